What follows belongs to an exercise in optimizing a design on an open flow for small area and a short achievable clock period; a production flow would make more cautious choices. Where RTL was checked, it was by simulation tests only, not by an equivalence proof against the original. Order is by start time. A run may have started before the one above it ended, and the first run may already hold edits. Not every run is shown, and edits may drop behaviour that the tests do not exercise. No functional check of the RTL was part of run 7. The clock input has no modelled driver; a real chip could not lean on it and would need a root buffer or a full tree. No activity file was given, so power comes from the tool's default toggle rates.

### flow/design.v
module nibble_mem (
    input  wire        clk,
    input  wire        rst_n,    
    input  wire [3:0]  din,
    input  wire        store,
    input  wire        next,
    input  wire        prev,
    output reg  [3:0]  dout,
    output reg  [5:0]  addr     
);
    reg [3:0] mem [0:63];
    reg store_ff1, store_ff2;
    reg next_ff1,  next_ff2;
    reg prev_ff1,  prev_ff2;
    always @(posedge clk or negedge rst_n) begin
        if (!rst_n) begin
            store_ff1 <= 1'b0; store_ff2 <= 1'b0;
            next_ff1  <= 1'b0; next_ff2  <= 1'b0;
            prev_ff1  <= 1'b0; prev_ff2  <= 1'b0;
        end else begin
            store_ff1 <= store; store_ff2 <= store_ff1;
            next_ff1  <= next;  next_ff2  <= next_ff1;
            prev_ff1  <= prev;  prev_ff2  <= prev_ff1;
        end
    end
    reg store_d, next_d, prev_d;
    wire store_pulse = store_ff2 & ~store_d;
    wire next_pulse  = next_ff2  & ~next_d;
    wire prev_pulse  = prev_ff2  & ~prev_d;
    always @(posedge clk or negedge rst_n) begin
        if (!rst_n) begin
            store_d <= 1'b0;
            next_d  <= 1'b0;
            prev_d  <= 1'b0;
        end else begin
            store_d <= store_ff2;
            next_d  <= next_ff2;
            prev_d  <= prev_ff2;
        end
    end
    integer i;
    wire [5:0] addr_inc = addr + 6'd1;
    wire [5:0] addr_dec = addr - 6'd1;
    wire [5:0] addr_after =
        store_pulse ? addr_inc :
        next_pulse  ? addr_inc :
        prev_pulse  ? addr_dec :
                      addr;
    always @(posedge clk or negedge rst_n) begin
        if (!rst_n) begin
            addr <= 6'd0;
            dout <= 4'd0;
            for (i = 0; i < 64; i = i + 1)
                mem[i] <= 4'd0;
        end else begin
            if (store_pulse) begin
                mem[addr] <= din;
            end
            addr <= addr_after;
            dout <= mem[addr_after];
        end
    end
endmodule
### flow/run.sh
#!/bin/bash
# synth_recipe.tcl (not shown) runs the flow's synth.tcl, then flattens the netlist and writes it again
# the make line also repeats each setting of config.mk as NAME=value (left out here)
make -C /OpenROAD-flow-scripts/flow DESIGN_CONFIG=/design/flow/config.mk WORK_HOME=/design/flow/orfs CLKGATE_MAP_FILE= SYNTH_SCRIPT=/design/flow/synth_recipe.tcl finish
### flow/config.mk
export PLATFORM = sky130hd
export DESIGN_NAME = nibble_mem
export DESIGN_NICKNAME = nibble_mem
export VERILOG_FILES = /design/flow/design.v
export SDC_FILE = /design/flow/constraint.sdc
export NUM_CORES = 4
export LEC_CHECK = 0
export CAP_MARGIN = 20
export CORE_MARGIN = 2
export CORE_UTILIZATION = 40
export SLEW_MARGIN = 20
### flow/constraint.sdc
create_clock -name core_clock -period 4.0 [get_ports {clk}]
set_input_delay 0.8000 -clock core_clock [delete_from_list [all_inputs] [get_ports {clk}]]
set_output_delay 0.8000 -clock core_clock [all_outputs]
set_load 0.01 [all_outputs]
==> flow_summary.yaml, run 1 <==
timing:
  rsz0062_at_grt: "false"
  tightest_slew_ns: 1.08
  relSlewSlack_pct: 28.2
  max_freq_mhz: 268
  slew_violations: 0
  fin_crit_sh_pct: 93.4
  skew_ns: 0.0177
  tns_ns: 0
  final_period_minus_worst_setup_slack_ns: 3.73
  setup_viol: 0
  timing_hold_violations_final: 0
cts:
  cts_root_buf: "clkbuf_16"
  clock-sinks: 275
  path_clk_slew_ns: 0.06
  cts_buffer_depth: 3
  insertion_delay_ns: 0.57
  cts_hold_buf: 0
  cts_max_level: 1
  cts_tree: "built"
  cts_buffers: 30
  cts_resized: 0
  cts_setup_buffers: 0
layout:
  regMostFlops: "mem"
  nets: 1167
  area_growth_pct: 14.8
  largest_registers: "mem x256, addr x6, dout x4"
  antenna_cells: 0
  drive_gt1_share_pct: 34.6
  largest_reg_flops: 256
  fin_util_pct: 46.8
placed_design:
  numPortBuffers: 18
  hpwl_um: 32100
  gp_congestion: 0.998
logic_synthesis:
  netlist_top_cells_area: "dfrtp_1 (52%), mux2_2 (22%), nand3_1 (2.0%)"
  synth_edf_count: 0
  yosys.area.top_type_share_pct: 51.8
  synth_top_flop_cell: "dfrtp_1"
  yosys-top-cells-count: "dfrtp_1 (275), mux2_2 (260), nor2_1 (72)"
  synthCells: 1119
  synth-simple-area-share_pct: 10.6
  avgSynthCellArea_um2: 11.9
  ys_seq_area_share_pct: 51.8
  yosys_warnings: 2
  synth_compound_area_share_pct: 11.4
  synth_top_family_by_area: "multiplexers"
  synth_area_um2: 13300
  synth_top_area_cell: "dfrtp_1"
  synth.most_common_cell: "dfrtp_1"
  synth_nets: 1133
  synth_xor_area_share_pct: 0.311
  yosys-mux-area-fraction_pct: 22.8
  synth_cell_types: 79
  synthAdderAreaFrac_pct: 0.471
  async_reset_ff_share_pct: 100
  yosys_register_bits: 275
critical_path:
  critPathLaunchType: "flop"
  worstPathArrival_ns: 4.17
  path_buf_inv: 1
  critPathRequiredTime_ns: 4.44
  max_stage_delay_ns: 0.56
  crit_family: "simple AND/OR/NAND/NOR gates"
  crit_type: "reg2reg"
  cp_slowest_cell: "or4_1"
  end_kind: "flop"
  crit_path_max_fanout: 15
  path_cells: "nand2b_1, a21boi_2, mux2_4, nor2_4, buf_4, nor2_1, and3_1, a211o_1, or4_1, nor4_1, nand4_1"
global_routing:
  grt-ovfl-total: 0
  grtUsageTotal_pct: 27.1
  grt_max_degree: 105
  grt_pass1_vias: 10100
  grt_first_pass_wirelength_um: 68800
  antenna_found_initial: 0
floorplanning:
  initial_core_util_pct: 40.7
  coreArea_um2: 32600
  dieArea_um2: 34700
  die_w_um: 186
  num_io_pins: 19
  die_y_um: 186
  rows: 66
route:
  vias_per_cell: 6.25
  vias: 10100
  drt_iter0_drc: 1074
  ant_nets: 0
  dr.pass1.iters: 5
  routedWlPerCell_um: 28.3
  wl_um: 45800
  drc: 0
pwr:
  p_sw_w: 0.00455
  total_power_w: 0.0117
  seqPwrFrac_pct: 37.2
  swShare_pct: 38.8
  ir_drop_uv: 363
  comb_power_share_pct: 38.7
  intPower_w: 0.00717
  clkPwrFrac_pct: 24.1
  p_leak_nw: 6.74
  powerDensity_nw_per_um2: 768
status:
  status: "no timing/DRC/antenna violations"
worst_hold_path:
  hold_path.class: "in2async"
flow_run:
  drv_cap: 0
==> worst paths after layout <==
kind	startpoint	to	slack, ns	cells after the start
max reg2reg	next_d$_DFF_PN0_	dout[2]$_DFF_PN0_	0.27	11
min reg2reg	prev_ff1$_DFF_PN0_	prev_ff2$_DFF_PN0_	0.35	0
min in group core_clock	prev_ff1$_DFF_PN0_	prev_ff2$_DFF_PN0_	0.35	0
max	next_d$_DFF_PN0_	dout[2]$_DFF_PN0_	0.27	11
min	rst_n	mem[36][2]$_DFFE_PN0P_	0.26	1
max in group asynchronous	rst_n	mem[62][0]$_DFFE_PN0P_	2.80	2
==> layout by cell type (no fill, tap or decap), types with 4 or more instances in the layout <==
master	netlist	final
o21ai_0	18	18
clkinv_2	0	4
nor3_1	29	25
buf_4	2	58
nor3_2	2	6
a22o_1	20	20
buf_12	0	5
a32oi_1	6	6
o221ai_1	5	5
a22oi_1	32	32
nor4_1	5	5
nand4_1	9	9
and3_1	18	18
mux2i_1	7	7
clkbuf_8	0	8
nand2_1	60	60
a211oi_1	9	9
a221oi_1	19	19
clkbuf_1	50	8
a21oi_1	27	27
or4_1	4	4
a311oi_1	4	4
clkdlybuf4s50_1	0	13
dfrtp_1	275	275
mux2_2	260	260
nor2_1	72	72
inv_1	5	5
ha_1	5	5
nand3_1	54	54
o22ai_1	5	5
o211ai_1	4	4
a221o_1	5	5
clkbuf_16	0	30
a31oi_1	11	11
==> power by group through the flow <==
stage / logic [W] / clock network, W / registers [W]
2_1_floorplan: 0.00276 / 0 / 0.00408
3_3_place_gp: 0.00440 / 0 / 0.00438
3_5_place_dp: 0.00443 / 0 / 0.00439
4_1_cts: 0.00444 / 0.00287 / 0.00435
5_1_grt: 0.00478 / 0.00300 / 0.00445
6_report: 0.00454 / 0.00282 / 0.00436
==> through the flow <==
stage	cell area (um2)	cells	hold WS, ns	worst slack, ns
6_report	15300	1619	0.261	0.266
5_1_grt	15300	1619	0.355	0.126
4_1_cts	15300	1619	0.348	0.316
3_5_place_dp	14200	1563	0.336	0.315
3_3_place_gp	14200	1563	0.334	0.353
2_1_floorplan	13300	1119	0.331	0.593
==> layout make-up <==
class,instances,area [um2]
clock buffers,46,891
clock inverters,10,120
fillers,3019,17400
inverters,7,26.3
multi-input cells,759,6090
flip-flops and latches,275,6880
well taps,442,553
repair buffers,80,696
==> worst reg2reg max path, cell delays in order, from the launching register on <==
cell      delay [ns]
dfrtp_1         0.37
nand2b_1        0.32
a21boi_2        0.29
mux2_4          0.36
nor2_4          0.19
buf_4           0.28
nor2_1          0.24
and3_1          0.25
a211o_1         0.27
or4_1           0.56
nor4_1          0.35
nand4_1         0.14
==> logic make-up after synthesis <==
group | after synthesis
AND/OR/NAND/NOR | 282
multiplexers | 269
buffers and inverters | 85
XOR/XNOR | 3
flip-flops | 275
AO/OA/AOI/OAI | 200
adder cells (fa/ha/maj) | 5
==> metal layers <==
layer,vias to the layer above,GRT usage (%),routed length (um)
met5,-,0,0
met4,0,10.7,2000
met3,117,4.21,3400
met2,485,40.8,19900
met1,5263,39.4,20500
li1,4254,-,-
==> inputs of run 2 (changes only) <==
==> flow/design.v (replaced) <==
module nibble_mem (
    input  wire        clk,
    input  wire        rst_n,    
    input  wire [3:0]  din,
    input  wire        store,
    input  wire        next,
    input  wire        prev,
    output wire [3:0]  dout,
    output reg  [5:0]  addr
);
    reg store_ff1, store_ff2;
    reg next_ff1,  next_ff2;
    reg prev_ff1,  prev_ff2;
    wire store_p = store_ff1 & ~store_ff2;
    wire next_p  = next_ff1  & ~next_ff2;
    wire prev_p  = prev_ff1  & ~prev_ff2;
    reg up;      
    reg dn;      
    reg wr;      
    reg hold;    
    reg step;    
    reg dir;     
    always @(posedge clk or negedge rst_n) begin
        if (!rst_n) begin
            store_ff1 <= 1'b0; store_ff2 <= 1'b0;
            next_ff1  <= 1'b0; next_ff2  <= 1'b0;
            prev_ff1  <= 1'b0; prev_ff2  <= 1'b0;
            up <= 1'b0;
            dn <= 1'b0;
            wr <= 1'b0;
            hold <= 1'b1;
            step <= 1'b0;
            dir  <= 1'b0;
        end else begin
            store_ff1 <= store; store_ff2 <= store_ff1;
            next_ff1  <= next;  next_ff2  <= next_ff1;
            prev_ff1  <= prev;  prev_ff2  <= prev_ff1;
            up <= store_p | next_p;
            dn <= prev_p & ~(store_p | next_p);
            wr <= store_p;
            hold <= ~(store_p | next_p | prev_p);
            step <= store_p | next_p | prev_p;
            if (store_p | next_p)
                dir <= 1'b1;
            else if (prev_p)
                dir <= 1'b0;
        end
    end
    always @(posedge clk or negedge rst_n) begin
        if (!rst_n)
            addr <= 6'd0;
        else if (step)
            addr <= dir ? addr + 6'd1 : addr - 6'd1;
    end
    reg       par;
    reg [3:0] pos [0:63];
    wire [3:0] pv  = {4{par}};
    wire [3:0] x0  = pos[0] ^ pv;             
    wire [3:0] d1  = pos[1] ^ pv;             
    wire [3:0] d63 = pos[63] ^ pv;            
    wire [3:0] w63 = (wr ? din : pos[0]) ^ pv;
    wire [3:0] src_up [0:63];    
    wire [3:0] src_dn [0:63];    
    genvar j;
    generate
        for (j = 1; j < 63; j = j + 1) begin : g_src
            assign src_up[j] = pos[j+1];
        end
        for (j = 2; j < 64; j = j + 1) begin : g_srd
            assign src_dn[j] = pos[j-1];
        end
    endgenerate
    assign src_up[63] = w63;
    assign src_dn[1]  = x0;
    assign src_up[0]  = 4'd0;    
    assign src_dn[0]  = 4'd0;    
    integer i;
    always @(posedge clk or negedge rst_n) begin
        if (!rst_n) begin
            par <= 1'b0;
            for (i = 0; i < 64; i = i + 1)
                pos[i] <= 4'd0;
        end else begin
            par <= ~par;
            pos[0] <= up ? d1 : dn ? d63 : pos[0];
            for (i = 1; i < 64; i = i + 1)
                pos[i] <= ~((pos[i] & {4{hold}}) | (src_up[i] & {4{up}}) | (src_dn[i] & {4{dn}}));
        end
    end
    assign dout = pos[0];
endmodule
==> flow/flow/run.sh (new file) <==
#!/bin/bash
# Layout flow: the standard ORFS flow (standard synthesis unchanged), with
#  - plain buffers (buf_2) on the ports instead of the default port buffer choice,
#  - resizing not restricted to the same cell footprint,
#  - CTS without dummy loads and with larger sink clusters,
#  - repair aimed at a tighter period than the design's (setup margin).
# Each make run writes its full output to a log file in this folder.
set -euo pipefail
export BUFFER_PORTS_ARGS="-buffer_cell sky130_fd_sc_hd__buf_2"
export CTS_ARGS="-sink_clustering_enable -repair_clock_nets -dont_use_dummy_load -sink_clustering_size 30 -sink_clustering_max_diameter 100"
bash standard.sh MATCH_CELL_FOOTPRINT=0 finish > make_finish.log 2>&1
==> flow/standard.sh (new file) <==
#!/bin/bash
# synth_recipe.tcl (not shown) runs the flow's synth.tcl, then flattens the netlist and writes it again
# the make line also repeats each setting of config.mk as NAME=value (left out here)
make -C /OpenROAD-flow-scripts/flow DESIGN_CONFIG=/design/flow/config.mk WORK_HOME=/design/flow/orfs CLKGATE_MAP_FILE= SYNTH_SCRIPT=/design/flow/synth_recipe.tcl "${@:-finish}"
--- a/flow/config.mk
+++ b/flow/config.mk
@@ -7,5 +7,8 @@
 export LEC_CHECK = 0
 export CAP_MARGIN = 20
 export CORE_MARGIN = 2
-export CORE_UTILIZATION = 40
-export SLEW_MARGIN = 20
+export CORE_UTILIZATION = 35
+export CTS_CLUSTER_DIAMETER = 100
+export CTS_CLUSTER_SIZE = 30
+export SETUP_SLACK_MARGIN = 2.4
+export SLEW_MARGIN = 60
removed: flow/run.sh
==> flow_summary.yaml, run 2 <==
status:
  status: "no timing/DRC/antenna violations"
layout:
  multiInputGateArea_um2: 3130
  area_growth_pct: 11.5
  regMostFlops: "pos"
  drive_gt1_share_pct: 14.6
  largest_registers: "pos x256, addr x6"
  largest_reg_flops: 256
  antenna_cells: 0
  regArea_um2: 6900
  nets: 695
  nFillCells: 2721
  final_cell_mix: "dfrtp_1 (269), a222oi_1 (252), buf_4 (21)"
  layout_commonest_cell: "dfrtp_1"
logic_synthesis:
  synth-simple-area-share_pct: 0.944
  synth_top_flop_cell: "dfrtp_1"
  yosys-top-cells-count: "dfrtp_1 (274), a222oi_1 (252), buf_2 (43)"
  synth_top_family_by_area: "compound AO/OA/AOI/OAI gates"
  synth_cell_types: 34
  yosys_warnings: 2
  netlist_top_cells_area: "dfrtp_1 (66%), a222oi_1 (24%), buf_2 (2.1%)"
  yosys.area.top_type_share_pct: 65.5
  yosys_register_bits: 275
  synthCells: 688
  synth_top_area_cell: "dfrtp_1"
  yosys-mux-area-fraction_pct: 0.705
  synth_compound_area_share_pct: 25.9
  synth.most_common_cell: "dfrtp_1"
  synth_edf_count: 0
  async_reset_ff_share_pct: 100
  synth_xor_area_share_pct: 1.00
  ys_seq_area_share_pct: 65.8
  avgSynthCellArea_um2: 15.2
  synth_nets: 702
  synth_area_um2: 10500
  synthAdderAreaFrac_pct: 0.669
cts:
  cts_buffer_depth: 3
  clock-sinks: 275
  path_clk_slew_ns: 0.11
  cts_hold_buf: 0
  cts_max_level: 1
  insertion_delay_ns: 0.49
  cts_root_buf: "clkbuf_16"
  cts_tree: "built"
  cts_buffers: 13
critical_path:
  path_buf_inv: 1
  critPathLaunchType: "flop"
  regToRegEndpoint: "addr[4]$_DFFE_PN0P_"
  crit_family: "flip-flops"
  endpoint: "dout[2]"
  crit_start: "pos[0][2]$_DFFE_PN0P_"
  crit_path_max_fanout: 2
  worstPathArrival_ns: 1.07
  rr_startpoint: "addr[0]$_DFFE_PN0P_"
  path_cells: "buf_6"
  max_stage_delay_ns: 0.45
  crit_type: "reg2out"
  cp.depth: 1
  regToRegSetupSlack_ns: 2.21
  end_kind: "primary output"
  cp_slowest_cell: "dfrtp_2"
  critPathRequiredTime_ns: 3.20
  r2r_cells: 7
floorplanning:
  die_w_um: 177
  coreArea_um2: 29600
  rows: 63
  initial_core_util_pct: 35.4
  num_io_pins: 19
  dieArea_um2: 31300
  die_y_um: 177
route:
  dr.pass1.iters: 14
  wl_um: 21200
  vias: 7084
  routedWlPerCell_um: 19.9
  drc: 0
  ant_nets: 0
  vias_per_cell: 6.63
  drt_iter0_drc: 1708
timing:
  fin_crit_sh_pct: 46.7
  final_period_minus_worst_setup_slack_ns: 1.87
  timing_hold_violations_final: 0
  setup_viol: 0
  skew_ns: 0.0600
  hold_ws_ns: 0.155
  rsz0062_at_grt: "true"
  relSlewSlack_pct: 70.3
  tightest_slew_ns: 0.445
  slew_violations: 0
  tns_ns: 0
  max_freq_mhz: 535
pwr:
  seqPwrFrac_pct: 59.3
  p_sw_w: 0.00199
  clkPwrFrac_pct: 20.3
  total_power_w: 0.00685
  p_leak_nw: 4.56
  ir_drop_uv: 344
  intPower_w: 0.00486
  swShare_pct: 29.0
  comb_power_share_pct: 20.4
  powerDensity_nw_per_um2: 587
global_routing:
  grt_first_pass_wirelength_um: 35100
  grt-ovfl-total: 0
  grt_max_degree: 128
  antenna_found_initial: 0
  grtUsageTotal_pct: 13.1
  grt_pass1_vias: 6717
placed_design:
  numPortBuffers: 18
  gp_congestion: 0.707
  hpwl_um: 10800
flow_run:
  drv_cap: 0
worst_hold_path:
  hold_path.class: "in2async"
run 2: cell count changes after synthesis, sizes merged, moves of 22 or more:
cell,before,now
clkbuf,51,29
nand2,61,0
a22oi,33,0
nor2,75,6
nor3,31,1
a21oi,27,5
buf,27,59
mux2,262,3
nand3,54,0
a222oi,2,252
run 2: metrics by stage:
stage / std cells / setup slack (ns) / area (um2) / utilization, %
global placement: 1017 / 1.98 / 10700 / 36.2
floorplan: 688 / 2.37 / 10500 / -
detailed placement: 1025 / 2.13 / 10900 / 36.8
global route: 1069 / 2.08 / 11700 / 39.5
CTS: 1062 / 2.09 / 11600 / 39.1
finish: 1069 / 2.13 / 11700 / 39.5
run 2: how the worst min path moves through the flow:
| stage | from | end | slack (ns) | cells past startpoint |
|---|---|---|---|---|
| 3_3_place_gp | store_ff1$_DFF_PN0_ | store_ff2$_DFF_PN0_ | 0.35 | 0 |
| 5_1_grt | rst_n | pos[56][3]$_DFF_PN0_ | 0.15 | 1 |
| 4_1_cts | rst_n | pos[56][3]$_DFF_PN0_ | 0.15 | 1 |
| 2_1_floorplan | store_ff1$_DFF_PN0_ | store_ff2$_DFF_PN0_ | 0.35 | 0 |
| 3_5_place_dp | store_ff1$_DFF_PN0_ | store_ff2$_DFF_PN0_ | 0.36 | 0 |
| 6_report | rst_n | pos[58][3]$_DFF_PN0_ | 0.15 | 1 |
run 2: power groups by stage:
stage	registers (W)	clock network, W	logic, W
CTS	0.00404	0.00145	0.00135
global placement	0.00415	0	0.00102
detailed placement	0.00413	0	0.00112
global route	0.00415	0.00154	0.00155
floorplan	0.00395	0	0.000882
finish	0.00406	0.00139	0.00140
run 2: final cells by class:
type | instances | area share [%]
Multi-Input combinational cell | 320 | 26.8
Clock buffer | 13 | 2.79
Sequential cell | 275 | 59.1
Timing Repair Buffer | 66 | 6.87
Tap cell | 390 | 4.18
Inverter | 5 | 0.182
run 2: cell families (layout without fill, tap and decap cells):
group | after synthesis | after routing
compound gates | 278 | 278
flops | 275 | 275
buf+inv | 93 | 84
simple gates | 18 | 18
xor+xnor | 12 | 12
mux | 7 | 7
fa+ha+maj | 5 | 5
run 2: repair_timing:
item                       4_1_cts  5_1_grt
setup buffers                   21        6
pin swaps                        7       16
gates cloned                     3        1
setup endpoints to repair      186       29
resized for setup               21        7
run 2: metal layers:
metal	global-route usage [%]	vias to the layer above	wire length, um
met1	20.1	3774	9870
met4	2.07	0	212
met5	0	-	0
li1	-	3067	-
met3	1.80	16	1080
met2	20.2	227	10100
==> inputs of run 3 (changes only) <==
==> flow/flow/run.sh (replaced) <==
#!/bin/bash
# Layout flow: the standard ORFS flow (standard synthesis unchanged), with
#  - plain buffers (buf_2) on the ports instead of the default port buffer choice,
#  - resizing not restricted to the same cell footprint,
#  - CTS without dummy loads and with larger sink clusters,
set -euo pipefail
export BUFFER_PORTS_ARGS="-buffer_cell sky130_fd_sc_hd__buf_2"
export CTS_ARGS="-sink_clustering_enable -repair_clock_nets -dont_use_dummy_load -sink_clustering_size 30 -sink_clustering_max_diameter 100"
R=orfs/results/sky130hd/nibble_mem/base
bash standard.sh MATCH_CELL_FOOTPRINT=0 cts > make_cts.log 2>&1
ODB_IN=$R/4_cts.odb ODB_OUT=$R/4_cts.odb openroad -no_init -exit flow/rmroot.tcl > rmroot.log 2>&1
bash standard.sh MATCH_CELL_FOOTPRINT=0 finish > make_finish.log 2>&1
==> flow/flow/rmroot.tcl (new file) <==
read_db $::env(ODB_IN)
set block [ord::get_db_block]
set clk_net [[$block findBTerm clk] getNet]
set its [$clk_net getITerms]
if {[llength $its] == 1} {
  set root [[lindex $its 0] getInst]
  set out_net [[$root findITerm X] getNet]
  set loads {}
  foreach it [$out_net getITerms] { if {[$it getInst] ne $root} { lappend loads $it } }
  if {[llength $loads] <= 4 && [llength [$out_net getBTerms]] == 0} {
    foreach it $loads { $it disconnect; $it connect $clk_net }
    [$root findITerm A] disconnect
    [$root findITerm X] disconnect
    puts "rmroot: removed [$root getName], clk now feeds [llength $loads] pins"
    odb::dbInst_destroy $root
    odb::dbNet_destroy $out_net
  }
}
write_db $::env(ODB_OUT)
==> flow_summary.yaml, run 3 <==
placed_design:
  hpwl_um: 10800
  dp_slack_ns: 2.13
  numPortBuffers: 18
  dpl_cell_area_um2: 10900
  gp_congestion: 0.707
pwr:
  powerDensity_nw_per_um2: 582
  ir_drop_uv: 344
  total_power_w: 0.00676
  p_leak_nw: 4.54
route:
  drc: 0
  drt_iter0_drc: 1682
  wl_um: 21000
  highest_layer: "met4"
  met1_length_um: 9860
  vias: 7076
  ant_nets: 0
  wl_met3_um: 1040
  routedWlPerCell_um: 19.7
  dr.pass1.iters: 12
  met2_length_um: 9850
  vias_per_cell: 6.64
critical_path:
  crit_type: "reg2out"
  crit_path_max_fanout: 2
  cp_slowest_cell: "dfrtp_2"
  end_kind: "primary output"
  rr_startpoint: "addr[2]$_DFFE_PN0P_"
  crit_family: "flip-flops"
  regToRegSetupSlack_ns: 2.34
  worstPathArrival_ns: 0.94
  max_stage_delay_ns: 0.45
  path_cells: "buf_6"
  path_buf_inv: 1
  crit_start: "pos[0][2]$_DFFE_PN0P_"
  critPathLaunchType: "flop"
  critPathRequiredTime_ns: 3.20
logic_synthesis:
  async_reset_ff_share_pct: 100
  synth_top_area_cell: "dfrtp_1"
  synthCells: 688
  yosys.area.top_type_share_pct: 65.5
  synth.most_common_cell: "dfrtp_1"
  yosys_register_bits: 275
  synth_nets: 702
  avgSynthCellArea_um2: 15.2
  synth_edf_count: 0
  synth_top_flop_cell: "dfrtp_1"
  synth_area_um2: 10500
  synth_cell_types: 34
  netlist_top_cells_area: "dfrtp_1 (66%), a222oi_1 (24%), buf_2 (2.1%)"
  yosys_warnings: 2
  ys_seq_area_share_pct: 65.8
  yosys-top-cells-count: "dfrtp_1 (274), a222oi_1 (252), buf_2 (43)"
worst_hold_path:
  hold_path.class: "in2async"
layout:
  antenna_cells: 0
  layout_commonest_cell: "dfrtp_1"
  drive_gt1_share_pct: 14.2
  largest_registers: "pos x256, addr x6"
  area_growth_pct: 11.1
  final_cell_mix: "dfrtp_1 (269), a222oi_1 (252), buf_4 (19)"
  regMostFlops: "pos"
  nets: 692
  largest_reg_flops: 256
  finalInstanceArea_um2: 11600
floorplanning:
  dieArea_um2: 31300
  die_y_um: 177
  rows: 63
  num_io_pins: 19
  initial_core_util_pct: 35.4
  coreArea_um2: 29600
  die_w_um: 177
timing:
  rsz0062_at_grt: "true"
  skew_ns: 0.0616
  final_period_minus_worst_setup_slack_ns: 1.74
  slew_violations: 0
  setup_viol: 0
  tns_ns: 0
  tightest_slew_ns: 0.445
  layout_setup_ws_ns: 2.26
  timing_hold_violations_final: 0
  fin_crit_sh_pct: 43.5
  relSlewSlack_pct: 70.3
  max_freq_mhz: 574
global_routing:
  antenna_found_initial: 0
  grtUsageTotal_pct: 13.1
  grt_first_pass_wirelength_um: 35100
  grt_pass1_vias: 6709
  grt_max_degree: 128
  grt-ovfl-total: 0
cts:
  insertion_delay_ns: 0.36
  path_clk_slew_ns: 0.11
  cts_hold_buf: 0
  clock-sinks: 275
status:
  status: "no timing/DRC/antenna violations"
flow_run:
  drv_cap: 0
## run 3: metrics by stage
stage                     instances  hold WS, ns  utilization (%)
after floorplan                 688        0.347                -
after global routing           1066        0.289             39.3
after CTS                      1062        0.151             39.1
final                          1066        0.289             39.3
after global placement         1017        0.353             36.2
after detailed placement       1025        0.362             36.8
## run 3: cell families after synthesis
kind of cell	count (synthesis)	share of synthesized area, %
compound gates	278	25.9
flops	275	65.8
buf+inv	93	4.97
simple gates	18	0.944
xor+xnor	12	1.00
mux	7	0.705
fa+ha+maj	5	0.669
## run 3: area by class of cell
cell class / instances / area, um2
repair buffers: 64 / 787
fillers: 2722 / 17900
multi-input cells: 320 / 3130
clock buffers: 12 / 300
inverters: 5 / 21.3
flip-flops and latches: 275 / 6900
well taps: 390 / 488
## run 3: routing by layer
| metal | track usage, % | vias to the layer above |
|---|---|---|
| met1 | 20.1 | 3789 |
| met4 | 2.07 | 0 |
| met5 | 0 | - |
| met2 | 20.2 | 209 |
| li1 | - | 3064 |
| met3 | 1.61 | 14 |
## run 3: what timing repair did
action	4_1_cts	5_1_grt
endpoints found under the setup margin	186	29
setup buffers	21	4
pin swaps	7	16
gates cloned	3	1
gates resized for setup	21	7
## run 3: final timing paths
path | endpoint | depth (start not counted)
worst max-delay path | dout[2] | 1
worst min-delay path | pos[56][3]$_DFF_PN0_ | 1
worst max register to register | addr[5]$_DFFE_PN0P_ | 6
min in group core_clock | store_ff2$_DFF_PN0_ | 0
max in group asynchronous | pos[29][0]$_DFF_PN0_ | 3
worst min register to register | store_ff2$_DFF_PN0_ | 0
## run 3: power breakdown
part	internal, W	leakage (nW)	switching, W
clock network	0.000545	0.148	0.000781
registers	0.00347	3.14	0.000587
logic	0.000787	1.25	0.000589
==> inputs of run 4 (changes only) <==
--- a/flow/config.mk
+++ b/flow/config.mk
@@ -11,4 +11,4 @@
 export CTS_CLUSTER_DIAMETER = 100
 export CTS_CLUSTER_SIZE = 30
 export SETUP_SLACK_MARGIN = 2.4
-export SLEW_MARGIN = 60
+export SLEW_MARGIN = 20
==> flow_summary.yaml, run 4 <==
status:
  status: "no timing/DRC/antenna violations"
critical_path:
  regToRegSetupSlack_ns: 2.30
  end_kind: "primary output"
  max_stage_delay_ns: 0.46
  path_buf_inv: 1
  cp_slowest_cell: "dfrtp_2"
  crit_path_max_fanout: 2
  critPathLaunchType: "flop"
  crit_family: "flip-flops"
  path_cells: "buf_6"
  crit_type: "reg2out"
  critPathRequiredTime_ns: 3.20
  worstPathArrival_ns: 0.95
cts:
  clock-sinks: 275
  insertion_delay_ns: 0.35
  path_clk_slew_ns: 0.11
logic_synthesis:
  async_reset_ff_share_pct: 100
  synth.most_common_cell: "dfrtp_1"
  yosys_warnings: 2
  avgSynthCellArea_um2: 15.2
  synth_cell_types: 34
  synthCells: 688
  synth_area_um2: 10500
  yosys-top-cells-count: "dfrtp_1 (274), a222oi_1 (252), buf_2 (43)"
  yosys.area.top_type_share_pct: 65.5
  yosys_register_bits: 275
  ys_seq_area_share_pct: 65.8
  synth_edf_count: 0
  synth_nets: 702
  netlist_top_cells_area: "dfrtp_1 (66%), a222oi_1 (24%), buf_2 (2.1%)"
  synth_top_area_cell: "dfrtp_1"
  synth_top_flop_cell: "dfrtp_1"
timing:
  hold_ws_ns: 0.356
  max_freq_mhz: 571
  slew_violations: 0
  final_period_minus_worst_setup_slack_ns: 1.75
  fin_crit_sh_pct: 43.8
  timing_hold_violations_final: 0
  rsz0062_at_grt: "true"
  tightest_slew_ns: 0.612
  tns_ns: 0
  relSlewSlack_pct: 59.2
  skew_ns: 0.0614
  setup_viol: 0
flow_run:
  drv_cap: 0
floorplanning:
  rows: 63
  coreArea_um2: 29600
  initial_core_util_pct: 35.4
  die_w_um: 177
  num_io_pins: 19
  dieArea_um2: 31300
  die_y_um: 177
global_routing:
  grt_first_pass_wirelength_um: 34900
  grt_max_degree: 128
  grt-ovfl-total: 0
  antenna_found_initial: 0
  grt_pass1_vias: 6549
  grtUsageTotal_pct: 13.2
layout:
  largest_reg_flops: 256
  largest_registers: "pos x256, addr x6"
  fin_util_pct: 38.6
  drive_gt1_share_pct: 12.8
  regMostFlops: "pos"
  final_cell_mix: "dfrtp_1 (270), a222oi_1 (252), buf_4 (20)"
  antenna_cells: 0
  area_growth_pct: 9.12
  layout_commonest_cell: "dfrtp_1"
  nets: 681
  final_cells: 1055
  nFillCells: 2754
route:
  wl_um: 21200
  dr.pass1.iters: 14
  drc: 0
  vias: 6995
  vias_per_cell: 6.63
  routedWlPerCell_um: 20.1
  drt_iter0_drc: 1477
  ant_nets: 0
pwr:
  ir_drop_uv: 332
  powerDensity_nw_per_um2: 592
  p_leak_nw: 4.44
worst_hold_path:
  hold_path.class: "in2async"
placed_design:
  gp_congestion: 0.707
  numPortBuffers: 18
  dp.cells: 1017
  hpwl_um: 10200
## run 4: cell counts after synthesis
Identical to the previous run, type by type.
## run 4: worst paths after layout
check,depth (start not counted),start,to
setup / recovery,1,pos[0][2]$_DFFE_PN0P_,dout[2]
hold / removal,1,rst_n,pos[56][3]$_DFF_PN0_
setup reg to reg,6,addr[1]$_DFFE_PN0P_,addr[4]$_DFFE_PN0P_
hold reg to reg,0,store_ff1$_DFF_PN0_,store_ff2$_DFF_PN0_
max in group asynchronous,2,rst_n,pos[40][0]$_DFF_PN0_
min in group core_clock,0,store_ff1$_DFF_PN0_,store_ff2$_DFF_PN0_
## run 4: cell type report
type                    count  area [um2]  share of cell area [%]
flip-flops and latches    275        6900                    60.4
multi-input cells         320        3140                    27.5
repair buffers             53         579                    5.07
well taps                 390         488                    4.27
clock buffers              12         300                    2.63
inverters                   5        21.3                   0.186
## run 4: kinds of logic (layout without fill, tap and decap cells)
logic type                 Yosys count  in the layout  synth area share (%)
AOI/OAI and AO/OA                  278            278                  25.9
xor gates and xnor gates            12             12                  1.00
adders and majority gates            5              5                 0.669
buffers and inverters               93             70                  4.97
DFF                                275            275                  65.8
muxes                                7              7                 0.705
and+or+nand+nor                     18             18                 0.944
## run 4: what timing repair did
| item | CTS | global route |
|---|---|---|
| resized for setup | 21 | 4 |
| buffers inserted | 21 | 4 |
| hold buffers | 0 | 0 |
| gates cloned | 1 | 0 |
| pin swaps | 10 | 2 |
| hold endpoints to repair | 0 | 0 |
| endpoints found under the setup margin | 269 | 277 |
## run 4: per-layer routing
metal  vias up  GRT usage (%)  routed length (um)
met3        16           1.76                1060
met4         0           2.65                 318
li1       3042              -                   -
met2       191           20.8                9770
met1      3746           19.6               10100
met5         -              0                   0
## run 4: through the flow
step	total power, W	instance area [um2]	worst slack, ns
2_1_floorplan	0.00484	10500	2.37
3_3_place_gp	0.00517	10700	1.98
3_5_place_dp	0.00522	10700	1.99
4_1_cts	0.00683	11400	2.10
5_1_grt	0.00715	11400	2.22
6_report	0.00676	11400	2.25
## run 4: where the power goes
part / total, W / switching, W / leakage (nW) / internal [W]
Sequential: 0.00408 / 0.000603 / 3.14 / 0.00347
Clock: 0.00135 / 0.000806 / 0.148 / 0.000546
Combinational: 0.00133 / 0.000573 / 1.15 / 0.000758
Total: 0.00676 / 0.00198 / 4.44 / 0.00478
==> inputs of run 5 (changes only) <==
--- a/flow/config.mk
+++ b/flow/config.mk
@@ -7,7 +7,7 @@
 export LEC_CHECK = 0
 export CAP_MARGIN = 20
 export CORE_MARGIN = 2
-export CORE_UTILIZATION = 35
+export CORE_UTILIZATION = 45
 export CTS_CLUSTER_DIAMETER = 100
 export CTS_CLUSTER_SIZE = 30
 export SETUP_SLACK_MARGIN = 2.4
==> flow_summary.yaml, run 5 <==
floorplanning:
  coreArea_um2: 22700
  rows: 55
  dieArea_um2: 24500
  die_y_um: 157
  initial_core_util_pct: 46.1
  num_io_pins: 19
  die_w_um: 157
layout:
  nets: 681
  area_growth_pct: 7.79
  layout_commonest_cell: "dfrtp_1"
  largest_registers: "pos x256, addr x6"
  final_cell_mix: "dfrtp_1 (270), a222oi_1 (252), buf_4 (17)"
  antenna_cells: 0
  regMostFlops: "pos"
  fin_util_pct: 49.7
  largest_reg_flops: 256
  drive_gt1_share_pct: 12.6
  final_cells: 950
critical_path:
  crit_start: "addr[3]$_DFFE_PN0P_"
  crit_type: "reg2reg"
  rr_startpoint: "addr[3]$_DFFE_PN0P_"
  critPathRequiredTime_ns: 4.16
  end_kind: "flop"
  worstPathArrival_ns: 1.92
  critPathLaunchType: "flop"
  r2r_cells: 6
  crit_path_max_fanout: 3
  regToRegSetupSlack_ns: 2.24
  regToRegEndpoint: "addr[5]$_DFFE_PN0P_"
logic_synthesis:
  synthCells: 688
  yosys-mux-area-fraction_pct: 0.705
  ys_seq_area_share_pct: 65.8
  async_reset_ff_share_pct: 100
  yosys.area.top_type_share_pct: 65.5
  synth_top_area_cell: "dfrtp_1"
  synth.most_common_cell: "dfrtp_1"
  yosys_warnings: 2
  synth_cell_types: 34
  synth_top_flop_cell: "dfrtp_1"
  synth_xor_area_share_pct: 1.00
  synth_edf_count: 0
  netlist_top_cells_area: "dfrtp_1 (66%), a222oi_1 (24%), buf_2 (2.1%)"
  synthAdderAreaFrac_pct: 0.669
  avgSynthCellArea_um2: 15.2
  yosys-top-cells-count: "dfrtp_1 (274), a222oi_1 (252), buf_2 (43)"
  synth-simple-area-share_pct: 0.944
  yosys_register_bits: 275
  synth_top_family_by_area: "compound AO/OA/AOI/OAI gates"
  synth_compound_area_share_pct: 25.9
  synth_nets: 702
  synth_area_um2: 10500
flow_run:
  drv_cap: 0
route:
  vias: 7215
  vias_per_cell: 7.59
  wl_um: 22100
  ant_nets: 0
  dr.pass1.iters: 15
  drt_iter0_drc: 1812
  routedWlPerCell_um: 23.2
  drc: 0
timing:
  setup_viol: 0
  rsz0062_at_grt: "true"
  relSlewSlack_pct: 54.9
  timing_hold_violations_final: 0
  fin_crit_sh_pct: 43.9
  layout_setup_ws_ns: 2.24
  max_freq_mhz: 569
  tns_ns: 0
  slew_violations: 0
  final_period_minus_worst_setup_slack_ns: 1.76
  skew_ns: 0.0624
  tightest_slew_ns: 0.676
pwr:
  p_leak_nw: 4.43
  ir_drop_uv: 402
  powerDensity_nw_per_um2: 600
worst_hold_path:
  hp-start: "store_ff1$_DFF_PN0_"
  whs_endpoint: "store_ff2$_DFF_PN0_"
  min_path_cells: 0
  hold_path.class: "reg2reg"
placed_design:
  numPortBuffers: 18
  hpwl_um: 11100
  dp_slack_ns: 1.88
  gp_congestion: 0.720
  dp.cells: 914
global_routing:
  grt-ovfl-total: 0
  grtUsageTotal_pct: 17.3
  antenna_found_initial: 0
  grt_first_pass_wirelength_um: 35300
  grt_pass1_vias: 6813
  grt_max_degree: 103
cts:
  insertion_delay_ns: 0.37
  path_clk_slew_ns: 0.11
  clock-sinks: 275
  cts_hold_buf: 0
status:
  status: "no timing/DRC/antenna violations"
## run 5: critical path, stage by stage, from the launching register on
cell	delay, ns
dfrtp_1	0.41
buf_4	0.15
ha_4	0.28
o211ai_1	0.10
or2_1	0.29
a41oi_2	0.21
o2111ai_1	0.12
## run 5: kinds of logic after synthesis
| family | Yosys count |
|---|---|
| multiplexers | 7 |
| adder cells (fa/ha/maj) | 5 |
| flip-flops | 275 |
| XOR/XNOR | 12 |
| buffers and inverters | 93 |
| AO/OA/AOI/OAI | 278 |
| AND/OR/NAND/NOR | 18 |
## run 5: metrics by stage
step                cell area [um2]  power [W]  hold WS (ns)
floorplan                     10500    0.00484         0.347
global placement              10600    0.00513         0.356
detailed placement            10600    0.00525         0.365
CTS                           11200    0.00680         0.308
global route                  11300    0.00714         0.412
finish                        11300    0.00676         0.383
## run 5: worst max-delay path by stage
stage	to	slack (ns)	cells past startpoint
6_report	addr[5]$_DFFE_PN0P_	2.24	6
5_1_grt	addr[5]$_DFFE_PN0P_	2.20	6
2_1_floorplan	addr[4]$_DFFE_PN0P_	2.37	5
3_3_place_gp	pos[46][1]$_DFF_PN0_	2.00	2
3_5_place_dp	pos[55][1]$_DFF_PN0_	1.88	2
4_1_cts	dout[1]	2.10	1
## run 5: what timing repair did
action | CTS | global route
cloned | 0 | 1
setup endpoints to repair | 269 | 84
pin swaps | 3 | 6
gates resized for setup | 16 | 10
endpoints found under the hold margin | 0 | 0
buffers inserted | 18 | 5
## run 5: area by class of cell
| cell class | count | area [um2] |
|---|---|---|
| repair buffers | 53 | 576 |
| fillers | 1886 | 11400 |
| inverters | 5 | 21.3 |
| multi-input cells | 320 | 3130 |
| flip-flops and latches | 275 | 6900 |
| well taps | 285 | 357 |
| clock buffers | 12 | 300 |
## run 5: metal layers
metal | up-vias | wire length (um) | track usage, % | share of wire [%]
met5 | - | 0 | 0 | 0
met4 | 0 | 470 | 4.28 | 2.1
met3 | 28 | 1340 | 2.05 | 6.1
met1 | 3840 | 9440 | 24.7 | 43
met2 | 300 | 10800 | 28.6 | 49
li1 | 3047 | - | - | -
## run 5: report_power, final
part / leakage, nW / switching, W / internal (W)
clock network: 0.148 / 0.000776 / 0.000545
logic: 1.15 / 0.000589 / 0.000757
registers: 3.14 / 0.000624 / 0.00347
==> inputs of run 6 (changes only) <==
--- a/flow/design.v
+++ b/flow/design.v
@@ -46,11 +46,24 @@
                 dir <= 1'b0;
         end
     end
+    wire [5:0] addr_inc, addr_dec;
+    genvar b;
+    generate
+        for (b = 0; b < 6; b = b + 1) begin : g_step
+            if (b == 0) begin : g_lsb
+                assign addr_inc[b] = ~addr[b];
+                assign addr_dec[b] = ~addr[b];
+            end else begin : g_bit
+                assign addr_inc[b] = addr[b] ^ (&addr[b-1:0]);
+                assign addr_dec[b] = addr[b] ^ ~(|addr[b-1:0]);
+            end
+        end
+    endgenerate
     always @(posedge clk or negedge rst_n) begin
         if (!rst_n)
             addr <= 6'd0;
         else if (step)
-            addr <= dir ? addr + 6'd1 : addr - 6'd1;
+            addr <= dir ? addr_inc : addr_dec;
     end
     reg       par;
     reg [3:0] pos [0:63];
--- a/flow/flow/run.sh
+++ b/flow/flow/run.sh
@@ -3,10 +3,16 @@
 #  - plain buffers (buf_2) on the ports instead of the default port buffer choice,
 #  - resizing not restricted to the same cell footprint,
 #  - CTS without dummy loads and with larger sink clusters,
+#  - after CTS, a shorter clock tree, the same for every register: the clock
+#    root buffer is removed and each first-level clock buffer is split in two,
+#    so the clock port drives 4 first-level clock buffers directly
+#    (rmroot.tcl, splitmid.tcl).
+# Each tool run writes its full output to a log file in this folder.
 set -euo pipefail
 export BUFFER_PORTS_ARGS="-buffer_cell sky130_fd_sc_hd__buf_2"
 export CTS_ARGS="-sink_clustering_enable -repair_clock_nets -dont_use_dummy_load -sink_clustering_size 30 -sink_clustering_max_diameter 100"
 R=orfs/results/sky130hd/nibble_mem/base
 bash standard.sh MATCH_CELL_FOOTPRINT=0 cts > make_cts.log 2>&1
 ODB_IN=$R/4_cts.odb ODB_OUT=$R/4_cts.odb openroad -no_init -exit flow/rmroot.tcl > rmroot.log 2>&1
+ODB_IN=$R/4_cts.odb ODB_OUT=$R/4_cts.odb openroad -no_init -exit flow/splitmid.tcl > splitmid.log 2>&1
 bash standard.sh MATCH_CELL_FOOTPRINT=0 finish > make_finish.log 2>&1
==> flow/flow/splitmid.tcl (new file) <==
# Split each first-level clock buffer (driven by the clock port) into two, each
# driving the half of its loads on one side, so that the port drives up to
# 4 first-level buffers with fewer loads each.
read_db $::env(ODB_IN)
set block [ord::get_db_block]
set clk_net [[$block findBTerm clk] getNet]
set mids {}
foreach it [$clk_net getITerms] { lappend mids [$it getInst] }
if {[llength $mids] <= 2} {
  set k 0
  foreach mid $mids {
    set master [$mid getMaster]
    set out_net [[$mid findITerm X] getNet]
    set loads {}
    foreach it [$out_net getITerms] {
      if {[$it getInst] eq $mid} { continue }
      set bb [[$it getInst] getBBox]
      lappend loads [list $it [expr {([$bb xMin]+[$bb xMax])/2}] [expr {([$bb yMin]+[$bb yMax])/2}]]
    }
    if {[llength $loads] < 4} { continue }
    # split along the wider spread
    set xs [lmap l $loads {lindex $l 1}]; set ys [lmap l $loads {lindex $l 2}]
    set dx [expr {[tcl::mathfunc::max {*}$xs] - [tcl::mathfunc::min {*}$xs]}]
    set dy [expr {[tcl::mathfunc::max {*}$ys] - [tcl::mathfunc::min {*}$ys]}]
    set idx [expr {$dx >= $dy ? 1 : 2}]
    set loads [lsort -integer -index $idx $loads]
    set half [expr {[llength $loads] / 2}]
    set move [lrange $loads $half end]
    set keep [lrange $loads 0 [expr {$half-1}]]
    incr k
    set nn [odb::dbNet_create $block "clknet_split_$k"]
    $nn setSigType CLOCK
    set ni [odb::dbInst_create $block $master "clkbuf_split_$k"]
    [$ni findITerm A] connect $clk_net
    [$ni findITerm X] connect $nn
    set sx 0; set sy 0
    foreach l $move { [lindex $l 0] disconnect; [lindex $l 0] connect $nn; incr sx [lindex $l 1]; incr sy [lindex $l 2] }
    set n [llength $move]
    $ni setLocation [expr {$sx/$n}] [expr {$sy/$n}]
    $ni setPlacementStatus PLACED
    # move the kept buffer to the centroid of its own loads
    set sx 0; set sy 0
    foreach l $keep { incr sx [lindex $l 1]; incr sy [lindex $l 2] }
    set n [llength $keep]
    $mid setLocation [expr {$sx/$n}] [expr {$sy/$n}]
    puts "splitmid: [$mid getName] split, [llength $keep] + [llength $move] loads"
  }
  detailed_placement
  check_placement
}
write_db $::env(ODB_OUT)
--- a/flow/config.mk
+++ b/flow/config.mk
@@ -7,7 +7,7 @@
 export LEC_CHECK = 0
 export CAP_MARGIN = 20
 export CORE_MARGIN = 2
-export CORE_UTILIZATION = 45
+export CORE_UTILIZATION = 35
 export CTS_CLUSTER_DIAMETER = 100
 export CTS_CLUSTER_SIZE = 30
 export SETUP_SLACK_MARGIN = 2.4
==> flow_summary.yaml, run 6 <==
logic_synthesis:
  synth_top_flop_cell: "dfrtp_1"
  synth_xor_area_share_pct: 1.95
  synth_edf_count: 0
  synthCells: 680
  synth_compound_area_share_pct: 25.1
  ys_seq_area_share_pct: 66.5
  synth_top_area_cell: "dfrtp_1"
  avgSynthCellArea_um2: 15.2
  synth-simple-area-share_pct: 1.10
  yosys-mux-area-fraction_pct: 0.387
  synth_cell_types: 27
  synth.most_common_cell: "dfrtp_1"
  synth_top_family_by_area: "compound AO/OA/AOI/OAI gates"
  async_reset_ff_share_pct: 100
  netlist_top_cells_area: "dfrtp_1 (66%), a222oi_1 (24%), buf_2 (1.8%)"
  synthAdderAreaFrac_pct: 0
  synth_nets: 689
  yosys_warnings: 2
  yosys-top-cells-count: "dfrtp_1 (274), a222oi_1 (252), buf_2 (38)"
  synth_area_um2: 10300
  yosys_register_bits: 275
  yosys.area.top_type_share_pct: 66.3
layout:
  finalInstanceArea_um2: 11200
  nets: 666
  final_cells: 1039
  layout_commonest_cell: "dfrtp_1"
  final_cell_mix: "dfrtp_1 (269), a222oi_1 (252), buf_4 (17)"
  antenna_cells: 0
  regMostFlops: "pos"
  largest_registers: "pos x256, addr x6"
  largest_reg_flops: 256
  area_growth_pct: 8.14
  fin_util_pct: 38.7
  drive_gt1_share_pct: 11.3
status:
  status: "no timing/DRC/antenna violations"
timing:
  max_freq_mhz: 594
  relSlewSlack_pct: 55.7
  fin_crit_sh_pct: 42.1
  rsz0062_at_grt: "true"
  tns_ns: 0
  slew_violations: 0
  final_period_minus_worst_setup_slack_ns: 1.68
  skew_ns: 0.0411
  tightest_slew_ns: 0.665
  setup_viol: 0
  timing_hold_violations_final: 0
pwr:
  powerDensity_nw_per_um2: 588
  total_power_w: 0.00658
  ir_drop_uv: 365
  p_leak_nw: 4.31
placed_design:
  gp_congestion: 0.701
  dp.cells: 1005
  dpl_cell_area_um2: 10600
  numPortBuffers: 18
  hpwl_um: 10500
global_routing:
  grtUsageTotal_pct: 13.1
  grt_max_degree: 128
  grt_first_pass_wirelength_um: 33900
  busiest_layer: "met2"
  antenna_found_initial: 0
  grt-ovfl-total: 0
  grtUsageMet3_pct: 2.67
  grt_pass1_vias: 6536
  grt.met1_usage_pct: 18.9
  grt_use_met2_pct: 20.9
critical_path:
  regToRegEndpoint: "pos[54][1]$_DFF_PN0_"
  end_kind: "primary output"
  crit_path_max_fanout: 2
  regToRegSetupSlack_ns: 2.48
  path_cells: "buf_2"
  r2r_cells: 2
  cp_slowest_cell: "dfrtp_1"
  crit_family: "flip-flops"
  rr_startpoint: "up$_DFF_PN0_"
  critPathLaunchType: "flop"
  path_buf_inv: 1
  critPathRequiredTime_ns: 3.20
  max_stage_delay_ns: 0.42
  crit_type: "reg2out"
  worstPathArrival_ns: 0.88
worst_hold_path:
  hold_path.class: "reg2reg"
  hp-start: "store_ff1$_DFF_PN0_"
  min_path_cells: 0
  whs_endpoint: "store_ff2$_DFF_PN0_"
cts:
  cts_hold_buf: 0
  clock-sinks: 275
  path_clk_slew_ns: 0.10
  insertion_delay_ns: 0.31
route:
  drc: 0
  wl_um: 20400
  drt_iter0_drc: 1873
  routedWlPerCell_um: 19.6
  ant_nets: 0
  vias_per_cell: 6.66
  dr.pass1.iters: 17
  vias: 6923
floorplanning:
  coreArea_um2: 28900
  die_w_um: 176
  num_io_pins: 19
  dieArea_um2: 31000
  initial_core_util_pct: 35.8
  die_y_um: 176
  rows: 62
flow_run:
  drv_cap: 0
==> run 6: cell types whose count changed after synthesis, sizes merged, moves of 4 or more <==
cell / before / now
xor2: 5 / 11
a221oi: 4 / 0
o22ai: 4 / 0
o21ai: 0 / 11
ha: 4 / 0
xnor2: 7 / 12
nor2: 6 / 1
o22a: 4 / 0
nand2: 0 / 10
a21oi: 5 / 0
==> run 6: metal layers <==
metal	routed length (um)	part of all wire [%]	vias up
li1	-	-	2970
met2	9880	48	304
met5	0	0	-
met3	1340	6.5	14
met1	9000	44	3635
met4	187	0.92	0
==> run 6: how the worst max path moves through the flow <==
| stage | from | end | slack, ns | cells past startpoint |
|---|---|---|---|---|
| finish | pos[0][2]$_DFFE_PN0P_ | dout[2] | 2.32 | 1 |
| global route | pos[0][2]$_DFFE_PN0P_ | dout[2] | 2.28 | 1 |
| CTS | pos[0][2]$_DFFE_PN0P_ | dout[2] | 2.13 | 1 |
| detailed placement | hold$_DFF_PN1_ | pos[11][3]$_DFF_PN0_ | 1.88 | 2 |
| global placement | hold$_DFF_PN1_ | pos[2][3]$_DFF_PN0_ | 1.97 | 2 |
| floorplan | din[0] | pos[63][0]$_DFF_PN0_ | 2.66 | 3 |
==> run 6: layout make-up <==
class	instances	area [um2]
Buffer	2	50.0
Clock buffer	12	300
Fill cell	2662	17700
Inverter	3	11.3
Multi-Input combinational cell	313	2950
Sequential cell	275	6900
Tap cell	384	480
Timing Repair Buffer	50	499
==> run 6: cell families after synthesis <==
family	count (synthesis)
flops	275
compound gates	265
buf+inv	92
xor+xnor	23
simple gates	21
mux	4
==> run 6: power by group <==
group,leakage (nW),switching (W),internal (W)
logic,0.999,0.000494,0.000629
registers,3.14,0.000603,0.00347
clock network,0.173,0.000752,0.000633
==> run 6: through the flow <==
step,hold WS (ns),worst slack (ns)
2_1_floorplan,0.347,2.66
3_3_place_gp,0.356,1.97
3_5_place_dp,0.365,1.88
4_1_cts,0.383,2.13
5_1_grt,0.393,2.28
6_report,0.376,2.32
==> run 6: what timing repair did <==
item | 4_1_cts | 5_1_grt
resized for setup | 8 | 4
pin swaps | 0 | 0
setup endpoints to repair | 266 | 216
endpoints found under the hold margin | 0 | 0
buffers inserted | 15 | 5
==> inputs of run 7 (changes only) <==
--- a/flow/design.v
+++ b/flow/design.v
@@ -17,9 +17,8 @@
     reg up;      
     reg dn;      
     reg wr;      
-    reg hold;    
-    reg step;    
-    reg dir;     
+    reg mv;      
+    wire hold = ~mv;
     always @(posedge clk or negedge rst_n) begin
         if (!rst_n) begin
             store_ff1 <= 1'b0; store_ff2 <= 1'b0;
@@ -28,9 +27,7 @@
             up <= 1'b0;
             dn <= 1'b0;
             wr <= 1'b0;
-            hold <= 1'b1;
-            step <= 1'b0;
-            dir  <= 1'b0;
+            mv <= 1'b0;
         end else begin
             store_ff1 <= store; store_ff2 <= store_ff1;
             next_ff1  <= next;  next_ff2  <= next_ff1;
@@ -38,12 +35,7 @@
             up <= store_p | next_p;
             dn <= prev_p & ~(store_p | next_p);
             wr <= store_p;
-            hold <= ~(store_p | next_p | prev_p);
-            step <= store_p | next_p | prev_p;
-            if (store_p | next_p)
-                dir <= 1'b1;
-            else if (prev_p)
-                dir <= 1'b0;
+            mv <= store_p | next_p | prev_p;
         end
     end
     wire [5:0] addr_inc, addr_dec;
@@ -62,8 +54,8 @@
     always @(posedge clk or negedge rst_n) begin
         if (!rst_n)
             addr <= 6'd0;
-        else if (step)
-            addr <= dir ? addr_inc : addr_dec;
+        else if (mv)
+            addr <= up ? addr_inc : addr_dec;
     end
     reg       par;
     reg [3:0] pos [0:63];
--- a/flow/config.mk
+++ b/flow/config.mk
@@ -10,5 +10,5 @@
 export CORE_UTILIZATION = 35
 export CTS_CLUSTER_DIAMETER = 100
 export CTS_CLUSTER_SIZE = 30
-export SETUP_SLACK_MARGIN = 2.4
+export SETUP_SLACK_MARGIN = 2.3
 export SLEW_MARGIN = 20
==> flow_summary.yaml, run 7 <==
layout:
  final_cells: 1033
  nets: 660
  nFillCells: 2597
  largest_reg_flops: 256
  finalInstanceArea_um2: 11200
  drive_gt1_share_pct: 11.2
  area_growth_pct: 10.3
  antenna_cells: 0
  layout_commonest_cell: "dfrtp_1"
  largest_registers: "pos x256, addr x6"
  regMostFlops: "pos"
  final_cell_mix: "dfrtp_1 (268), a222oi_1 (252), buf_4 (22)"
pwr:
  intPower_w: 0.00473
  clkPwrFrac_pct: 21.0
  total_power_w: 0.00663
  comb_power_share_pct: 18.0
  seqPwrFrac_pct: 61.0
  p_leak_nw: 4.29
  ir_drop_uv: 264
  powerDensity_nw_per_um2: 593
  swShare_pct: 28.6
  p_sw_w: 0.00189
global_routing:
  grt-ovfl-total: 0
  grt_first_pass_wirelength_um: 34600
  antenna_found_initial: 0
  grt_max_degree: 109
  grtUsageTotal_pct: 13.4
  grt_pass1_vias: 6692
logic_synthesis:
  synth_area_um2: 10100
  synth_top_area_cell: "dfrtp_1"
  synthCells: 672
  ys_seq_area_share_pct: 67.4
  yosys-top-cells-count: "dfrtp_1 (273), a222oi_1 (252), clkbuf_1 (74)"
  synth_nets: 681
  yosys_warnings: 2
  synth_edf_count: 0
  async_reset_ff_share_pct: 100
  synth_cell_types: 24
  yosys.area.top_type_share_pct: 67.4
  synth.most_common_cell: "dfrtp_1"
  yosys_register_bits: 273
  synth_top_flop_cell: "dfrtp_1"
  netlist_top_cells_area: "dfrtp_1 (67%), a222oi_1 (25%), clkbuf_1 (2.7%)"
  avgSynthCellArea_um2: 15.1
critical_path:
  critPathRequiredTime_ns: 3.20
  path_cells: "buf_6"
  cp_slowest_cell: "dfrtp_2"
  crit_type: "reg2out"
  crit_family: "flip-flops"
  worstPathArrival_ns: 0.88
  max_stage_delay_ns: 0.43
  path_buf_inv: 1
  end_kind: "primary output"
  crit_path_max_fanout: 2
  critPathLaunchType: "flop"
route:
  drc: 0
  wl_um: 20900
  dr.pass1.iters: 12
  vias_per_cell: 6.68
  drt_iter0_drc: 1698
  ant_nets: 0
  routedWlPerCell_um: 20.2
  vias: 6904
floorplanning:
  dieArea_um2: 30300
  die_w_um: 174
  coreArea_um2: 28600
  rows: 62
  initial_core_util_pct: 35.4
  num_io_pins: 19
  die_y_um: 174
timing:
  fin_crit_sh_pct: 42.1
  skew_ns: 0.0888
  final_period_minus_worst_setup_slack_ns: 1.68
  setup_viol: 0
  tightest_slew_ns: 0.857
  rsz0062_at_grt: "true"
  relSlewSlack_pct: 42.9
  max_freq_mhz: 594
  timing_hold_violations_final: 0
  tns_ns: 0
  slew_violations: 0
  hold_ws_ns: 0.383
placed_design:
  numPortBuffers: 18
  dp.cells: 999
  gp_congestion: 0.699
  dpl_cell_area_um2: 10500
  hpwl_um: 11000
cts:
  path_clk_slew_ns: 0.11
  insertion_delay_ns: 0.32
  cts_hold_buf: 0
  clock-sinks: 273
status:
  status: "no timing/DRC/antenna violations"
flow_run:
  drv_cap: 0
worst_hold_path:
  hold_path.class: "reg2reg"
[run 7: changes by cell type after synthesis, sizes merged, moves of 4 or more]
| cell | previous run | this run |
|---|---|---|
| mux2i | 4 | 8 |
| xor2 | 11 | 16 |
| clkbuf | 32 | 74 |
| xnor2 | 12 | 7 |
| o21ai | 11 | 5 |
| nand2 | 10 | 6 |
| buf | 57 | 14 |
[run 7: area by class of cell]
class	instances	area [um2]	area share [%]
Buffer	2	50.0	0.448
Clock buffer	12	300	2.69
Inverter	3	37.5	0.336
Multi-Input combinational cell	308	2960	26.5
Sequential cell	273	6840	61.2
Tap cell	384	480	4.30
Timing Repair Buffer	50	492	4.40
Timing Repair inverter	1	8.76	0.0784
[run 7: repair_timing]
item | CTS | global route
setup buffers | 16 | 3
pin swaps | 0 | 2
cloned | 1 | 0
setup endpoints to repair | 263 | 16
gates resized for setup | 21 | 2
[run 7: cell families after synthesis]
family	synth area share (%)
AOI/OAI and AO/OA	25.5
and+or+nand+nor	0.840
buffers and inverters	3.43
DFF	67.4
muxes	0.791
xor gates and xnor gates	1.99
[run 7: path summary, 6_finish.rpt]
path,slack [ns],from,end,depth (start not counted)
min in group asynchronous,0.53,rst_n,pos[4][0]$_DFF_PN0_,1
max reg2reg,2.34,up$_DFF_PN0_,addr[5]$_DFFE_PN0P_,3
min,0.38,pos[14][0]$_DFF_PN0_,pos[15][0]$_DFF_PN0_,1
max,2.32,addr[0]$_DFFE_PN0P_,addr[0],1
min reg2reg,0.38,pos[14][0]$_DFF_PN0_,pos[15][0]$_DFF_PN0_,1
max in group asynchronous,2.51,rst_n,pos[37][0]$_DFF_PN0_,2
[run 7: power by group through the flow]
stage               registers [W]  logic [W]  clock network [W]
finish                    0.00404    0.00119            0.00139
global route              0.00413    0.00131            0.00154
CTS                       0.00403    0.00119            0.00143
detailed placement        0.00411    0.00101                  0
global placement          0.00407   0.000933                  0
floorplan                 0.00393   0.000767                  0
[run 7: per-layer routing]
metal	track usage (%)	share of wire, %	vias to the layer above	wire length (um)
met5	0	0	-	0
met4	3.22	1.2	0	248
met3	1.68	6.1	22	1270
met2	22.4	50	270	10500
met1	18.8	42	3666	8830
li1	-	-	2946	-
[run 7: stage by stage]
| stage | util [%] | setup WS, ns |
|---|---|---|
| global route | 39.0 | 2.28 |
| floorplan | - | 2.50 |
| global placement | 36.8 | 2.09 |
| finish | 39.0 | 2.32 |
| detailed placement | 36.8 | 1.98 |
| CTS | 38.8 | 2.12 |
==> inputs of run 8 (changes only) <==
--- a/flow/design.v
+++ b/flow/design.v
@@ -17,8 +17,9 @@
     reg up;      
     reg dn;      
     reg wr;      
-    reg mv;      
-    wire hold = ~mv;
+    reg hold;    
+    reg step;    
+    reg dir;     
     always @(posedge clk or negedge rst_n) begin
         if (!rst_n) begin
             store_ff1 <= 1'b0; store_ff2 <= 1'b0;
@@ -27,7 +28,9 @@
             up <= 1'b0;
             dn <= 1'b0;
             wr <= 1'b0;
-            mv <= 1'b0;
+            hold <= 1'b1;
+            step <= 1'b0;
+            dir  <= 1'b0;
         end else begin
             store_ff1 <= store; store_ff2 <= store_ff1;
             next_ff1  <= next;  next_ff2  <= next_ff1;
@@ -35,7 +38,12 @@
             up <= store_p | next_p;
             dn <= prev_p & ~(store_p | next_p);
             wr <= store_p;
-            mv <= store_p | next_p | prev_p;
+            hold <= ~(store_p | next_p | prev_p);
+            step <= store_p | next_p | prev_p;
+            if (store_p | next_p)
+                dir <= 1'b1;
+            else if (prev_p)
+                dir <= 1'b0;
         end
     end
     wire [5:0] addr_inc, addr_dec;
@@ -54,8 +62,8 @@
     always @(posedge clk or negedge rst_n) begin
         if (!rst_n)
             addr <= 6'd0;
-        else if (mv)
-            addr <= up ? addr_inc : addr_dec;
+        else if (step)
+            addr <= dir ? addr_inc : addr_dec;
     end
     reg       par;
     reg [3:0] pos [0:63];
==> flow_summary.yaml, run 8 <==
status:
  status: "no timing/DRC/antenna violations"
placed_design:
  gp_congestion: 0.701
  dp_slack_ns: 1.88
  hpwl_um: 10500
  numPortBuffers: 18
critical_path:
  crit_type: "reg2out"
  crit_path_max_fanout: 2
  r2r_cells: 2
  path_cells: "buf_2"
  end_kind: "primary output"
  rr_startpoint: "hold$_DFF_PN1_"
  crit_family: "flip-flops"
  critPathLaunchType: "flop"
  max_stage_delay_ns: 0.42
  regToRegEndpoint: "pos[47][3]$_DFF_PN0_"
  critPathRequiredTime_ns: 3.20
  cp.depth: 1
  crit_start: "pos[0][2]$_DFFE_PN0P_"
  path_buf_inv: 1
  cp_slowest_cell: "dfrtp_1"
  worstPathArrival_ns: 0.88
  regToRegSetupSlack_ns: 2.39
timing:
  skew_ns: 0.0409
  timing_hold_violations_final: 0
  slew_violations: 0
  tightest_slew_ns: 0.662
  relSlewSlack_pct: 55.8
  tns_ns: 0
  setup_viol: 0
  layout_setup_ws_ns: 2.32
  final_period_minus_worst_setup_slack_ns: 1.68
  rsz0062_at_grt: "true"
  max_freq_mhz: 595
  fin_crit_sh_pct: 42.0
global_routing:
  grtUsageTotal_pct: 12.9
  antenna_found_initial: 0
  grt_max_degree: 128
  grt_first_pass_wirelength_um: 33600
  grt-ovfl-total: 0
  grt_pass1_vias: 6517
logic_synthesis:
  netlist_top_cells_area: "dfrtp_1 (66%), a222oi_1 (24%), buf_2 (1.8%)"
  yosys-mux-area-fraction_pct: 0.387
  synth_xor_area_share_pct: 1.95
  synth_edf_count: 0
  synth_nets: 689
  synth_top_area_cell: "dfrtp_1"
  avgSynthCellArea_um2: 15.2
  yosys-top-cells-count: "dfrtp_1 (274), a222oi_1 (252), buf_2 (38)"
  synthCells: 680
  synth_area_um2: 10300
  synth_top_family_by_area: "compound AO/OA/AOI/OAI gates"
  async_reset_ff_share_pct: 100
  synth_compound_area_share_pct: 25.1
  yosys_warnings: 2
  synth_cell_types: 27
  synth_top_flop_cell: "dfrtp_1"
  synthAdderAreaFrac_pct: 0
  ys_seq_area_share_pct: 66.5
  synth.most_common_cell: "dfrtp_1"
  yosys_register_bits: 275
  yosys.area.top_type_share_pct: 66.3
  synth-simple-area-share_pct: 1.10
pwr:
  ir_drop_uv: 365
  p_leak_nw: 4.28
  powerDensity_nw_per_um2: 589
layout:
  drive_gt1_share_pct: 10.8
  nets: 662
  largest_registers: "pos x256, addr x6"
  fin_util_pct: 38.5
  antenna_cells: 0
  largest_reg_flops: 256
  layout_commonest_cell: "dfrtp_1"
  area_growth_pct: 7.56
  regMostFlops: "pos"
  final_cell_mix: "dfrtp_1 (269), a222oi_1 (252), buf_4 (18)"
floorplanning:
  coreArea_um2: 28900
  die_y_um: 176
  num_io_pins: 19
  rows: 62
  die_w_um: 176
  dieArea_um2: 31000
  initial_core_util_pct: 35.8
worst_hold_path:
  whs_endpoint: "store_ff2$_DFF_PN0_"
  hp-start: "store_ff1$_DFF_PN0_"
  hold_path.class: "reg2reg"
  min_path_cells: 0
route:
  wl_um: 20100
  vias_per_cell: 6.63
  drc: 0
  dr.pass1.iters: 15
  vias: 6867
  ant_nets: 0
  drt_iter0_drc: 1941
  routedWlPerCell_um: 19.4
cts:
  clock-sinks: 275
  insertion_delay_ns: 0.31
  path_clk_slew_ns: 0.11
  cts_hold_buf: 0
flow_run:
  drv_cap: 0
## run 8: timing repair
action	CTS	global route
setup buffers	14	2
setup endpoints to repair	258	73
gates resized for setup	4	3
## run 8: worst max path at each step
stage                                      end  slack, ns
after floorplan           pos[63][0]$_DFF_PN0_       2.66
after global placement     pos[2][3]$_DFF_PN0_       1.97
after detailed placement  pos[11][3]$_DFF_PN0_       1.88
after CTS                              dout[2]       2.13
after global routing                   dout[2]       2.28
final                                  dout[2]       2.32
## run 8: final cells by class
type                       instances  area (um2)
buffer                             2        50.0
sequential                       275        6900
tap                              384         480
multi-input combinational        313        2950
clock buffer                      12         300
fill                            2667       17800
inverter                           3        11.3
timing repair buffer              46         439
## run 8: logic make-up after synthesis
group,count (synthesis)
flip-flops,275
buffers and inverters,92
AND/OR/NAND/NOR,21
AO/OA/AOI/OAI,265
multiplexers,4
XOR/XNOR,23
## run 8: report_power, final
part	switching, W	internal [W]
logic	0.000484	0.000611
clock network	0.000749	0.000633
registers	0.000602	0.00347
## run 8: per-stage QoR
| stage | area [um2] | hold WS [ns] | cells | power, W |
|---|---|---|---|---|
| final | 11100 | 0.376 | 1035 | 0.00655 |
| after global routing | 11100 | 0.393 | 1035 | 0.00694 |
| after CTS | 11100 | 0.383 | 1032 | 0.00660 |
| after detailed placement | 10600 | 0.365 | 1005 | 0.00511 |
| after global placement | 10600 | 0.356 | 1005 | 0.00499 |
| after floorplan | 10300 | 0.347 | 680 | 0.00474 |
## run 8: layer usage
metal	global-route usage, %	wire length (um)
met1	18.6	8890
met2	20.7	9730
met3	2.52	1320
met4	2.24	176
met5	0	0
==> inputs of run 9 (changes only) <==
--- a/flow/design.v
+++ b/flow/design.v
@@ -69,8 +69,7 @@
     reg [3:0] pos [0:63];
     wire [3:0] pv  = {4{par}};
     wire [3:0] x0  = pos[0] ^ pv;             
-    wire [3:0] d1  = pos[1] ^ pv;             
-    wire [3:0] d63 = pos[63] ^ pv;            
+    wire [3:0] s0  = ~((x0 & {4{hold}}) | (pos[1] & {4{up}}) | (pos[63] & {4{dn}}));
     wire [3:0] w63 = (wr ? din : pos[0]) ^ pv;
     wire [3:0] src_up [0:63];    
     wire [3:0] src_dn [0:63];    
@@ -95,7 +94,7 @@
                 pos[i] <= 4'd0;
         end else begin
             par <= ~par;
-            pos[0] <= up ? d1 : dn ? d63 : pos[0];
+            pos[0] <= ~(s0 ^ pv);
             for (i = 1; i < 64; i = i + 1)
                 pos[i] <= ~((pos[i] & {4{hold}}) | (src_up[i] & {4{up}}) | (src_dn[i] & {4{dn}}));
         end
==> flow_summary.yaml, run 9 <==
critical_path:
  crit_type: "reg2out"
  path_cells: "buf_2"
  crit_family: "flip-flops"
  r2r_cells: 2
  cp.depth: 1
  path_buf_inv: 1
  cp_slowest_cell: "dfrtp_1"
  end_kind: "primary output"
  critPathLaunchType: "flop"
  crit_path_max_fanout: 2
  max_stage_delay_ns: 0.41
  worstPathArrival_ns: 0.86
  critPathRequiredTime_ns: 3.20
floorplanning:
  coreArea_um2: 28900
  num_io_pins: 19
  initial_core_util_pct: 35.7
  rows: 62
  die_y_um: 176
  die_w_um: 176
  dieArea_um2: 30800
layout:
  largest_registers: "pos x256, addr x6"
  area_growth_pct: 7.47
  regMostFlops: "pos"
  nFillCells: 2666
  final_cell_mix: "dfrtp_1 (271), a222oi_1 (252), buf_2 (16)"
  regArea_um2: 6900
  drive_gt1_share_pct: 10.0
  largest_reg_flops: 256
  layout_commonest_cell: "dfrtp_1"
  multiInputGateArea_um2: 2900
  antenna_cells: 0
  nets: 651
timing:
  slew_violations: 0
  setup_viol: 0
  max_freq_mhz: 602
  hold_ws_ns: 0.382
  relSlewSlack_pct: 63.1
  fin_crit_sh_pct: 41.5
  skew_ns: 0.0675
  layout_setup_ws_ns: 2.34
  tns_ns: 0
  final_period_minus_worst_setup_slack_ns: 1.66
  tightest_slew_ns: 0.553
  rsz0062_at_grt: "false"
  timing_hold_violations_final: 0
placed_design:
  numPortBuffers: 18
  hpwl_um: 9470
  gp_congestion: 0.730
  dp_slack_ns: 1.89
route:
  wl_um: 19300
  ant_nets: 0
  vias: 6883
  dr.pass1.iters: 17
  drc: 0
  drt_iter0_drc: 1919
  routedWlPerCell_um: 18.8
  vias_per_cell: 6.72
logic_synthesis:
  synth_edf_count: 0
  yosys_register_bits: 275
  synth_top_area_cell: "dfrtp_1"
  avgSynthCellArea_um2: 15.4
  synth.most_common_cell: "dfrtp_1"
  synth_area_um2: 10300
  synth_top_flop_cell: "dfrtp_1"
  yosys-top-cells-count: "dfrtp_1 (274), a222oi_1 (252), clkbuf_1 (34)"
  netlist_top_cells_area: "dfrtp_1 (67%), a222oi_1 (24%), buf_6 (2.2%)"
  ys_seq_area_share_pct: 66.8
  async_reset_ff_share_pct: 100
  synth_cell_types: 29
  synthCells: 671
  yosys.area.top_type_share_pct: 66.5
  synth_nets: 680
  yosys_warnings: 2
global_routing:
  grtUsageTotal_pct: 12.1
  grt-ovfl-total: 0
  antenna_found_initial: 0
  grt.met1_usage_pct: 16.9
  grt_use_met2_pct: 19.7
  grt_max_degree: 121
  grt_first_pass_wirelength_um: 31900
  grtUsageMet3_pct: 1.99
  busiest_layer: "met2"
  grt_pass1_vias: 6350
worst_hold_path:
  min_path_cells: 0
  hold_path.class: "reg2reg"
cts:
  clock-sinks: 275
  path_clk_slew_ns: 0.10
  insertion_delay_ns: 0.31
pwr:
  ir_drop_uv: 371
  total_power_w: 0.00654
  p_leak_nw: 4.26
  powerDensity_nw_per_um2: 591
flow_run:
  drv_cap: 0
status:
  status: "no timing/DRC/antenna violations"
==> run 9: final timing paths <==
path,start,endpoint,slack [ns]
max in group asynchronous,rst_n,pos[0][2]$_DFF_PN0_,2.53
worst min-delay path,store_ff1$_DFF_PN0_,store_ff2$_DFF_PN0_,0.38
worst max-delay path,pos[0][0]$_DFF_PN0_,dout[0],2.34
min in group asynchronous,rst_n,pos[32][1]$_DFF_PN0_,0.40
worst min register to register,store_ff1$_DFF_PN0_,store_ff2$_DFF_PN0_,0.38
worst max register to register,hold$_DFF_PN1_,pos[50][2]$_DFF_PN0_,2.37
==> run 9: timing repair <==
| item | CTS | global route |
|---|---|---|
| setup endpoints to repair | 240 | 100 |
| hold buffers | 0 | 0 |
| resized for setup | 4 | 6 |
| setup buffers | 13 | 2 |
==> run 9: report_power, final <==
part | switching [W] | internal, W | total (W) | leakage, nW
sequential | 0.000587 | 0.00347 | 0.00406 | 3.14
combinational | 0.000478 | 0.000599 | 0.00108 | 0.950
clock | 0.000773 | 0.000633 | 0.00141 | 0.173
==> run 9: cells by family after synthesis <==
| kind of cell | Yosys count | synth area share [%] |
|---|---|---|
| buffers and inverters | 90 | 5.05 |
| flip-flops | 275 | 66.8 |
| XOR/XNOR | 15 | 1.28 |
| multiplexers | 4 | 0.389 |
| AO/OA/AOI/OAI | 269 | 25.5 |
| AND/OR/NAND/NOR | 18 | 0.996 |
==> run 9: cell type report <==
type | count | share of cell area [%]
repair buffers | 42 | 3.93
clock buffers | 12 | 2.71
inverters | 3 | 0.102
plain buffers | 2 | 0.452
multi-input cells | 306 | 26.2
well taps | 384 | 4.34
flip-flops and latches | 275 | 62.3
==> run 9: layer usage <==
| layer | part of all wire (%) | vias up |
|---|---|---|
| li1 | - | 2941 |
| met1 | 44 | 3637 |
| met2 | 48 | 287 |
| met3 | 6.3 | 18 |
| met4 | 1.2 | 0 |
| met5 | 0 | - |
==> run 9: through the flow <==
step | std cells | instance area (um2) | util, %
after detailed placement | 995 | 10500 | 36.4
after global placement | 995 | 10500 | 36.4
final | 1024 | 11100 | 38.4
after global routing | 1024 | 11100 | 38.4
after floorplan | 671 | 10300 | -
after CTS | 1021 | 11000 | 38.1
==> inputs of run 10 (changes only) <==
--- a/flow/flow/run.sh
+++ b/flow/flow/run.sh
@@ -10,7 +10,7 @@
 # Each tool run writes its full output to a log file in this folder.
 set -euo pipefail
 export BUFFER_PORTS_ARGS="-buffer_cell sky130_fd_sc_hd__buf_2"
-export CTS_ARGS="-sink_clustering_enable -repair_clock_nets -dont_use_dummy_load -sink_clustering_size 30 -sink_clustering_max_diameter 100"
+export CTS_ARGS="-sink_clustering_enable -repair_clock_nets -dont_use_dummy_load -sink_clustering_size 22 -sink_clustering_max_diameter 80"
 R=orfs/results/sky130hd/nibble_mem/base
 bash standard.sh MATCH_CELL_FOOTPRINT=0 cts > make_cts.log 2>&1
 ODB_IN=$R/4_cts.odb ODB_OUT=$R/4_cts.odb openroad -no_init -exit flow/rmroot.tcl > rmroot.log 2>&1
--- a/flow/config.mk
+++ b/flow/config.mk
@@ -8,7 +8,7 @@
 export CAP_MARGIN = 20
 export CORE_MARGIN = 2
 export CORE_UTILIZATION = 35
-export CTS_CLUSTER_DIAMETER = 100
-export CTS_CLUSTER_SIZE = 30
+export CTS_CLUSTER_DIAMETER = 80
+export CTS_CLUSTER_SIZE = 22
 export SETUP_SLACK_MARGIN = 2.3
 export SLEW_MARGIN = 20
==> flow_summary.yaml, run 10 <==
logic_synthesis:
  yosys-top-cells-count: "dfrtp_1 (274), a222oi_1 (252), clkbuf_1 (34)"
  synth_top_flop_cell: "dfrtp_1"
  synth_cell_types: 29
  synth.most_common_cell: "dfrtp_1"
  synth_nets: 680
  yosys_register_bits: 275
  synth_area_um2: 10300
  async_reset_ff_share_pct: 100
  ys_seq_area_share_pct: 66.8
  yosys_warnings: 2
  netlist_top_cells_area: "dfrtp_1 (67%), a222oi_1 (24%), buf_6 (2.2%)"
  avgSynthCellArea_um2: 15.4
  synth_top_area_cell: "dfrtp_1"
  yosys.area.top_type_share_pct: 66.5
  synth_edf_count: 0
  synthCells: 671
worst_hold_path:
  hp-start: "store_ff1$_DFF_PN0_"
  min_path_cells: 0
  whs_endpoint: "store_ff2$_DFF_PN0_"
  hold_path.class: "reg2reg"
critical_path:
  crit_type: "reg2reg"
  critPathLaunchType: "flop"
  crit_family: "flip-flops"
  path_buf_inv: 1
  crit_path_max_fanout: 98
  regToRegEndpoint: "pos[33][2]$_DFF_PN0_"
  cp_slowest_cell: "dfstp_4"
  worstPathArrival_ns: 1.80
  rr_startpoint: "hold$_DFF_PN1_"
  r2r_cells: 2
  path_cells: "buf_16, a222oi_1"
  max_stage_delay_ns: 0.86
  critPathRequiredTime_ns: 4.15
  regToRegSetupSlack_ns: 2.35
  end_kind: "flop"
route:
  drt_iter0_drc: 1894
  routedWlPerCell_um: 18.8
  ant_nets: 0
  vias: 6809
  vias_per_cell: 6.64
  dr.pass1.iters: 19
  wl_um: 19300
  drc: 0
layout:
  final_cell_mix: "dfrtp_1 (271), a222oi_1 (252), clkbuf_16 (17)"
  largest_reg_flops: 256
  antenna_cells: 0
  layout_commonest_cell: "dfrtp_1"
  final_cells: 1026
  nFillCells: 2656
  regMostFlops: "pos"
  nets: 653
  drive_gt1_share_pct: 10.3
  largest_registers: "pos x256, addr x6"
  area_growth_pct: 8.12
placed_design:
  dp.cells: 995
  gp_congestion: 0.730
  hpwl_um: 9470
  numPortBuffers: 18
floorplanning:
  initial_core_util_pct: 35.7
  rows: 62
  coreArea_um2: 28900
  die_w_um: 176
  num_io_pins: 19
  dieArea_um2: 30800
  die_y_um: 176
timing:
  relSlewSlack_pct: 62.3
  rsz0062_at_grt: "true"
  skew_ns: 0.0490
  final_period_minus_worst_setup_slack_ns: 1.65
  tightest_slew_ns: 0.566
  setup_viol: 0
  timing_hold_violations_final: 0
  fin_crit_sh_pct: 41.2
  tns_ns: 0
  slew_violations: 0
  max_freq_mhz: 607
cts:
  path_clk_slew_ns: 0.09
  clock-sinks: 275
  insertion_delay_ns: 0.31
  cts_hold_buf: 0
pwr:
  p_leak_nw: 4.30
  powerDensity_nw_per_um2: 601
  total_power_w: 0.00670
  ir_drop_uv: 415
global_routing:
  grtUsageTotal_pct: 12.2
  grt_max_degree: 121
  antenna_found_initial: 0
  grt-ovfl-total: 0
  grt_first_pass_wirelength_um: 32100
  grt_pass1_vias: 6375
status:
  status: "no timing/DRC/antenna violations"
flow_run:
  drv_cap: 0
[run 10: kinds of logic after synthesis]
logic type / after synthesis / share of synthesized area [%]
AO/OA/AOI/OAI: 269 / 25.5
XOR/XNOR: 15 / 1.28
buffers and inverters: 90 / 5.05
flip-flops: 275 / 66.8
multiplexers: 4 / 0.389
AND/OR/NAND/NOR: 18 / 0.996
[run 10: worst max path at each step]
stage                              startpoint                    to  slack, ns  cells after the start
final                          hold$_DFF_PN1_  pos[33][2]$_DFF_PN0_       2.35                      2
after floorplan                        din[3]  pos[63][3]$_DFF_PN0_       2.66                      3
after global routing           hold$_DFF_PN1_  pos[27][2]$_DFF_PN0_       2.29                      2
after detailed placement         up$_DFF_PN0_  pos[23][2]$_DFF_PN0_       1.89                      2
after global placement           up$_DFF_PN0_  pos[25][2]$_DFF_PN0_       1.96                      2
after CTS                 pos[0][1]$_DFF_PN0_               dout[1]       2.14                      1
[run 10: stage by stage]
| stage | util [%] | cell area, um2 | hold slack (ns) | setup slack (ns) |
|---|---|---|---|---|
| 2_1_floorplan | - | 10300 | 0.347 | 2.66 |
| 3_3_place_gp | 36.4 | 10500 | 0.357 | 1.96 |
| 3_5_place_dp | 36.4 | 10500 | 0.362 | 1.89 |
| 4_1_cts | 38.4 | 11100 | 0.270 | 2.14 |
| 5_1_grt | 38.6 | 11100 | 0.408 | 2.29 |
| 6_report | 38.6 | 11100 | 0.368 | 2.35 |
[run 10: timing repair]
item / in CTS / in global routing
endpoints found under the hold margin: 0 / 0
setup endpoints to repair: 237 / 88
gates resized for setup: 4 / 7
gates cloned: 0 / 0
setup buffers: 13 / 1
[run 10: final cells by class]
class | instances | area [um2] | area share (%)
clock buffers | 15 | 375 | 3.37
inverters | 3 | 11.3 | 0.101
plain buffers | 2 | 50.0 | 0.449
repair buffers | 41 | 428 | 3.84
flip-flops and latches | 275 | 6900 | 61.9
multi-input cells | 306 | 2900 | 26.0
well taps | 384 | 480 | 4.31
[run 10: report_power, final]
part | leakage, nW | total [W] | switching (W) | internal [W]
registers | 3.14 | 0.00406 | 0.000589 | 0.00347
clock network | 0.209 | 0.00156 | 0.000799 | 0.000763
logic | 0.946 | 0.00107 | 0.000476 | 0.000598
[run 10: routing by layer]
layer | wire (um) | track usage (%)
met5 | 0 | 0
met4 | 256 | 3.03
met3 | 1270 | 2.21
met2 | 9180 | 19.6
met1 | 8570 | 17.1

## re-timing with driven ports
The flow's constraints put no driver on any port. The routed layouts listed below were extracted and timed again, unchanged, in two steps. Step 1 assumes that a clkbuf_16 drives the clock port and a buf_2 every other input. Step 2 moves the port delays by t, midway between the first and last clock arrival at a register: inputs arrive t later, outputs are due t later. That takes back most of the time a late clock gives input paths. a / b / c = ideal ports / drivers / drivers and shift; a / b = the first two.
run | shift t [ns] | setup WS [ns] | worst setup path at the end | slew at the worst register clock pin (ns)
run 1 | 0.619 | 0.266 / 0.266 / 0.266 | register to register | 0.07 / 0.07
run 2 | 0.498 | 2.131 / 2.090 / 2.215 | register to register | 0.11 / 0.11
run 3 | 0.383 | 2.258 / 2.202 / 2.343 | register to register | 0.11 / 0.11
run 4 | 0.385 | 2.247 / 2.188 / 2.264 | input, reset recovery | 0.11 / 0.11
run 5 | 0.394 | 2.243 / 2.197 / 2.238 | input, reset recovery | 0.11 / 0.11
run 6 | 0.391 | 2.318 / 2.220 / 2.306 | input, reset recovery | 0.11 / 0.11
run 7 | 0.362 | 2.316 / 2.229 / 2.184 | input, reset recovery | 0.11 / 0.11
run 8 | 0.391 | 2.320 / 2.221 / 2.313 | input, reset recovery | 0.11 / 0.11
run 9 | 0.375 | 2.338 / 2.246 / 2.176 | input, reset recovery | 0.11 / 0.11
run 10 | 0.382 | 2.353 / 2.264 / 2.183 | input, reset recovery | 0.09 / 0.09
After both steps setup and hold are still met in every run listed. For run 10, which loses most, drivers alone change the setup slack by -0.089 ns; drivers and shift together by -0.170 ns. The worst setup slack also covers recovery checks on asynchronous resets.
